Context: an optimization exercise on an open-source flow, tuned for small area, a short achievable clock period and few clock cycles. The choices shown serve that exercise and are no tape-out recipe. RTL that was checked went through simulation tests only; none was proved equivalent to the original. Order is by start time. A run may have started before the one above it ended, and the first run may already hold edits. The series may have gaps, and a smaller design here may also do less where the tests do not look. No functional check of the RTL was part of runs 2 to 4. Power and IR drop assume default switching activity.

==> flow/design.v <==
module divider_control
(
    input  logic clk,
    input  logic rst,
    input  logic div_start,
    input  logic [2:0] div_op,
    input  logic [31:0] dividend,  
    input  logic [31:0] divisor,  
    input  logic [31:0] dividend_reg,
    input  logic [31:0] divisor_reg,
    input  logic dividend_msb,
    input  logic divisor_msb,
    input  logic [31:0] R_reg,
    output logic sub_shift,
    output logic shift_signal,
    output logic div_done,
    output logic [31:0] counter,
    output logic flip_dividend,
    output logic flip_divisor,
    output logic compute_sign,
    output logic special_zero,
    output logic divide_by_zero,
    output logic overflow,
    output logic div_stall,
    output logic compute_start
);
enum logic [2:0] {
    idle_state,
    shift_state,
    sub_state,
    start_state,
    done_compute
} state, next_state;
logic [31:0] counter_next;
always_comb begin : state_outputs
    div_done = '0;
    div_stall = '0;
    flip_dividend = '0;
    flip_divisor = '0;
    compute_sign = '0;
    compute_start = '0;
    special_zero = '0;
    divide_by_zero = '0;
    overflow = '0;
    sub_shift = '0;
    shift_signal = '0;
    counter_next = counter;
    unique case(state)
        idle_state: begin
            counter_next = 32'd31;
            if(div_start) begin
                div_stall = '1;
                compute_sign = '1;
                if(divisor == '0)
                    divide_by_zero = '1;
                else if((div_op == 3'b100 || div_op == 3'b110) && divisor == '1 && dividend == 32'h80000000)
                    overflow = '1;  
                else if((div_op == 3'b101 || div_op == 3'b111) && (divisor > dividend))
                    special_zero = '1;    
                else if(div_op == 3'b100 || div_op == 3'b110) begin
                    if(dividend_msb)
                        flip_dividend = '1;
                    if(divisor_msb)
                        flip_divisor = '1;
                end 
            end
        end
        start_state: begin
            div_stall = '1;
            compute_start = '1;
        end
        shift_state: begin
            div_stall = '1;
            shift_signal = '1;
        end
        sub_state: begin
            div_stall = '1;
            if(divisor_reg <= R_reg) begin
                sub_shift = '1;
            end
            counter_next = counter - 32'd1;
        end
        done_compute: begin
            div_done = '1;
        end
    endcase
end
always_comb begin : next_state_logic
    unique case(state)
        idle_state: begin
            if(div_start) begin
                if(divisor == '0)
                    next_state = done_compute;
                else if((div_op == 3'b100 || div_op == 3'b110) && divisor == '1 && dividend == 32'h80000000)
                    next_state = done_compute;
                else 
                    next_state = start_state;
            end
            else
                next_state = idle_state;            
        end
        start_state: begin
            if(divisor_reg > dividend_reg)
                next_state = done_compute;
            else begin    
                next_state = shift_state;
            end
        end
        shift_state: begin
            next_state = sub_state;
        end
        sub_state: begin
            if(counter == 0) begin
                next_state = done_compute;
            end
            else begin
                next_state = shift_state;
            end
        end
        done_compute: begin
            next_state = idle_state;
        end
        default: next_state = idle_state;
    endcase
end
always_ff @(posedge clk) begin: next_state_assignment
    if (rst) begin
        state <= idle_state;
        counter <= 0;
    end
    else begin
        state <= next_state;
        counter <= counter_next;
    end
end
endmodule
module divider_datapath
(
    input clk,
    input rst,
    input  logic [31:0] dividend,  
    input  logic [31:0] divisor,  
    input  logic [31:0] counter,
    input logic sub_shift,
    input logic [2:0] div_op,
    input  logic shift_signal,
    input  logic flip_dividend,
    input  logic flip_divisor,
    input  logic compute_sign,
    input  logic special_zero,
    input  logic divide_by_zero,
    input  logic overflow,
    input  logic compute_start,
    output logic [31:0] quotient,  
    output logic [31:0] remainder,  
    output logic dividend_msb,
    output logic divisor_msb,
    output logic [31:0] dividend_reg,
    output logic [31:0] divisor_reg,
    output logic [31:0] R_reg
); 
logic [31:0] Q_reg;
assign dividend_msb = dividend[31];
assign divisor_msb = divisor[31];
always_ff @(posedge clk) begin : set_inputs
    if(rst) begin
        dividend_reg <= '0;
        divisor_reg <= '0;
    end
    else if(compute_sign) begin
        if(flip_dividend && flip_divisor) begin
            dividend_reg <= ~(dividend) + 1;
            divisor_reg <= ~(divisor) + 1;
        end
        else if(flip_dividend) begin
            dividend_reg <= ~(dividend) + 1;
            divisor_reg <= divisor;
        end
        else if(flip_divisor) begin
            dividend_reg <= dividend;
            divisor_reg <= ~(divisor) + 1;
        end
        else begin
            dividend_reg <= dividend;
            divisor_reg <= divisor;
        end
    end
end : set_inputs
always_ff @(posedge clk) begin 
    if(rst) begin
        Q_reg <= '0;
        R_reg <= '0;
    end
    else if(special_zero) begin
        Q_reg <= '0;
        R_reg <= dividend_reg;
    end
    else if(divide_by_zero)begin
        Q_reg <= '1;
        R_reg <= dividend;
    end
    else if(overflow) begin
        Q_reg <= dividend;
        R_reg <= '0;
    end
    else if(compute_start) begin
        Q_reg <= '0;
        R_reg <= (divisor_reg > dividend_reg) ? dividend_reg : '0;
    end
    else if(sub_shift) begin
        R_reg <= R_reg - divisor_reg;
        Q_reg[counter] <= 1'b1;
    end
    else if(shift_signal) begin
        R_reg <= {R_reg[30:0], dividend_reg[counter]};
    end
end
always_comb begin
    if((div_op == 3'b100 || div_op == 3'b110) && divisor != '0) begin
        if(dividend_msb) begin
            if(~divisor_msb) begin
                quotient = ~(Q_reg) + 1;
                remainder = ~(R_reg) + 1;
            end
            else begin
                quotient = Q_reg;
                remainder = ~(R_reg) + 1;
            end
        end
        else begin
            if(divisor_msb) begin
                quotient = ~(Q_reg) + 1;
                remainder = R_reg;
            end
            else begin
                quotient = Q_reg;
                remainder = R_reg;
            end
        end    
    end
    else begin
        quotient = Q_reg;
        remainder = R_reg;
    end
end
endmodule
module divider
(
    input clk,
    input rst,
    input  logic div_start,
    input logic [2:0] div_op,
    input  logic [31:0] dividend,  
    input  logic [31:0] divisor,  
    output logic [31:0] quotient,  
    output logic [31:0] remainder,  
    output logic div_stall,
    output logic div_done
);
    logic sub_shift;
    logic shift_signal;
    logic flip_dividend;
    logic flip_divisor;
    logic compute_sign;
    logic special_zero;
    logic divide_by_zero;
    logic overflow;
    logic dividend_reg_bit;
    logic dividend_msb;
    logic divisor_msb;
    logic [31:0] dividend_reg;
    logic [31:0] divisor_reg;
    logic [31:0] R_reg;
    logic [31:0] counter;
    logic compute_start;
divider_control DIVIDER_CONTROL(
    .clk(clk),
    .rst(rst),
    .div_start(div_start),
    .div_op(div_op),
    .dividend(dividend), 
    .divisor(divisor),
    .dividend_reg(dividend_reg),
    .divisor_reg(divisor_reg),
    .dividend_msb(dividend_msb),
    .divisor_msb(divisor_msb),
    .R_reg(R_reg),
    .sub_shift(sub_shift),
    .shift_signal(shift_signal),
    .div_done(div_done),
    .flip_dividend(flip_dividend),
    .flip_divisor(flip_divisor),
    .compute_sign(compute_sign),
    .special_zero(special_zero),
    .divide_by_zero(divide_by_zero),
    .overflow(overflow),
    .counter(counter),
    .div_stall(div_stall),
    .compute_start(compute_start)
);
divider_datapath divider_datapath(
    .clk(clk),
    .rst(rst),
    .dividend(dividend), 
    .divisor(divisor),
    .dividend_reg(dividend_reg),
    .divisor_reg(divisor_reg),
    .dividend_msb(dividend_msb),
    .divisor_msb(divisor_msb),
    .div_op(div_op),
    .R_reg(R_reg),
    .sub_shift(sub_shift),
    .shift_signal(shift_signal),
    .flip_dividend(flip_dividend),
    .flip_divisor(flip_divisor),
    .compute_sign(compute_sign),
    .special_zero(special_zero),
    .divide_by_zero(divide_by_zero),
    .overflow(overflow),
    .counter(counter),
    .quotient(quotient),
    .remainder(remainder),
    .compute_start(compute_start)
);
endmodule
==> flow/run.sh <==
#!/bin/bash
# synth_recipe.tcl (not shown) runs the flow's synth.tcl, then flattens the netlist and writes it again
# the make line also repeats each setting of config.mk as NAME=value (left out here)
make -C /OpenROAD-flow-scripts/flow DESIGN_CONFIG=/design/flow/config.mk WORK_HOME=/design/flow/orfs CLKGATE_MAP_FILE= SYNTH_SCRIPT=/design/flow/synth_recipe.tcl finish
==> flow/config.mk <==
export PLATFORM = sky130hd
export DESIGN_NAME = divider
export DESIGN_NICKNAME = divider
export VERILOG_FILES = /design/flow/design.v
export SDC_FILE = /design/flow/constraint.sdc
export NUM_CORES = 4
export LEC_CHECK = 0
export CAP_MARGIN = 20
export CORE_MARGIN = 2
export CORE_UTILIZATION = 40
export PLACE_DENSITY = 0.6
export SLEW_MARGIN = 20
==> flow/constraint.sdc <==
create_clock -name core_clock -period 10.0 [get_ports {clk}]
set_input_delay 2.0000 -clock core_clock [delete_from_list [all_inputs] [get_ports {clk}]]
set_output_delay 2.0000 -clock core_clock [all_outputs]
set_load 0.01 [all_outputs]
==> results.json, run 1 <==
{
  "status": "no timing/DRC/antenna violations",
  "rsz0062_at_grt": "no",
  "final.setup.worst_slack_ns": 1.95,
  "cts_resized": 0,
  "die_area_mm2": 0.0388,
  "relSlewSlack_pct": 32.3,
  "finalSetupViolations": 0,
  "synthTopCellsByCount": "nor2_1, dfxtp_1, nand2_1",
  "cts-root-buf": "clkbuf_16",
  "timing.max_cap.violations": 0,
  "antenna_found_initial": 0,
  "fillers": 3724,
  "clock_path_buffers": 2,
  "via_per_inst": 6.18,
  "hp-start": "divider_datapath.dividend_reg[31]",
  "wirelength_mm": 53.4,
  "syn2layout_area_growth_pct": 14.9,
  "synth-edff-count": 0,
  "r2r_start": "DIVIDER_CONTROL.counter[1]",
  "yosysTopAreaCell": "dfxtp_1",
  "cts_max_level": 4,
  "fp.dieH_um": 197,
  "ant_nets": 0,
  "firstDrtPassIters": 5,
  "worstMarginPinSlew_ns": 1.02,
  "rr_endpoint": "divider_datapath.Q_reg[14]",
  "fmax_ghz": 0.124,
  "clk_pin_slew_ns": 0.06,
  "final_nets": 2251,
  "postCtsSetupBuffers": 0,
  "hold_path_end": "divider_datapath.dividend_reg[31]",
  "critPathLaunchType": "primary input",
  "cp.required_ns": 8.00,
  "cts_hold_repair.buffers": 0,
  "slew_viol_final": 0,
  "yosys_warnings": 2,
  "startpoint": "divisor[0]",
  "wl_per_cell_um": 20.9,
  "rrSetupSlack_ns": 4.95,
  "num_vias": 15800,
  "grt_pass1_wl_mm": 82.7,
  "syn-cell-area_mm2": 0.0149,
  "drc": 0,
  "die_w_um": 197,
  "clock_sinks": 163,
  "ys_async_sr_fraction_pct": 0,
  "critPathCaptureType": "output pin",
  "power.density_mw_per_mm2": 195,
  "ys_types": 77,
  "cts_inserted_buffers": 17,
  "critPathArrivalTime_ns": 6.05,
  "hold_class": "register to register",
  "cts_tree": "done",
  "tns_ns": 0,
  "ir_drop_uv": 126,
  "grt_pass1_vias": 14800,
  "ff2ff_path_depth": 11,
  "post-synth-top-count-cell": "nor2_1",
  "pre_cts_ws_ns": 1.92,
  "hold_path_depth": 2,
  "diodes": 0,
  "rows": 70,
  "yosysTopAreaCellShare_pct": 21.9,
  "place_hpwl_mm": 40.8,
  "clk_latency_ns": 0.46,
  "synth.avg_cell_area_um2": 7.31,
  "grtUsageTotal_pct": 27.3,
  "first_iter_violations": 1316,
  "port_buffers": 134,
  "coreArea_mm2": 0.0366,
  "period_share_pct": 80.5,
  "io_pins": 136,
  "syn_nets": 2213,
  "start_util_pct": 40.7,
  "clock_skew_ns": 0.00881,
  "synth-seq-area-share_pct": 21.9,
  "synth_flop_cell": "dfxtp_1",
  "place_congestion": 0.944,
  "grt_max_degree": 95,
  "grt-ovfl-total": 0,
  "ys_ff_latch": 163,
  "layout-drive-gt1-share_pct": 4.35,
  "crit_type": "primary input to output pin",
  "finalCriticalPeriod_ns": 8.05,
  "synthCells": 2039,
  "p_leak_uw": 0.00643,
  "synth_area_leaders": "dfxtp_1, ha_1, xnor2_1",
  "worstPathMaxFanout": 32,
  "finalHoldViolations": 0
}
-- kinds of logic after synthesis --
group | share of synthesized area (%)
AND/OR/NAND/NOR | 22.1
flip-flops | 21.9
AO/OA/AOI/OAI | 29.6
multiplexers | 2.00
buffers and inverters | 6.88
XOR/XNOR | 8.76
adder cells (fa/ha/maj) | 8.78
-- layer usage --
layer | GRT usage [%] | routed length, um
met4 | 14.2 | 2600
met3 | 3.38 | 2630
met5 | 0 | 0
met2 | 47.7 | 26100
met1 | 32.8 | 22000
-- cells in the final DEF, fill, tap and decap left out, drive strengths merged, types with 103 or more instances in the layout --
master and count:
a21oi 149, clkdlybuf4s50 133, dfxtp 163, ha 103
inv 131, nand2 154, nor2 208, o21ai 135
xnor2 118
-- worst max-delay path by stage --
stage,to
6_report,quotient[26]
5_1_grt,quotient[26]
4_1_cts,remainder[21]
3_5_place_dp,remainder[21]
3_3_place_gp,remainder[11]
2_1_floorplan,remainder[26]
-- power breakdown --
group / switching, uW / internal (uW)
clock: 287 / 437
combinational: 991 / 718
sequential: 170 / 729
total: 1450 / 1880
-- through the flow --
step	instances	power (uW)	instance area [um^2]	utilization (%)	hold WS, ns
after floorplan	2039	2050	14900	-	0.449
after global placement	2525	2570	16500	45.0	0.506
after detailed placement	2526	2590	16500	45.1	0.516
after CTS	2558	3320	17100	46.8	0.521
after global routing	2558	3550	17100	46.8	0.546
final	2558	3330	17100	46.8	0.518
-- final cells by class --
type / count / area, um^2 / share of cell area (%)
multi-input combinational: 1608 / 10700 / 62.2
sequential: 163 / 3260 / 19.1
tap: 468 / 586 / 3.42
clock inverter: 9 / 151 / 0.884
clock buffer: 23 / 478 / 2.79
timing repair buffer: 154 / 1490 / 8.69
inverter: 133 / 499 / 2.91
-- worst max-delay path, cell delays in order --
cell and delay, ns:
clkdlybuf4s50_1 0.47, inv_1 0.11, ha_1 0.20, or4b_1 0.51
or2_2 0.33, nor4_1 0.18, buf_4 0.19, nand4_1 0.39
and3_1 0.67, o41ai_1 0.23, xnor2_1 0.18, clkdlybuf4s50_1 0.56
Testbench counts, summed over its fixed seeds: cycles 77,838.
==> inputs of run 2 (changes only) <==
==> flow/design.v (replaced) <==
module divider
(
    input clk,
    input rst,
    input  logic div_start,
    input logic [2:0] div_op,
    input  logic [31:0] dividend,  
    input  logic [31:0] divisor,  
    output logic [31:0] quotient,  
    output logic [31:0] remainder,  
    output logic div_stall,
    output logic div_done
);
    localparam logic [1:0] S_IDLE = 2'b00, S_PREP = 2'b01, S_ITER = 2'b11, S_DONE = 2'b10;
    logic [1:0]  state;
    logic [31:0] rq;     
    logic [31:0] rr;     
    logic [31:0] rd;     
    logic [3:0]  cnt;    
    logic        nq;     
    logic        nr;     
    logic [31:0] rq_s, rr_s;
    assign rq_s = nq ? -rq : rq;
    assign rr_s = nr ? -rr : rr;
    assign quotient  = rq_s;
    assign remainder = rr_s;
    assign div_stall = state[0] | (div_start & ~state[1]);
    assign div_done  = (state == S_DONE);
    function automatic [5:0] lead0(input logic [31:0] x);
        lead0 = 6'd32;
        for (int i = 0; i < 32; i++)
            if (x[i]) lead0 = 6'(31 - i);
    endfunction
    logic [5:0] za, zb;
    logic       bzero;
    logic [6:0] diff;
    logic [4:0] it;
    assign za = lead0(rq ^ {32{nq}}) - {5'd0, nq};
    assign zb = lead0(rr ^ {32{nr}});
    assign bzero = zb[5] & ~nr;
    assign diff = {1'b0, zb} + 7'd2 - {1'b0, za};
    always_comb begin
        if (bzero || diff >= 7'd33 && !diff[6]) it = 5'd16;
        else if (diff[6]) it = 5'd0;
        else it = diff[5:1];
    end
    logic [31:0] rot0, rot1, rot2, rot3, rot4, hm;
    assign rot0 = rq_s;
    assign rot1 = it[0] ? {rot0[1:0],  rot0[31:2]}  : rot0;
    assign rot2 = it[1] ? {rot1[3:0],  rot1[31:4]}  : rot1;
    assign rot3 = it[2] ? {rot2[7:0],  rot2[31:8]}  : rot2;
    assign rot4 = it[3] ? {rot3[15:0], rot3[31:16]} : rot3;
    assign hm = ~(32'hffff_ffff >> {it, 1'b0});
    logic [33:0] x;
    logic [34:0] t1, t2, t3, s3, c3, a3, b3, d3;
    logic        ge1, ge2, ge3;
    assign x  = {rr, rq[31:30]};
    assign t1 = {1'b0, x} - {3'b0, rd};
    assign t2 = {1'b0, x} - {2'b0, rd, 1'b0};
    assign a3 = {1'b0, x};
    assign b3 = ~{2'b0, rd, 1'b0};
    assign d3 = ~{3'b0, rd};
    assign s3 = a3 ^ b3 ^ d3;
    assign c3 = (a3 & b3) | (a3 & d3) | (b3 & d3);
    logic [35:0] t3w;
    assign t3w = {s3, 1'b1} + {c3[33:0], 1'b1, 1'b1};
    assign t3 = t3w[35:1];
    assign ge1 = ~t1[34];
    assign ge2 = ~t2[34];
    assign ge3 = ~t3[34];
    logic [31:0] r_next;
    logic [1:0]  q_dig;
    always_comb begin
        if (ge3)      begin r_next = t3[31:0]; q_dig = 2'd3; end
        else if (ge2) begin r_next = t2[31:0]; q_dig = 2'd2; end
        else if (ge1) begin r_next = t1[31:0]; q_dig = 2'd1; end
        else          begin r_next = x[31:0];  q_dig = 2'd0; end
    end
    always_ff @(posedge clk) begin
        if (rst) state <= S_IDLE;
        else begin
            case (state)
                S_IDLE: if (div_start) state <= S_PREP;
                S_PREP: state <= (it == 5'd0) ? S_DONE : S_ITER;
                S_ITER: if (cnt == 4'd0) state <= S_DONE;
                default: state <= S_IDLE;
            endcase
        end
    end
    always_ff @(posedge clk) begin
        case (state)
            S_PREP: begin
                rr  <= rot4 & ~hm;
                rq  <= rot4 & hm;
                rd  <= rr_s;
                cnt <= it[3:0] - 4'd1;
                nq  <= (nq ^ nr) & ~bzero;
                nr  <= nq;
            end
            S_ITER: begin
                rr  <= r_next;
                rq  <= {rq[29:0], q_dig};
                cnt <= cnt - 4'd1;
            end
            default: begin
                rr  <= divisor;
                rq  <= dividend;
                nq  <= ~div_op[0] & dividend[31];
                nr  <= ~div_op[0] & divisor[31];
            end
        endcase
    end
endmodule
==> run 2 against run 1 <==
Non-clock buffer count is 2 lower. Cell count is 0.66% lower. Synthesized cell count fell by 2.5%. Clock skew rose by 0.0080 ns. Fmax down 3.1%. Critical path depth is 19 higher. Flip-flop and latch count shrank 59.
==> results.json, run 2 <==
{
  "ys_types": 88,
  "place_hpwl_mm": 41.2,
  "coreArea_mm2": 0.0374,
  "cts_max_level": 3,
  "clk_latency_ns": 0.40,
  "diodes": 0,
  "critPathLaunchType": "register",
  "syn-cell-area_mm2": 0.0151,
  "drc": 0,
  "yosys_warnings": 1,
  "start_util_pct": 40.3,
  "status": "no timing/DRC/antenna violations",
  "wirelength_mm": 52.4,
  "syn_nets": 2208,
  "timing.max_cap.violations": 0,
  "hold_ws_ns": 0.641,
  "grt-ovfl-total": 0,
  "pre_cts_ws_ns": 1.81,
  "clock_skew_ns": 0.0168,
  "ant_nets": 0,
  "antenna_found_initial": 0,
  "grt_pass1_wl_mm": 80.7,
  "clk_pin_slew_ns": 0.09,
  "final_util_pct": 45.4,
  "final_nets": 2244,
  "clock_path_buffers": 2,
  "wl_per_cell_um": 20.6,
  "synth_flop_cell": "dfxtp_1",
  "grt_max_degree": 71,
  "synthTopCellsByCount": "nand2_1, nor2_1, o21ai_0",
  "layout-drive-gt1-share_pct": 5.22,
  "finalSetupViolations": 0,
  "worstMarginPinSlew_ns": 1.12,
  "synth_area_leaders": "ha_1, dfxtp_1, edfxtp_1",
  "synthCells": 1989,
  "layout_commonest_cell": "nand2_1",
  "io_pins": 136,
  "critPathCaptureType": "register",
  "place_congestion": 0.926,
  "ys_async_sr_fraction_pct": 0,
  "cpMaxStageDelayCell": "edfxtp_1",
  "yosysTopAreaCellShare_pct": 9.45,
  "crit_top_cell": "o21ai_0",
  "post-synth-top-count-cell": "nand2_1",
  "period_share_pct": 83.1,
  "die_area_mm2": 0.0393,
  "firstDrtPassIters": 5,
  "die_w_um": 198,
  "yosysTopAreaCell": "ha_1",
  "cp.required_ns": 10.26,
  "rows": 71,
  "cts-root-buf": "clkbuf_16",
  "port_buffers": 133,
  "final_cell_mix": "nand2_1, nor2_1, o21ai_0",
  "finalCriticalPeriod_ns": 8.31,
  "finalHoldViolations": 0,
  "synth-seq-area-share_pct": 16.3,
  "via_per_inst": 5.86,
  "synth-edff-count": 38,
  "crit_type": "register to register",
  "fp.dieH_um": 198,
  "hold_class": "register to register",
  "tns_ns": 0,
  "num_vias": 14900,
  "cts_hold_repair.buffers": 0,
  "ys_ff_latch": 104,
  "cts_resized": 0,
  "top_regs": "rd x32, rq x32, rr x32",
  "postCtsSetupBuffers": 0,
  "cts_inserted_buffers": 9,
  "critPathArrivalTime_ns": 8.57,
  "syn2layout_area_growth_pct": 12.4,
  "synth.avg_cell_area_um2": 7.59,
  "cts_tree": "done",
  "first_iter_violations": 1135,
  "fmax_ghz": 0.120,
  "rsz0062_at_grt": "no",
  "relSlewSlack_pct": 24.6,
  "final.setup.worst_slack_ns": 1.69,
  "crit_path_max_incr_delay_ns": 0.87,
  "clock_sinks": 104,
  "worstPathMaxFanout": 70,
  "slew_viol_final": 0,
  "grt_pass1_vias": 14500,
  "grtUsageTotal_pct": 26.6
}
[run 2: area by class of cell]
class	instances	area [um^2]
repair buffers	152	1470
multi-input cells	1629	11600
fillers	3768	20400
clock inverters	7	51.3
flip-flops and latches	104	2460
inverters	129	484
well taps	511	639
clock buffers	9	225
[run 2: metrics by stage]
step	area, um^2	std cells
global route	17000	2541
finish	17000	2541
global placement	16700	2525
CTS	17000	2541
floorplan	15100	1989
detailed placement	16700	2525
[run 2: per-layer routing]
| metal | part of all wire (%) | GRT usage [%] | wire length [um] | up-vias |
|---|---|---|---|---|
| met5 | 0 | 0 | 0 | - |
| met1 | 45 | 35.0 | 23700 | 7022 |
| met3 | 4.6 | 2.38 | 2410 | 95 |
| met4 | 4.8 | 13.3 | 2500 | 0 |
| li1 | - | - | - | 7311 |
| met2 | 45 | 43.6 | 23800 | 467 |
[run 2: path summary, 6_finish.rpt]
| kind | from | end | slack (ns) | cells past startpoint |
|---|---|---|---|---|
| setup / recovery | nr | rr[6] | 1.69 | 31 |
| setup reg to reg | nr | rr[6] | 1.69 | 31 |
| hold / removal | cnt[0] | cnt[0] | 0.64 | 1 |
| hold reg to reg | cnt[0] | cnt[0] | 0.64 | 1 |
[run 2: cells by family (layout without fill, tap and decap cells)]
family                   count (synthesis)  in the layout  synth area share (%)
flip-flops                             104            104                  16.3
XOR/XNOR                               132            132                  7.71
buffers and inverters                  256            297                  6.86
multiplexers                           117            117                  8.19
adder cells (fa/ha/maj)                149            149                  14.1
AND/OR/NAND/NOR                        623            623                  19.6
AO/OA/AOI/OAI                          608            608                  27.2
[run 2: critical path: cells and delay by family, from the launching register on]
family	cells	cell delay, ns
AO/OA/AOI/OAI	17	3.27
AND/OR/NAND/NOR	4	1.05
buffers and inverters	4	1.03
multiplexers	3	0.99
adder cells (fa/ha/maj)	3	0.91
flip-flops	1	0.87
Power of run 2 is left out: the tool's default activity adds up to more than one toggle a clock period on the data nets, which glitch-free logic cannot reach.
==> inputs of run 3 (changes only) <==
--- a/flow/design.v
+++ b/flow/design.v
@@ -21,5 +21,7 @@
     logic        nr;     
+    logic [5:0]  lza;    
+    logic [5:0]  lzb;    
     logic [31:0] rq_s, rr_s;
-    assign rq_s = nq ? -rq : rq;
-    assign rr_s = nr ? -rr : rr;
+    cneg u_nq (.x(rq), .n(nq), .y(rq_s));
+    cneg u_nr (.x(rr), .n(nr), .y(rr_s));
     assign quotient  = rq_s;
@@ -28,8 +30,8 @@
     assign div_done  = (state == S_DONE);
-    function automatic [5:0] lead0(input logic [31:0] x);
-        lead0 = 6'd32;
-        for (int i = 0; i < 32; i++)
-            if (x[i]) lead0 = 6'(31 - i);
-    endfunction
-    logic [5:0] za, zb;
+    logic sa_in, sb_in;
+    logic [5:0] lza_in, lzb_in;
+    assign sa_in = ~div_op[0] & dividend[31];
+    assign sb_in = ~div_op[0] & divisor[31];
+    lzc32 u_lza (.x(dividend ^ {32{sa_in}}), .n(lza_in));
+    lzc32 u_lzb (.x(divisor ^ {32{sb_in}}), .n(lzb_in));
     logic       bzero;
@@ -37,10 +39,8 @@
     logic [4:0] it;
-    assign za = lead0(rq ^ {32{nq}}) - {5'd0, nq};
-    assign zb = lead0(rr ^ {32{nr}});
-    assign bzero = zb[5] & ~nr;
-    assign diff = {1'b0, zb} + 7'd2 - {1'b0, za};
+    assign bzero = lzb[5] & ~nr;
+    assign diff = {1'b0, lzb} + {6'd0, nq} + 7'd2 - {1'b0, lza};    
     always_comb begin
-        if (bzero || diff >= 7'd33 && !diff[6]) it = 5'd16;
+        if (bzero || (!diff[6] && diff[5])) it = 5'd16;
         else if (diff[6]) it = 5'd0;
-        else it = diff[5:1];
+        else it = {1'b0, diff[4:1]};
     end
@@ -54,7 +54,9 @@
     logic [33:0] x;
-    logic [34:0] t1, t2, t3, s3, c3, a3, b3, d3;
-    logic        ge1, ge2, ge3;
-    assign x  = {rr, rq[31:30]};
-    assign t1 = {1'b0, x} - {3'b0, rd};
-    assign t2 = {1'b0, x} - {2'b0, rd, 1'b0};
+    assign x = {rr, rq[31:30]};
+    logic [33:0] t1; logic c1;
+    skadd #(34) u_t1 (.a(x), .b(~{2'b0, rd}), .ci(1'b1), .s(t1), .co(c1));
+    logic [32:0] t2h; logic c2;
+    skadd #(33) u_t2 (.a(x[33:1]), .b(~{1'b0, rd}), .ci(1'b1), .s(t2h), .co(c2));
+    logic [34:0] a3, b3, d3, s3, c3, t3;
+    logic c3o;
     assign a3 = {1'b0, x};
@@ -64,7 +66,6 @@
     assign c3 = (a3 & b3) | (a3 & d3) | (b3 & d3);
-    logic [35:0] t3w;
-    assign t3w = {s3, 1'b1} + {c3[33:0], 1'b1, 1'b1};
-    assign t3 = t3w[35:1];
-    assign ge1 = ~t1[34];
-    assign ge2 = ~t2[34];
+    skadd #(35) u_t3 (.a(s3), .b({c3[33:0], 1'b1}), .ci(1'b1), .s(t3), .co(c3o));
+    logic ge1, ge2, ge3;
+    assign ge1 = c1;
+    assign ge2 = c2;
     assign ge3 = ~t3[34];
@@ -73,6 +74,7 @@
     always_comb begin
-        if (ge3)      begin r_next = t3[31:0]; q_dig = 2'd3; end
-        else if (ge2) begin r_next = t2[31:0]; q_dig = 2'd2; end
-        else if (ge1) begin r_next = t1[31:0]; q_dig = 2'd1; end
-        else          begin r_next = x[31:0];  q_dig = 2'd0; end
+        if (ge3)      r_next = t3[31:0];
+        else if (ge2) r_next = {t2h[30:0], x[0]};
+        else if (ge1) r_next = t1[31:0];
+        else          r_next = x[31:0];
+        q_dig = {ge2, ge3 | (ge1 & ~ge2)};
     end
@@ -90,2 +92,4 @@
     always_ff @(posedge clk) begin
+        lza <= lza_in;
+        lzb <= lzb_in;
         case (state)
@@ -107,4 +111,4 @@
                 rq  <= dividend;
-                nq  <= ~div_op[0] & dividend[31];
-                nr  <= ~div_op[0] & divisor[31];
+                nq  <= sa_in;
+                nr  <= sb_in;
             end
@@ -113 +117,65 @@
 endmodule
+module skadd #(parameter int W = 32)
+(
+    input  logic [W-1:0] a,
+    input  logic [W-1:0] b,
+    input  logic         ci,
+    output logic [W-1:0] s,
+    output logic         co
+);
+    logic [W-1:0] g, p, G, P;
+    always_comb begin
+        g = a & b;
+        p = a ^ b;
+        G = g;
+        P = p;
+        G[0] = g[0] | (p[0] & ci);
+        for (int l = 0; (1 << l) < W; l++)
+            for (int i = 0; i < W; i++)
+                if ((i >> l) & 1) begin
+                    G[i] = G[i] | (P[i] & G[((i >> l) << l) - 1]);
+                    P[i] = P[i] & P[((i >> l) << l) - 1];
+                end
+    end
+    assign s  = p ^ {G[W-2:0], ci};
+    assign co = G[W-1];
+endmodule
+module cneg
+(
+    input  logic [31:0] x,
+    input  logic        n,
+    output logic [31:0] y
+);
+    logic [31:0] o;
+    always_comb begin
+        o = x;
+        for (int l = 0; l < 5; l++)
+            for (int i = 0; i < 32; i++)
+                if ((i >> l) & 1)
+                    o[i] = o[i] | o[((i >> l) << l) - 1];
+    end
+    assign y = x ^ ({32{n}} & {o[30:0], 1'b0});
+endmodule
+module lzc32
+(
+    input  logic [31:0] x,
+    output logic [5:0]  n
+);
+    logic [31:0] v1;
+    logic [15:0] v2;
+    logic [7:0]  v3;
+    logic [3:0]  v4;
+    logic [4:0]  z;
+    always_comb begin
+        z[4] = (x[31:16] == 16'd0);
+        v1   = z[4] ? {x[15:0], 16'd0} : x;
+        z[3] = (v1[31:24] == 8'd0);
+        v2   = z[3] ? v1[23:8] : v1[31:16];
+        z[2] = (v2[15:12] == 4'd0);
+        v3   = z[2] ? v2[11:4] : v2[15:8];
+        z[1] = (v3[7:6] == 2'd0);
+        v4   = z[1] ? v3[5:2] : v3[7:4];
+        z[0] = ~v4[3];
+        n    = (x == 32'd0) ? 6'd32 : {1'b0, z};
+    end
+endmodule
--- a/flow/config.mk
+++ b/flow/config.mk
@@ -11,2 +11,3 @@
 export PLACE_DENSITY = 0.6
+export SETUP_SLACK_MARGIN = 5
 export SLEW_MARGIN = 20
==> run 3 against run 2 <==
First-iteration DRC count grew 49%. Largest cell class unchanged. Die area grew 0.48%. Synthesized cell count down 2.7%. Fmax rose by 33%. Critical endpoint is now remainder[28]. Area after synthesis is 0.50% higher. Highest routed layer is now met5. Critical path depth shrank 19. Critical path type is now register to output pin. Sequential share of layout area is 0.10 points higher. Routed wire length rose by 21%.
==> results.json, run 3 <==
{
  "cp.depth": 12,
  "crit_chain": "or4_4 > or3_4 > or4_4 > or4b_4 > nand4b_4 > or4_4 > buf_4 > buf_6 > buf_6 > o31ai_4 > xnor2_2 > buf_2",
  "clock_path_buffers": 2,
  "ir_drop_uv": 142,
  "period_share_pct": 62.6,
  "synth_flop_cell": "dfxtp_1",
  "fp.dieH_um": 199,
  "post-synth-top-count-cell": "nand2_1",
  "finalHoldViolations": 0,
  "status": "no timing/DRC/antenna violations",
  "clock_skew_ns": 0.00969,
  "syn_nets": 2162,
  "grtUsageTotal_pct": 31.9,
  "rsz0062_at_grt": "yes",
  "grt_pass1_vias": 15600,
  "via_per_inst": 6.31,
  "hp-start": "rq[2]",
  "num_vias": 16500,
  "coreArea_mm2": 0.0375,
  "crit_top_cell": "or4_4",
  "hold_class": "register to register",
  "ys_types": 85,
  "cts_inserted_buffers": 17,
  "finalCriticalPeriod_ns": 6.26,
  "cts_max_level": 4,
  "start_util_pct": 40.4,
  "wl_per_cell_um": 24.3,
  "clk_pin_slew_ns": 0.06,
  "grt_max_degree": 59,
  "power.density_mw_per_mm2": 313,
  "place_hpwl_mm": 48.1,
  "critPathCaptureType": "output pin",
  "grt_use_met1_pct": 44.3,
  "cp_num_buf_inv": 4,
  "top_regs": "rd x32, rq x32, rr x32",
  "ff2ff_path_depth": 13,
  "stdcell_count": 2612,
  "tns_ns": 0,
  "hold_path_depth": 2,
  "layout-drive-gt1-share_pct": 13.9,
  "cts_tree": "done",
  "use_met3_pct": 5.54,
  "p_total_uw": 5820,
  "p_leak_uw": 0.00759,
  "ant_nets": 0,
  "synth.avg_cell_area_um2": 7.83,
  "first_iter_violations": 1693,
  "yosysTopAreaCell": "dfxtp_1",
  "use_met2_pct": 48.3,
  "relSlewSlack_pct": 34.9,
  "yosys_warnings": 6,
  "rrSetupSlack_ns": 5.02,
  "busiest_layer": "met2",
  "fmax_ghz": 0.160,
  "synth_area_leaders": "dfxtp_1, ha_1, edfxtp_1",
  "slew_viol_final": 0,
  "place_congestion": 0.980,
  "worstPathMaxFanout": 5,
  "synth-seq-area-share_pct": 17.8,
  "layout_commonest_cell": "nand2_1",
  "final_nets": 2313,
  "yosysTopAreaCellShare_pct": 10.3,
  "worstMarginPinSlew_ns": 0.975,
  "pre_cts_ws_ns": 3.71,
  "final.setup.worst_slack_ns": 3.74,
  "design_area_mm2": 0.0186,
  "clk_latency_ns": 0.45,
  "synth-edff-count": 38,
  "rows": 71,
  "grt-ovfl-total": 0,
  "firstDrtPassIters": 5,
  "crit_path_max_incr_delay_ns": 0.54,
  "cts-root-buf": "clkbuf_16",
  "synthCells": 1936,
  "setup.worst_path.end": "remainder[28]",
  "critPathLaunchType": "register",
  "die_w_um": 199,
  "rr_endpoint": "rq[12]",
  "clock_sinks": 116,
  "finalSetupViolations": 0,
  "crit_type": "register to output pin",
  "dp.cells": 2505,
  "cpLargestDelayFamily": "simple AND/OR/NAND/NOR gates",
  "cp.required_ns": 8.00,
  "port_buffers": 133,
  "r2r_start": "nq",
  "startpoint": "rr[3]",
  "syn-cell-area_mm2": 0.0152,
  "cpMaxStageDelayCell": "or4b_4",
  "grt_pass1_wl_mm": 94.9,
  "syn2layout_area_growth_pct": 22.8,
  "ys_ff_latch": 116,
  "critPathArrivalTime_ns": 4.26,
  "io_pins": 136,
  "timing.max_cap.violations": 0,
  "antenna_found_initial": 3,
  "die_area_mm2": 0.0395,
  "final_cell_mix": "nand2_1, o21ai_0, inv_1, nor2_1, a21oi_1",
  "synthTopCellsByCount": "nand2_1, o21ai_0, inv_1",
  "drc": 0,
  "ys_async_sr_fraction_pct": 0,
  "place_area_mm2": 0.0170,
  "wirelength_mm": 63.6
}
## run 3: cell count changes in the layout (fill, tap and decap cells not counted), sizes merged, moves of 18 or more
| cell | before | now |
|---|---|---|
| a211oi | 16 | 34 |
| a21o | 56 | 29 |
| buf | 19 | 118 |
| clkdlybuf4s50 | 133 | 92 |
| nand2 | 200 | 177 |
| nand4 | 5 | 24 |
| nor2 | 161 | 126 |
| nor4 | 4 | 23 |
| o211ai | 16 | 50 |
## run 3: kinds of logic after synthesis
logic type | share of synthesized area (%)
AOI/OAI and AO/OA | 28.0
and+or+nand+nor | 18.6
buffers and inverters | 5.86
adders and majority gates | 15.2
xor gates and xnor gates | 7.80
DFF | 17.8
muxes | 6.76
## run 3: power by group
part / switching (uW) / total, uW / internal (uW)
sequential: 212 / 851 / 639
combinational: 2610 / 4370 / 1760
clock: 270 / 594 / 325
total: 3090 / 5820 / 2730
## run 3: metrics by stage
stage                     hold WS [ns]  utilization [%]
after global placement           0.569             45.4
after detailed placement         0.590             45.4
after floorplan                  0.510                -
final                            0.556             49.7
after global routing             0.606             49.6
after CTS                        0.610             48.4
## run 3: what timing repair did
action | 4_1_cts | 5_1_grt
setup buffers | 54 | 19
gates cloned | 1 | 0
gates resized for setup | 144 | 73
hold buffers | 0 | 0
endpoints found under the setup margin | 114 | 96
pin swaps | 26 | 22
## run 3: how the worst min path moves through the flow
stage / endpoint
2_1_floorplan: rq[31]
3_5_place_dp: rq[4]
3_3_place_gp: rq[4]
6_report: rq[4]
5_1_grt: rq[4]
4_1_cts: rq[4]
## run 3: worst register-to-register path: stages (launching register included)
cell,delay [ns]
edfxtp_1,0.43
inv_1,0.31
nor2_1,0.13
fa_1,0.44
a211o_1,0.34
a2111oi_4,0.54
o31a_1,0.44
o21ai_2,0.09
buf_4,0.29
mux2_2,0.38
mux2i_1,0.41
mux2i_1,0.20
mux2i_1,0.66
o21ai_0,0.17
## run 3: metal layers
metal | wire (um) | part of all wire [%]
met1 | 27900 | 44
met3 | 5100 | 8.0
met2 | 27700 | 44
met4 | 2950 | 4.6
met5 | 13 | 0.020
## run 3: final cells by class
cell class	count	area, um^2
Multi-Input combinational cell	1589	12200
Timing Repair Buffer	236	2050
Antenna cell	1	2.50
Tap cell	511	639
Clock buffer	18	439
Sequential cell	116	2720
Inverter	127	478
Fill cell	3682	18900
Clock inverter	14	105
==> inputs of run 4 (changes only) <==
--- a/flow/config.mk
+++ b/flow/config.mk
@@ -11,3 +11,2 @@
 export PLACE_DENSITY = 0.6
-export SETUP_SLACK_MARGIN = 5
 export SLEW_MARGIN = 20
==> run 4 against run 3 <==
Cell count shrank 2.7%. Sequential share of layout area increased by 0.70 points. Critical path depth decreased by 2. Die area is the same. Power fell by 2.7%. Global-route usage fell by 0.54 points. Critical endpoint is now remainder[31]. Clock power is 11% higher. Highest routed layer is now met4. Synthesized cell count unchanged. Hold slack improved by 0.073 ns.
==> results.json, run 4 <==
{
  "crit_chain": "or4_4 > or3_4 > or4_4 > or4b_4 > nand4b_4 > or4_4 > or3_4 > o21ai_2 > xnor2_1 > clkdlybuf4s50_1",
  "critPathArrivalTime_ns": 4.76,
  "synthCells": 1936,
  "clock_path_buffers": 2,
  "rsz0062_at_grt": "no",
  "grt_max_degree": 58,
  "grt_pass1_vias": 15000,
  "cts-root-buf": "clkbuf_16",
  "power.density_mw_per_mm2": 321,
  "timing.max_cap.violations": 0,
  "yosys_warnings": 6,
  "post-synth-top-count-cell": "nand2_1",
  "hold_ws_ns": 0.628,
  "worstMarginPinSlew_ns": 1.18,
  "grtUsageTotal_pct": 31.4,
  "tns_ns": 0,
  "ir_drop_uv": 151,
  "fillers": 3779,
  "wirelength_mm": 61.8,
  "p_int_uw": 2690,
  "ys_async_sr_fraction_pct": 0,
  "synthTopCellsByCount": "nand2_1, o21ai_0, inv_1",
  "num_vias": 16000,
  "syn-cell-area_mm2": 0.0152,
  "cp_num_buf_inv": 1,
  "clk_latency_ns": 0.45,
  "ant_nets": 0,
  "p_seq_share_pct": 14.9,
  "ys_types": 85,
  "cts_inserted_buffers": 17,
  "crit_path_max_incr_delay_ns": 0.59,
  "synth_area_leaders": "dfxtp_1, ha_1, edfxtp_1",
  "synth_flop_cell": "dfxtp_1",
  "synth-edff-count": 38,
  "combinationalPowerShare_pct": 73.4,
  "status": "no timing/DRC/antenna violations",
  "slew_viol_final": 0,
  "cts_resized": 0,
  "finalCriticalPeriod_ns": 6.76,
  "crit_top_cell": "or4_4",
  "rr_endpoint": "rr[4]",
  "cp.required_ns": 8.00,
  "finalHoldViolations": 0,
  "p_leak_uw": 0.00706,
  "grt-ovfl-total": 0,
  "period_share_pct": 67.6,
  "clk_pin_slew_ns": 0.06,
  "coreArea_mm2": 0.0375,
  "switching_share_pct": 52.4,
  "critPathCaptureType": "output pin",
  "cts_tree": "done",
  "worstPathMaxFanout": 8,
  "die_area_mm2": 0.0395,
  "critPathLaunchType": "register",
  "postCtsSetupBuffers": 0,
  "grt_pass1_wl_mm": 93.4,
  "via_per_inst": 6.28,
  "first_iter_violations": 1635,
  "layout_commonest_cell": "nand2_1",
  "hp-start": "rq[14]",
  "regArea_mm2": 0.00270,
  "place_congestion": 0.977,
  "start_util_pct": 40.4,
  "rows": 71,
  "firstDrtPassIters": 6,
  "wl_per_cell_um": 24.3,
  "port_buffers": 133,
  "hold_path_depth": 2,
  "multi_input_area_mm2": 0.0116,
  "p_clk_share_pct": 11.7,
  "ys_ff_latch": 116,
  "relSlewSlack_pct": 19.0,
  "synth-seq-area-share_pct": 17.8,
  "fmax_ghz": 0.148,
  "synth.avg_cell_area_um2": 7.83,
  "finalSetupViolations": 0,
  "drc": 0,
  "ff2ff_path_depth": 13,
  "layout-drive-gt1-share_pct": 5.81,
  "hold_class": "register to register",
  "cts_hold_repair.buffers": 0,
  "io_pins": 136,
  "syn2layout_area_growth_pct": 16.3,
  "syn_nets": 2162,
  "r2r_start": "nq",
  "clock_skew_ns": 0.0177,
  "cts_max_level": 4,
  "cpLargestDelayFamily": "simple AND/OR/NAND/NOR gates",
  "netSwitchingPower_uw": 2970,
  "top_regs": "rd x32, rq x32, rr x32",
  "cpMaxStageDelayCell": "clkdlybuf4s50_1",
  "yosysTopAreaCellShare_pct": 10.3,
  "crit_type": "register to output pin",
  "final_nets": 2243,
  "place_hpwl_mm": 48.4,
  "die_w_um": 199,
  "antenna_found_initial": 0,
  "rrSetupSlack_ns": 3.95,
  "final_cell_mix": "nand2_1, o21ai_0, clkdlybuf4s50_1",
  "yosysTopAreaCell": "dfxtp_1",
  "fp.dieH_um": 199,
  "diodes": 0,
  "clock_sinks": 116,
  "hold_path_end": "rq[16]"
}
## run 4: worst min-delay path, delay by kind of cell, from the launching register on
family,cells,cell delay (ns)
flip-flops,1,0.36
AO/OA/AOI/OAI,1,0.11
AND/OR/NAND/NOR,1,0.10
## run 4: area by class of cell
cell class	count	share of cell area, %
Sequential cell	116	15.3
Inverter	127	2.71
Clock buffer	21	2.80
Timing Repair Buffer	167	9.04
Multi-Input combinational cell	1588	65.8
Clock inverter	11	0.681
Tap cell	511	3.63
## run 4: how the worst max path moves through the flow
stage	from	endpoint	slack, ns	cells after the start
6_report	rr[2]	remainder[31]	3.24	10
5_1_grt	rr[2]	remainder[31]	3.10	10
4_1_cts	rr[2]	remainder[31]	3.19	10
3_5_place_dp	rr[2]	remainder[31]	3.69	10
3_3_place_gp	rr[1]	remainder[31]	3.69	10
2_1_floorplan	rr[2]	remainder[31]	4.51	9
## run 4: kinds of logic after synthesis
kind of cell               Yosys count  synth area share (%)
buffers and inverters              232                  5.86
and+or+nand+nor                    573                  18.6
muxes                               99                  6.76
AOI/OAI and AO/OA                  625                  28.0
xor gates and xnor gates           135                  7.80
adders and majority gates          156                  15.2
DFF                                116                  17.8
## run 4: metal layers
| layer | part of all wire (%) | routed length, um | global-route usage [%] |
|---|---|---|---|
| met4 | 3.9 | 2410 | 12.9 |
| met5 | 0 | 0 | 0 |
| met3 | 8.2 | 5100 | 6.07 |
| met2 | 43 | 26700 | 46.9 |
| met1 | 45 | 27700 | 44.0 |
## run 4: power groups by stage
stage | sequential, uW | combinational (uW) | clock [uW]
after floorplan | 760 | 2780 | 0
after global placement | 849 | 3990 | 0
after detailed placement | 850 | 4040 | 0
after CTS | 842 | 4070 | 664
after global routing | 861 | 4540 | 683
final | 844 | 4160 | 660
## run 4: metrics by stage
step                      cells  power [uW]  setup slack [ns]  area [um^2]  util, %
after global placement     2508        4840              3.69        17000     45.4
after detailed placement   2508        4890              3.69        17000     45.4
after floorplan            1936        3540              4.51        15200        -
after global routing       2541        6080              3.10        17600     47.0
after CTS                  2540        5580              3.19        17600     47.0
final                      2541        5660              3.24        17600     47.0
==> inputs of run 5 (changes only) <==
--- a/flow/design.v
+++ b/flow/design.v
@@ -13,4 +13,5 @@
 );
-    localparam logic [1:0] S_IDLE = 2'b00, S_PREP = 2'b01, S_ITER = 2'b11, S_DONE = 2'b10;
-    logic [1:0]  state;
+    localparam logic [2:0] S_IDLE = 3'b000, S_PREP = 3'b001, S_ITER = 3'b011,
+                           S_FIX  = 3'b101, S_DONE = 3'b010;
+    logic [2:0]  state;
     logic [31:0] rq;     
@@ -23,2 +24,3 @@
     logic [5:0]  lzb;    
+    logic        bzr;    
     logic [31:0] rq_s, rr_s;
@@ -26,6 +28,6 @@
     cneg u_nr (.x(rr), .n(nr), .y(rr_s));
-    assign quotient  = rq_s;
-    assign remainder = rr_s;
+    assign quotient  = rq;
+    assign remainder = rr;
     assign div_stall = state[0] | (div_start & ~state[1]);
-    assign div_done  = (state == S_DONE);
+    assign div_done  = state[1] & ~state[0];
     logic sa_in, sb_in;
@@ -36,19 +38,18 @@
     lzc32 u_lzb (.x(divisor ^ {32{sb_in}}), .n(lzb_in));
-    logic       bzero;
-    logic [6:0] diff;
-    logic [4:0] it;
-    assign bzero = lzb[5] & ~nr;
-    assign diff = {1'b0, lzb} + {6'd0, nq} + 7'd2 - {1'b0, lza};    
-    always_comb begin
-        if (bzero || (!diff[6] && diff[5])) it = 5'd16;
-        else if (diff[6]) it = 5'd0;
-        else it = {1'b0, diff[4:1]};
-    end
+    logic       big;
+    logic [4:0] diff;
+    logic [3:0] itl;
+    logic [4:0] itr;
+    assign big  = lzb[5] | (lzb[4:1] == 4'hf);
+    logic [6:0] dfull; assign dfull = {1'b0,lzb} + {6'd0, nq} + 7'd2 - {1'b0,lza}; assign diff = dfull[6] ? 5'd0 : dfull[4:0];
+    assign itl  = big ? 4'd0 : diff[4:1];
+    assign itr  = {big, itl};
+    assign bzr  = lzb[5] & ~nr;
     logic [31:0] rot0, rot1, rot2, rot3, rot4, hm;
     assign rot0 = rq_s;
-    assign rot1 = it[0] ? {rot0[1:0],  rot0[31:2]}  : rot0;
-    assign rot2 = it[1] ? {rot1[3:0],  rot1[31:4]}  : rot1;
-    assign rot3 = it[2] ? {rot2[7:0],  rot2[31:8]}  : rot2;
-    assign rot4 = it[3] ? {rot3[15:0], rot3[31:16]} : rot3;
-    assign hm = ~(32'hffff_ffff >> {it, 1'b0});
+    assign rot1 = itr[0] ? {rot0[1:0],  rot0[31:2]}  : rot0;
+    assign rot2 = itr[1] ? {rot1[3:0],  rot1[31:4]}  : rot1;
+    assign rot3 = itr[2] ? {rot2[7:0],  rot2[31:8]}  : rot2;
+    assign rot4 = itr[3] ? {rot3[15:0], rot3[31:16]} : rot3;
+    assign hm = ~(32'hffff_ffff >> {itr, 1'b0});
     logic [33:0] x;
@@ -85,4 +86,5 @@
                 S_IDLE: if (div_start) state <= S_PREP;
-                S_PREP: state <= (it == 5'd0) ? S_DONE : S_ITER;
-                S_ITER: if (cnt == 4'd0) state <= S_DONE;
+                S_PREP: state <= (itr != 5'd0) ? S_ITER : (nq ^ nr) | nq ? S_FIX : S_DONE;
+                S_ITER: if (cnt == 4'd0) state <= (nq | nr) ? S_FIX : S_DONE;
+                S_FIX:  state <= S_DONE;
                 default: state <= S_IDLE;
@@ -99,4 +101,4 @@
                 rd  <= rr_s;
-                cnt <= it[3:0] - 4'd1;
-                nq  <= (nq ^ nr) & ~bzero;
+                cnt <= itl - 4'd1;
+                nq  <= (nq ^ nr) & ~bzr;
                 nr  <= nq;
@@ -107,2 +109,6 @@
                 cnt <= cnt - 4'd1;
+            end
+            S_FIX: begin
+                rr  <= rr_s;
+                rq  <= rq_s;
             end
--- a/flow/config.mk
+++ b/flow/config.mk
@@ -11,2 +11,3 @@
 export PLACE_DENSITY = 0.6
+export SETUP_SLACK_MARGIN = 5
 export SLEW_MARGIN = 20
==> run 5 against run 4 <==
Critical path depth shrank 6. Utilization is 0.30 points lower. Cell count is 6.3% higher. Highest routed layer unchanged. Critical path type is now primary input to output pin. Flip-flop and latch count is 1 higher. Global-route usage up 2.6 points. Count of clock-buffer cells in the layout grew 4.
==> results.json, run 5 <==
{
  "start_util_pct": 40.4,
  "port_buffers": 133,
  "synth-edff-count": 40,
  "cts_hold_repair.buffers": 0,
  "final_cell_mix": "a21oi_1, nor2_1, nand2_1",
  "synth-seq-area-share_pct": 17.2,
  "worstMarginPinSlew_ns": 1.16,
  "die_area_mm2": 0.0415,
  "finalHoldViolations": 0,
  "fmax_ghz": 0.204,
  "ys_types": 85,
  "hp-start": "cnt[0]",
  "startpoint": "div_start",
  "first_iter_violations": 2005,
  "via_per_inst": 6.69,
  "timing.max_cap.violations": 0,
  "rsz0062_at_grt": "yes",
  "grtUsageTotal_pct": 34.0,
  "firstDrtPassIters": 6,
  "clk_latency_ns": 0.44,
  "synth.avg_cell_area_um2": 7.63,
  "layout_commonest_cell": "a21oi_1",
  "syn2layout_area_growth_pct": 15.8,
  "cts_max_level": 4,
  "cts-root-buf": "clkbuf_16",
  "rows": 73,
  "wl_per_cell_um": 26.5,
  "clock_skew_ns": 0.0134,
  "yosysTopAreaCell": "dfxtp_1",
  "period_share_pct": 49.0,
  "layout-drive-gt1-share_pct": 6.34,
  "place_hpwl_mm": 54.1,
  "synthTopCellsByCount": "a21oi_1, nor2_1, nand2_1",
  "crit_type": "primary input to output pin",
  "slew_viol_final": 0,
  "critPathArrivalTime_ns": 2.90,
  "relSlewSlack_pct": 22.3,
  "ys_ff_latch": 117,
  "cp.required_ns": 8.00,
  "finalCriticalPeriod_ns": 4.90,
  "tns_ns": 0,
  "ant_nets": 0,
  "finalSetupViolations": 0,
  "clock_path_buffers": 2,
  "clk_pin_slew_ns": 0.06,
  "rrSetupSlack_ns": 5.17,
  "syn_nets": 2319,
  "synth_area_leaders": "dfxtp_1, ha_1, edfxtp_1",
  "fp.dieH_um": 204,
  "ys_async_sr_fraction_pct": 0,
  "clock_sinks": 117,
  "top_regs": "rd x32, rq x32, rr x32",
  "critPathCaptureType": "output pin",
  "grt_pass1_vias": 17300,
  "synth_flop_cell": "dfxtp_1",
  "drc": 0,
  "num_vias": 18100,
  "grt_pass1_wl_mm": 108,
  "antenna_found_initial": 0,
  "yosys_warnings": 6,
  "cts_inserted_buffers": 17,
  "coreArea_mm2": 0.0395,
  "yosysTopAreaCellShare_pct": 9.65,
  "final_nets": 2390,
  "worstPathMaxFanout": 2,
  "diodes": 0,
  "critPathLaunchType": "primary input",
  "die_w_um": 204,
  "place_congestion": 0.995,
  "post-synth-top-count-cell": "a21oi_1",
  "syn-cell-area_mm2": 0.0160,
  "wirelength_mm": 71.6,
  "grt_max_degree": 57,
  "grt-ovfl-total": 0,
  "io_pins": 136,
  "r2r_start": "nq",
  "hold_class": "register to register",
  "cts_tree": "done",
  "synthCells": 2093,
  "status": "no timing/DRC/antenna violations"
}
[run 5: kinds of logic (layout without fill, tap and decap cells)]
group                      Yosys count  count (layout)  share of synthesized area, %
DFF                                117             117                          17.2
AOI/OAI and AO/OA                  771             771                          32.2
xor gates and xnor gates           128             128                          7.02
buffers and inverters              221             305                          5.29
and+or+nand+nor                    642             642                          20.0
muxes                               58              58                          3.91
adders and majority gates          156             156                          14.4
[run 5: per-stage QoR]
step	cell area, um^2	setup WS (ns)	util, %	cells	hold slack (ns)
6_report	18500	5.10	46.7	2702	0.655
5_1_grt	18500	4.87	46.7	2702	0.685
4_1_cts	18400	4.90	46.6	2702	0.649
3_5_place_dp	17800	4.04	45.1	2670	0.635
3_3_place_gp	17800	4.04	45.1	2670	0.626
2_1_floorplan	16000	5.50	-	2093	0.556
[run 5: per-layer routing]
metal	part of all wire (%)	global-route usage (%)	wire, um
met5	0	0	0
met2	44	53.4	31700
met1	41	44.6	29100
met4	5.5	17.0	3910
met3	9.5	6.26	6830
[run 5: area by class of cell]
| class | count | area (um^2) |
|---|---|---|
| timing repair buffer | 175 | 1650 |
| tap | 525 | 657 |
| clock buffer | 25 | 538 |
| multi-input combinational | 1755 | 12500 |
| fill | 3934 | 21100 |
| sequential | 117 | 2740 |
| inverter | 98 | 368 |
| clock inverter | 7 | 65.1 |
[run 5: worst max-delay path, stage by stage]
cell,delay [ns]
clkdlybuf4s50_1,0.46
nand2b_1,0.08
nand2b_1,0.08
dlygate4sd2_1,0.28
[run 5: timing repair]
item                                    CTS  global route
gates resized for setup                   5            12
setup buffers                             0             0
endpoints found under the setup margin    9            14
[run 5: final timing paths]
| kind | cells past startpoint | endpoint |
|---|---|---|
| worst min register to register | 1 | cnt[0] |
| worst min-delay path | 1 | cnt[0] |
| worst max-delay path | 4 | div_stall |
| worst max register to register | 13 | rr[21] |
Testbench counts for the RTL of run 5, summed over its fixed seeds: cycles 16,580.
Power of run 5 is not shown: the default activity estimate is doubtful for this run.
==> inputs of run 6 (changes only) <==
--- a/flow/config.mk
+++ b/flow/config.mk
@@ -9,4 +9,4 @@
 export CORE_MARGIN = 2
-export CORE_UTILIZATION = 40
-export PLACE_DENSITY = 0.6
+export CORE_UTILIZATION = 60
+export PLACE_DENSITY = 0.75
 export SETUP_SLACK_MARGIN = 5
==> run 6 against run 5 <==
Cell count decreased by 7.0%. Routed wire length decreased by 5.0%. Via count increased by 4.1%. Die area decreased by 33%.
==> results.json, run 6 <==
{
  "fillers": 2182,
  "synth_compound_area_share_pct": 32.2,
  "ys_types": 85,
  "hold_ws_ns": 0.684,
  "startpoint": "nq",
  "coreArea_mm2": 0.0261,
  "yosysTopAreaCellShare_pct": 9.65,
  "clock_path_buffers": 2,
  "rsz0062_at_grt": "yes",
  "place_hpwl_mm": 49.8,
  "crit_type": "register to register",
  "num_vias": 18800,
  "cts_tree": "done",
  "cp.required_ns": 10.27,
  "via_per_inst": 7.50,
  "grt_pass1_wl_mm": 103,
  "drc": 0,
  "synth_top_family_by_area": "compound AO/OA/AOI/OAI gates",
  "synth_xor_area_share_pct": 7.02,
  "wl_per_cell_um": 27.1,
  "yosys_warnings": 6,
  "synthTopCellsByCount": "a21oi_1, nor2_1, nand2_1",
  "finalCriticalPeriod_ns": 5.10,
  "cts_hold_repair.buffers": 0,
  "clk_latency_ns": 0.44,
  "critPathArrivalTime_ns": 5.37,
  "wirelength_mm": 68.0,
  "clock_skew_ns": 0.0141,
  "port_buffers": 133,
  "die_w_um": 167,
  "critPathCaptureType": "register",
  "syn-cell-area_mm2": 0.0160,
  "timing.max_cap.violations": 0,
  "final_nets": 2391,
  "syn_nets": 2319,
  "clk_pin_slew_ns": 0.06,
  "io_pins": 136,
  "fmax_ghz": 0.196,
  "grt_max_degree": 57,
  "ys_async_sr_fraction_pct": 0,
  "finalSetupViolations": 0,
  "syn2layout_area_growth_pct": 14.1,
  "synthCells": 2093,
  "synth-seq-area-share_pct": 17.2,
  "firstDrtPassIters": 7,
  "hp-start": "lzb[5]",
  "final_cell_mix": "a21oi_1, nor2_1, nand2_1",
  "grt_pass1_vias": 17700,
  "post-synth-top-count-cell": "a21oi_1",
  "synth_area_leaders": "dfxtp_1, ha_1, edfxtp_1",
  "cts_inserted_buffers": 17,
  "clock_sinks": 117,
  "slew_viol_final": 0,
  "worstPathMaxFanout": 42,
  "die_area_mm2": 0.0279,
  "finalHoldViolations": 0,
  "synthMuxAreaShare_pct": 3.91,
  "critPathLaunchType": "register",
  "antenna_found_initial": 0,
  "ant_nets": 0,
  "fp.dieH_um": 167,
  "grtUsageTotal_pct": 47.1,
  "synthAdderAreaFrac_pct": 14.4,
  "status": "no timing/DRC/antenna violations",
  "cts_max_level": 4,
  "first_iter_violations": 3147,
  "relSlewSlack_pct": 25.7,
  "grt-ovfl-total": 0,
  "yosysTopAreaCell": "dfxtp_1",
  "hold_class": "register to register",
  "ys_ff_latch": 117,
  "rows": 59,
  "layout-drive-gt1-share_pct": 6.29,
  "yosys.area_share.simple_pct": 20.0,
  "worstMarginPinSlew_ns": 1.10,
  "period_share_pct": 51.0,
  "synth.avg_cell_area_um2": 7.63,
  "place_congestion": 1.06,
  "synth-edff-count": 40,
  "tns_ns": 0,
  "layout_commonest_cell": "a21oi_1",
  "start_util_pct": 61.3,
  "top_regs": "rd x32, rq x32, rr x32",
  "cts-root-buf": "clkbuf_16",
  "synth_flop_cell": "dfxtp_1",
  "r2r_start": "nq"
}
==> run 6: changes by cell type in the layout (fill, tap and decap cells not counted), sizes merged <==
cell           before  now
bufinv              1    2
clkinv              4    9
diode               0    1
clkdlybuf4s50     130  132
dlymetal6s2s        2    0
clkbuf             25   20
inv                98   97
==> run 6: final timing paths <==
check                           cells past startpoint  slack, ns  endpoint
worst min register to register                      3       0.68        nq
worst min-delay path                                3       0.68        nq
worst max-delay path                               14       4.90    rq[27]
worst max register to register                     14       4.90    rq[27]
==> run 6: repair_timing <==
action	4_1_cts	5_1_grt
setup buffers	0	0
setup endpoints to repair	4	13
resized for setup	4	12
==> run 6: metal layers <==
| metal | GRT usage, % | up-vias | wire length, um |
|---|---|---|---|
| met2 | 71.3 | 1592 | 28900 |
| met3 | 12.2 | 430 | 9250 |
| met1 | 58.3 | 8669 | 23900 |
| met4 | 33.5 | 0 | 5960 |
| li1 | - | 8146 | - |
| met5 | 0 | - | 0 |
==> run 6: cell families after synthesis <==
group	count (synthesis)
muxes	58
xor gates and xnor gates	128
adders and majority gates	156
AOI/OAI and AO/OA	771
and+or+nand+nor	642
buffers and inverters	221
DFF	117
==> run 6: area by class of cell <==
| class | count | area (um^2) | area share [%] |
|---|---|---|---|
| multi-input cells | 1755 | 12500 | 68.5 |
| repair buffers | 176 | 1650 | 9.07 |
| clock inverters | 12 | 113 | 0.618 |
| inverters | 98 | 368 | 2.02 |
| well taps | 335 | 419 | 2.30 |
| flip-flops and latches | 117 | 2740 | 15.1 |
| clock buffers | 19 | 443 | 2.43 |
| diodes | 1 | 2.50 | 0.0137 |
==> run 6: worst max-delay path, stage by stage (launching register included) <==
cell and delay (ns):
edfxtp_1 0.33, buf_4 0.44, nand2b_1 0.18, fa_1 0.43, nor2b_1 0.23, o31ai_1 0.20
and3_1 0.22, buf_4 0.21, nor2_2 0.12, buf_4 0.45, mux2i_1 0.66, mux2i_1 0.25
mux2i_1 0.47, nand2_1 0.10, a21oi_1 0.57
==> run 6: through the flow <==
stage / instances / setup slack (ns) / utilization (%) / instance area (um^2)
4_1_cts: 2511 / 4.93 / 69.6 / 18100
3_5_place_dp: 2480 / 4.05 / 67.5 / 17600
3_3_place_gp: 2480 / 4.00 / 67.5 / 17600
5_1_grt: 2512 / 4.83 / 69.9 / 18200
2_1_floorplan: 2093 / 5.50 / - / 16000
6_report: 2513 / 4.90 / 69.9 / 18200
Power of run 6 is not shown: the default activity estimate is doubtful for this run.
==> inputs of run 7 (changes only) <==
--- a/flow/design.v
+++ b/flow/design.v
@@ -45,3 +45,3 @@
     assign itl  = big ? 4'd0 : diff[4:1];
-    assign itr  = {big, itl};
+    assign itr  = (big | state[2]) ? 5'b10000 : {1'b0, itl};
     assign bzr  = lzb[5] & ~nr;
@@ -112,3 +112,3 @@
                 rr  <= rr_s;
-                rq  <= rq_s;
+                rq  <= rot4 & hm;
             end
--- a/flow/config.mk
+++ b/flow/config.mk
@@ -9,4 +9,4 @@
 export CORE_MARGIN = 2
-export CORE_UTILIZATION = 60
-export PLACE_DENSITY = 0.75
+export CORE_UTILIZATION = 40
+export PLACE_DENSITY = 0.6
 export SETUP_SLACK_MARGIN = 5
==> run 7 against run 6 <==
Via count shrank 8.5%. Final area grew 0.79%. Still clean on timing, DRC and antenna. Area after synthesis shrank 1.1%. Fmax grew 3.6%. Sequential share of layout area shrank 0.17 points. Synthesized cell count shrank 2.6%. Critical path depth is the same. Count of clock-buffer cells in the layout grew 2. Register-to-register slack gained 0.18 ns.
==> results.json, run 7 <==
{
  "post-synth-top-count-cell": "nand2_1",
  "grt_pass1_wl_mm": 101,
  "synth_area_leaders": "dfxtp_1, ha_1, edfxtp_1",
  "timing.max_cap.violations": 0,
  "finalCriticalPeriod_ns": 4.92,
  "period_share_pct": 49.2,
  "antenna_found_initial": 4,
  "cts-root-buf": "clkbuf_16",
  "fillers": 3885,
  "worstMarginPinSlew_ns": 1.13,
  "clock_path_buffers": 2,
  "layout_commonest_cell": "nand2_1",
  "cpMaxStageDelayCell": "a221oi_1",
  "grtUsageTotal_pct": 32.4,
  "io_pins": 136,
  "final_cell_mix": "nand2_1, nor2_1, o21ai_0",
  "slew_viol_final": 0,
  "status": "no timing/DRC/antenna violations",
  "ys_types": 98,
  "drc": 0,
  "yosysTopAreaCell": "dfxtp_1",
  "num_vias": 17200,
  "ys_ff_latch": 117,
  "cp.required_ns": 10.31,
  "grt-ovfl-total": 0,
  "wl_per_cell_um": 25.7,
  "fp.dieH_um": 203,
  "cts_tree": "done",
  "critPathLaunchType": "register",
  "ant_nets": 0,
  "cp_num_buf_inv": 3,
  "finalHoldViolations": 0,
  "final_nets": 2330,
  "cts_max_level": 4,
  "crit_type": "register to register",
  "top_regs": "rd x32, rq x32, rr x32",
  "r2r_start": "nq",
  "coreArea_mm2": 0.0388,
  "syn-cell-area_mm2": 0.0158,
  "first_iter_violations": 1893,
  "grt_pass1_vias": 16400,
  "die_area_mm2": 0.0411,
  "clock_sinks": 117,
  "yosys_warnings": 6,
  "synth-edff-count": 39,
  "startpoint": "nq",
  "tns_ns": 0,
  "synthCells": 2039,
  "synth-seq-area-share_pct": 17.3,
  "start_util_pct": 40.7,
  "via_per_inst": 6.54,
  "clock_skew_ns": 0.0176,
  "syn2layout_area_growth_pct": 16.2,
  "hold_class": "register to register",
  "cts_inserted_buffers": 17,
  "critPathArrivalTime_ns": 5.24,
  "place_hpwl_mm": 52.5,
  "finalSetupViolations": 0,
  "layout-drive-gt1-share_pct": 7.18,
  "diodes": 0,
  "syn_nets": 2265,
  "port_buffers": 133,
  "clk_latency_ns": 0.45,
  "rows": 72,
  "grt_max_degree": 53,
  "synth_flop_cell": "dfxtp_1",
  "worstPathMaxFanout": 44,
  "cpLargestDelayFamily": "compound AO/OA/AOI/OAI gates",
  "critPathCaptureType": "register",
  "crit_chain": "buf_6 > clkinvlp_4 > nor2_1 > fa_1 > a211o_1 > and4_1 > or3_4 > nand2_2 > buf_4 > mux2i_1 > mux2_2 > a22oi_1 > a221oi_1 > nand2_1",
  "synthTopCellsByCount": "nand2_1, nor2_1, o21ai_0",
  "yosysTopAreaCellShare_pct": 9.88,
  "relSlewSlack_pct": 24.6,
  "crit_path_max_incr_delay_ns": 0.63,
  "ys_async_sr_fraction_pct": 0,
  "wirelength_mm": 67.6,
  "die_w_um": 203,
  "clk_pin_slew_ns": 0.07,
  "hp-start": "cnt[0]",
  "synth.avg_cell_area_um2": 7.75,
  "place_congestion": 1.02,
  "fmax_ghz": 0.203,
  "rsz0062_at_grt": "no",
  "firstDrtPassIters": 6
}
run 7: cell types whose count changed in the layout (fill, tap and decap cells not counted), moves of 16 or more:
cell / delta
buf_4: -16
a22oi_1: +21
a21o_1: -21
a21oi_1: -50
nand2_1: +21
o22ai_1: -29
a211oi_1: -28
run 7: per-stage QoR:
stage | util (%) | instance area (um^2) | setup slack, ns | hold WS, ns | cells
2_1_floorplan | - | 15800 | 5.33 | 0.547 | 2039
3_3_place_gp | 45.2 | 17500 | 4.03 | 0.607 | 2600
3_5_place_dp | 45.2 | 17600 | 3.96 | 0.607 | 2600
4_1_cts | 47.0 | 18200 | 4.92 | 0.633 | 2632
5_1_grt | 47.3 | 18400 | 5.00 | 0.667 | 2635
6_report | 47.3 | 18400 | 5.08 | 0.624 | 2635
run 7: logic make-up after synthesis:
family | Yosys count | synth area share, %
buffers and inverters | 218 | 5.43
flip-flops | 117 | 17.3
AND/OR/NAND/NOR | 666 | 20.9
adder cells (fa/ha/maj) | 156 | 14.5
AO/OA/AOI/OAI | 681 | 29.9
XOR/XNOR | 135 | 7.48
multiplexers | 66 | 4.45
run 7: layout make-up:
| class | count | area (um^2) | share of cell area (%) |
|---|---|---|---|
| clock buffer | 21 | 526 | 2.86 |
| clock inverter | 11 | 96.3 | 0.525 |
| sequential | 117 | 2730 | 14.9 |
| multi-input combinational | 1704 | 12400 | 67.5 |
| inverter | 102 | 387 | 2.11 |
| timing repair buffer | 162 | 1580 | 8.63 |
| tap | 518 | 648 | 3.53 |
run 7: path summary, 6_finish.rpt:
| kind | slack, ns | to | cells past startpoint |
|---|---|---|---|
| setup / recovery | 5.08 | rr[8] | 14 |
| hold / removal | 0.62 | state[0] | 2 |
| setup reg to reg | 5.08 | rr[8] | 14 |
| hold reg to reg | 0.62 | state[0] | 2 |
run 7: what timing repair did:
action	4_1_cts	5_1_grt
gates resized for setup	15	29
buffers inserted	0	2
hold buffers	0	0
setup endpoints to repair	22	45
run 7: routing by layer:
metal | wire length (um) | vias to the layer above | global-route usage, % | part of all wire (%)
met1 | 28300 | 8207 | 43.1 | 42
met4 | 3620 | 6 | 15.9 | 5.3
li1 | - | 7859 | - | -
met3 | 5800 | 175 | 5.46 | 8.6
met5 | 42 | - | 0 | 0.062
met2 | 29800 | 988 | 50.7 | 44
run 7: worst register-to-register path, delay by kind of cell, from the launching register on:
kind                       cells  cell delay [ns]
muxes                          2             0.69
AOI/OAI and AO/OA              3             1.20
adders and majority gates      1             0.47
and+or+nand+nor                5             1.12
DFF                            1             0.38
buffers and inverters          3             0.95
Testbench counts for the RTL of run 7, summed over its fixed seeds: cycles 16,580.
Power of run 7 is not shown: default switching activity piles up to over one toggle a cycle in this logic, so the estimate is an artifact.
==> inputs of run 8 (changes only) <==
==> flow/flow/run.sh (new file) <==
#!/bin/bash
# Standard layout (standard.sh, unchanged synthesis), with two
# changes to how the layout is made:
#  - the port buffers are buf_1 cells (repair_timing upsizes them where
#    timing needs it) instead of the delay cells buffer_ports picks
#  - repair_timing aims for a setup slack of 5.6 ns
export BUFFER_PORTS_ARGS="-buffer_cell sky130_fd_sc_hd__buf_1"
export SETUP_SLACK_MARGIN=5.6
bash standard.sh > standard.log 2>&1
==> flow/standard.sh (new file) <==
#!/bin/bash
# synth_recipe.tcl (not shown) runs the flow's synth.tcl, then flattens the netlist and writes it again
# the make line also repeats each setting of config.mk as NAME=value (left out here)
make -C /OpenROAD-flow-scripts/flow DESIGN_CONFIG=/design/flow/config.mk WORK_HOME=/design/flow/orfs CLKGATE_MAP_FILE= SYNTH_SCRIPT=/design/flow/synth_recipe.tcl "${@:-finish}"
--- a/flow/config.mk
+++ b/flow/config.mk
@@ -11,3 +11,2 @@
 export PLACE_DENSITY = 0.6
-export SETUP_SLACK_MARGIN = 5
 export SLEW_MARGIN = 20
removed: flow/run.sh
==> run 8 against run 7 <==
Synthesized cell count stayed put. Count of clock-buffer cells in the layout grew 3. Flip-flop and latch count unchanged. Utilization fell by 0.57 points. Hold slack gained 0.0077 ns. Fmax grew 12%. Setup slack better by 0.52 ns. Routed wire length is 0.38% lower. Via count is 2.2% higher. Sequential share of layout area increased by 0.21 points. Die area did not move. First-iteration DRC count up 8.8%.
==> results.json, run 8 <==
{
  "status": "no timing/DRC/antenna violations",
  "synthTopCellsByCount": "nand2_1, nor2_1, o21ai_0",
  "num_vias": 17600,
  "fillers": 3878,
  "syn-cell-area_mm2": 0.0158,
  "port_buffers": 133,
  "ys_ff_latch": 117,
  "grt_max_degree": 53,
  "final_cell_mix": "nand2_1, nor2_1, a21oi_1",
  "synth_area_leaders": "dfxtp_1, ha_1, edfxtp_1",
  "wl_per_cell_um": 25.2,
  "final_nets": 2369,
  "yosysTopAreaCellShare_pct": 9.88,
  "slew_viol_final": 0,
  "finalSetupViolations": 0,
  "place_hpwl_mm": 51.6,
  "ys_async_sr_fraction_pct": 0,
  "grt_pass1_wl_mm": 100,
  "ys_types": 98,
  "critPathLaunchType": "primary input",
  "synth.avg_cell_area_um2": 7.75,
  "synth-seq-area-share_pct": 17.3,
  "cts-root-buf": "clkbuf_16",
  "synth_flop_cell": "dfxtp_1",
  "hold_class": "register to register",
  "start_util_pct": 40.7,
  "firstDrtPassIters": 7,
  "grtUsageTotal_pct": 31.7,
  "layout_commonest_cell": "nand2_1",
  "io_pins": 136,
  "worstPathMaxFanout": 2,
  "cts_max_level": 4,
  "clock_skew_ns": 0.0160,
  "ant_nets": 0,
  "fp.dieH_um": 203,
  "synth-edff-count": 39,
  "antenna_found_initial": 1,
  "via_per_inst": 6.58,
  "post-synth-top-count-cell": "nand2_1",
  "timing.max_cap.violations": 0,
  "clock_path_buffers": 2,
  "relSlewSlack_pct": 42.2,
  "wirelength_mm": 67.4,
  "pre_cts_ws_ns": 4.23,
  "syn_nets": 2265,
  "critPathArrivalTime_ns": 2.40,
  "die_area_mm2": 0.0411,
  "finalCriticalPeriod_ns": 4.40,
  "yosys_warnings": 6,
  "coreArea_mm2": 0.0388,
  "first_iter_violations": 2059,
  "tns_ns": 0,
  "cts_inserted_buffers": 17,
  "clk_latency_ns": 0.44,
  "place_congestion": 1.03,
  "clock_sinks": 117,
  "final.setup.worst_slack_ns": 5.60,
  "yosysTopAreaCell": "dfxtp_1",
  "crit_type": "primary input to output pin",
  "rsz0062_at_grt": "yes",
  "period_share_pct": 44.0,
  "critPathCaptureType": "output pin",
  "worstMarginPinSlew_ns": 0.860,
  "cts_tree": "done",
  "grt-ovfl-total": 0,
  "finalHoldViolations": 0,
  "synthCells": 2039,
  "clk_pin_slew_ns": 0.06,
  "drc": 0,
  "top_regs": "rd x32, rq x32, rr x32",
  "layout-drive-gt1-share_pct": 11.6,
  "grt_pass1_vias": 16300,
  "syn2layout_area_growth_pct": 14.8,
  "cp.required_ns": 8.00,
  "fmax_ghz": 0.227,
  "die_w_um": 203,
  "rows": 72
}
[run 8: cell count changes in the layout (fill, tap and decap cells not counted), sizes merged, moves of 7 or more]
cell           previous run  this run
buf                      29       192
inv                     109       102
dlymetal6s2s              7         0
clkdlybuf4s50           123         0
clkbuf                   23        30
[run 8: final timing paths]
| path | from | end | slack (ns) | depth (start not counted) |
|---|---|---|---|---|
| setup / recovery | div_start | div_stall | 5.60 | 4 |
| setup reg to reg | state[2] | rr[12] | 5.66 | 10 |
| hold reg to reg | rq[27] | rq[29] | 0.63 | 2 |
| hold / removal | rq[27] | rq[29] | 0.63 | 2 |
[run 8: kinds of logic after synthesis]
family,share of synthesized area [%]
buf+inv,5.43
compound gates,29.9
xor+xnor,7.48
fa+ha+maj,14.5
mux,4.45
simple gates,20.9
flops,17.3
[run 8: through the flow]
stage | hold WS, ns | instances | util (%) | cell area (um^2)
CTS | 0.615 | 2666 | 46.0 | 17900
global placement | 0.608 | 2601 | 43.2 | 16800
global route | 0.665 | 2674 | 46.7 | 18100
finish | 0.632 | 2675 | 46.7 | 18100
floorplan | 0.547 | 2039 | - | 15900
detailed placement | 0.601 | 2601 | 43.2 | 16800
[run 8: final cells by class]
class | count | area, um^2 | share of cell area, %
tap | 518 | 648 | 3.57
sequential | 117 | 2740 | 15.1
timing repair inverter | 1 | 5.00 | 0.0276
multi-input combinational | 1706 | 12700 | 70.0
timing repair buffer | 198 | 1080 | 5.94
inverter | 102 | 390 | 2.15
clock inverter | 8 | 71.3 | 0.393
antenna | 1 | 2.50 | 0.0138
clock buffer | 24 | 503 | 2.77
[run 8: layer usage]
layer,track usage [%],vias up,share of wire [%]
met5,0,-,0.024
met3,4.74,202,9.4
li1,-,7949,-
met2,49.3,1075,44
met1,42.6,8386,41
met4,16.3,2,5.6
[run 8: worst max-delay path, cell delays in order]
cell and delay, ns:
buf_8 0.10, nand2b_4 0.08, nand2b_4 0.07, buf_2 0.15
[run 8: timing repair]
| action | CTS | global route |
|---|---|---|
| hold buffers | 0 | 0 |
| cloned | 1 | 2 |
| setup endpoints to repair | 72 | 67 |
| pin swaps | 4 | 6 |
| buffers inserted | 32 | 6 |
| gates resized for setup | 67 | 55 |
Power of run 8 is left out for the same reason.
==> inputs of run 9 (changes only) <==
--- a/flow/flow/run.sh
+++ b/flow/flow/run.sh
@@ -5,5 +5,5 @@
 #    timing needs it) instead of the delay cells buffer_ports picks
-#  - repair_timing aims for a setup slack of 5.6 ns
+#  - repair_timing aims for a setup slack of 5.4 ns
 export BUFFER_PORTS_ARGS="-buffer_cell sky130_fd_sc_hd__buf_1"
-export SETUP_SLACK_MARGIN=5.6
+export SETUP_SLACK_MARGIN=5.4
 bash standard.sh > standard.log 2>&1
==> run 9 against run 8 <==
Global-route usage increased by 0.57 points. Setup slack worse by 0.19 ns. Critical path depth is 10 higher. First-iteration DRC count increased by 4.6%.
==> results.json, run 9 <==
{
  "post-synth-top-count-cell": "nand2_1",
  "finalCriticalPeriod_ns": 4.60,
  "wirelength_mm": 67.6,
  "ant_nets": 0,
  "rsz0062_at_grt": "yes",
  "syn2layout_area_growth_pct": 13.0,
  "grtUsageTotal_pct": 32.3,
  "start_util_pct": 40.7,
  "crit_path_max_incr_delay_ns": 0.49,
  "io_pins": 136,
  "num_vias": 17300,
  "worstMarginPinSlew_ns": 1.07,
  "ys_async_sr_fraction_pct": 0,
  "antenna_found_initial": 4,
  "cts_max_level": 4,
  "grt_max_degree": 53,
  "timing.max_cap.violations": 0,
  "finalHoldViolations": 0,
  "synth-seq-area-share_pct": 17.3,
  "fillers": 3910,
  "hold_class": "register to register",
  "cts-root-buf": "clkbuf_16",
  "status": "no timing/DRC/antenna violations",
  "top_regs": "rd x32, rq x32, rr x32",
  "synth-edff-count": 39,
  "yosysTopAreaCellShare_pct": 9.88,
  "period_share_pct": 46.0,
  "ys_ff_latch": 117,
  "firstDrtPassIters": 9,
  "via_per_inst": 6.52,
  "cts_inserted_buffers": 17,
  "layout_commonest_cell": "nand2_1",
  "synth.avg_cell_area_um2": 7.75,
  "grt_pass1_wl_mm": 102,
  "synth_flop_cell": "dfxtp_1",
  "place_congestion": 1.01,
  "critPathArrivalTime_ns": 4.81,
  "syn-cell-area_mm2": 0.0158,
  "coreArea_mm2": 0.0388,
  "clock_sinks": 117,
  "place_hpwl_mm": 52.5,
  "clk_pin_slew_ns": 0.06,
  "wl_per_cell_um": 25.5,
  "syn_nets": 2265,
  "tns_ns": 0,
  "port_buffers": 133,
  "cts_hold_repair.buffers": 0,
  "final_nets": 2347,
  "fp.dieH_um": 203,
  "layout-drive-gt1-share_pct": 9.37,
  "grt-ovfl-total": 0,
  "synthTopCellsByCount": "nand2_1, nor2_1, o21ai_0",
  "relSlewSlack_pct": 28.4,
  "multi_input_area_mm2": 0.0126,
  "crit_type": "register to register",
  "rows": 72,
  "fmax_ghz": 0.217,
  "ys_types": 98,
  "cp.required_ns": 10.22,
  "first_iter_violations": 2154,
  "worstPathMaxFanout": 52,
  "regArea_mm2": 0.00274,
  "die_area_mm2": 0.0411,
  "finalSetupViolations": 0,
  "cts_tree": "done",
  "clock_skew_ns": 0.0139,
  "yosys_warnings": 6,
  "slew_viol_final": 0,
  "clock_path_buffers": 2,
  "synth_area_leaders": "dfxtp_1, ha_1, edfxtp_1",
  "die_w_um": 203,
  "drc": 0,
  "grt_pass1_vias": 16200,
  "cpMaxStageDelayCell": "or3_2",
  "synthCells": 2039,
  "final_cell_mix": "nand2_1, nor2_1, o21ai_0",
  "critPathLaunchType": "register",
  "crit_chain": "buf_6 > clkinvlp_4 > nor2_1 > fa_1 > a211o_1 > a211oi_4 > o31ai_4 > or3_2 > clkbuf_8 > nand2_2 > o22ai_1 > nor3_4 > nand2b_1 > o2111ai_1",
  "clk_latency_ns": 0.43,
  "critPathCaptureType": "register",
  "yosysTopAreaCell": "dfxtp_1"
}
-- run 9: layout make-up --
cell class / instances / area share (%)
Multi-Input combinational cell: 1704 / 70.5
Clock buffer: 18 / 2.40
Tap cell: 518 / 3.63
Inverter: 102 / 2.16
Sequential cell: 117 / 15.3
Clock inverter: 14 / 0.862
Antenna cell: 2 / 0.0280
Timing Repair Buffer: 179 / 5.12
-- run 9: final timing paths --
path / from / end / cells past startpoint / slack (ns)
worst min-delay path: cnt[2] / state[1] / 2 / 0.62
worst min register to register: cnt[2] / state[1] / 2 / 0.62
worst max register to register: nq / rr[4] / 14 / 5.40
worst max-delay path: nq / rr[4] / 14 / 5.40
-- run 9: logic make-up after synthesis --
kind of cell               count (synthesis)  synth area share, %
AOI/OAI and AO/OA                        681                 29.9
and+or+nand+nor                          666                 20.9
buffers and inverters                    218                 5.43
adders and majority gates                156                 14.5
xor gates and xnor gates                 135                 7.48
DFF                                      117                 17.3
muxes                                     66                 4.45
-- run 9: per-stage QoR --
stage | instances | utilization (%) | worst slack, ns | hold slack, ns | area (um^2)
after global routing | 2652 | 46.0 | 5.33 | 0.655 | 17900
after floorplan | 2039 | - | 5.40 | 0.547 | 15800
after detailed placement | 2598 | 43.0 | 4.18 | 0.613 | 16700
after global placement | 2598 | 43.0 | 4.20 | 0.612 | 16700
final | 2654 | 46.0 | 5.40 | 0.621 | 17900
after CTS | 2635 | 45.1 | 5.25 | 0.625 | 17500
-- run 9: per-layer routing --
layer	track usage [%]	vias to the layer above	wire length, um
li1	-	7912	-
met1	42.8	8327	28200
met2	50.1	882	29900
met3	6.63	187	5980
met4	15.2	4	3460
met5	0	-	22
-- run 9: what timing repair did --
action                     CTS  global route
setup buffers                5            16
pin swaps                    1             4
cloned                       0             1
gates resized for setup     38            53
setup endpoints to repair   69            54
-- run 9: worst max-delay path: cells and delay by family, from the launching register on --
kind	cells	cell delay (ns)
AO/OA/AOI/OAI	5	1.22
adder cells (fa/ha/maj)	1	0.45
buffers and inverters	3	0.76
flip-flops	1	0.38
AND/OR/NAND/NOR	5	1.54
Power of run 9 is left out for the same reason.
==> inputs of run 10 (changes only) <==
--- a/flow/flow/run.sh
+++ b/flow/flow/run.sh
@@ -5,5 +5,5 @@
 #    timing needs it) instead of the delay cells buffer_ports picks
-#  - repair_timing aims for a setup slack of 5.4 ns
+#  - repair_timing aims for a setup slack of 5.6 ns
 export BUFFER_PORTS_ARGS="-buffer_cell sky130_fd_sc_hd__buf_1"
-export SETUP_SLACK_MARGIN=5.4
+export SETUP_SLACK_MARGIN=5.6
 bash standard.sh > standard.log 2>&1
--- a/flow/config.mk
+++ b/flow/config.mk
@@ -10,2 +10,3 @@
 export CORE_UTILIZATION = 40
+export CTS_BUF_LIST = sky130_fd_sc_hd__clkbuf_4 sky130_fd_sc_hd__clkbuf_8
 export PLACE_DENSITY = 0.6
==> run 10 against run 9 <==
Fmax increased by 4.8%. Via count increased by 2.2%. Largest cell class unchanged. Still clean on timing, DRC and antenna. Critical path depth decreased by 10. Die area unchanged. Critical endpoint is now div_stall. Area after synthesis unchanged. Highest routed layer unchanged.
==> results.json, run 10 <==
{
  "final.setup.worst_slack_ns": 5.61,
  "cts-root-buf": "clkbuf_8",
  "worstPathMaxFanout": 2,
  "die_w_um": 203,
  "num_vias": 17700,
  "cts_max_level": 4,
  "start_util_pct": 40.7,
  "synth_flop_cell": "dfxtp_1",
  "final_cell_mix": "nand2_1, nor2_1, a21oi_1",
  "place_hpwl_mm": 51.6,
  "period_share_pct": 43.9,
  "grtUsageTotal_pct": 31.7,
  "cp.required_ns": 8.00,
  "diodes": 0,
  "rsz0062_at_grt": "yes",
  "syn_nets": 2265,
  "antenna_found_initial": 1,
  "final_nets": 2370,
  "ys_types": 98,
  "die_area_mm2": 0.0411,
  "timing.max_cap.violations": 0,
  "via_per_inst": 6.62,
  "port_buffers": 133,
  "pre_cts_ws_ns": 4.23,
  "coreArea_mm2": 0.0388,
  "grt-ovfl-total": 0,
  "yosysTopAreaCell": "dfxtp_1",
  "critPathLaunchType": "primary input",
  "syn2layout_area_growth_pct": 13.9,
  "place_congestion": 1.03,
  "ys_ff_latch": 117,
  "relSlewSlack_pct": 39.5,
  "yosysTopAreaCellShare_pct": 9.88,
  "hold_class": "register to register",
  "grt_pass1_vias": 16400,
  "synth-edff-count": 39,
  "status": "no timing/DRC/antenna violations",
  "clock_skew_ns": 0.0247,
  "ys_async_sr_fraction_pct": 0,
  "wl_per_cell_um": 25.1,
  "clock_sinks": 117,
  "finalCriticalPeriod_ns": 4.39,
  "rows": 72,
  "layout_commonest_cell": "nand2_1",
  "synth-seq-area-share_pct": 17.3,
  "finalHoldViolations": 0,
  "synth.avg_cell_area_um2": 7.75,
  "firstDrtPassIters": 9,
  "layout-drive-gt1-share_pct": 11.7,
  "fp.dieH_um": 203,
  "hold_path_depth": 2,
  "synthCells": 2039,
  "cts_tree": "done",
  "syn-cell-area_mm2": 0.0158,
  "clock_path_buffers": 2,
  "post-synth-top-count-cell": "nand2_1",
  "grt_max_degree": 53,
  "slew_viol_final": 0,
  "ff2ff_path_depth": 14,
  "synth_area_leaders": "dfxtp_1, ha_1, edfxtp_1",
  "finalSetupViolations": 0,
  "wirelength_mm": 67.2,
  "crit_type": "primary input to output pin",
  "top_regs": "rd x32, rq x32, rr x32",
  "critPathCaptureType": "output pin",
  "synthTopCellsByCount": "nand2_1, nor2_1, o21ai_0",
  "drc": 0,
  "fmax_ghz": 0.228,
  "cts_inserted_buffers": 17,
  "clk_latency_ns": 0.47,
  "yosys_warnings": 6,
  "cts_hold_repair.buffers": 0,
  "tns_ns": 0,
  "ant_nets": 0,
  "first_iter_violations": 1970,
  "worstMarginPinSlew_ns": 0.897,
  "io_pins": 136,
  "critPathArrivalTime_ns": 2.39,
  "clk_pin_slew_ns": 0.07,
  "grt_pass1_wl_mm": 100
}
run 10: cell counts after synthesis:
Identical to the previous run, type by type.
run 10: cell type report:
| class | count | area (um^2) |
|---|---|---|
| multi-input combinational | 1706 | 12700 |
| tap | 518 | 648 |
| inverter | 102 | 390 |
| timing repair buffer | 199 | 1080 |
| fill | 3923 | 20800 |
| clock buffer | 23 | 298 |
| timing repair inverter | 1 | 5.00 |
| clock inverter | 9 | 101 |
| sequential | 117 | 2740 |
run 10: worst max-delay path, stage by stage:
cell and delay (ns):
buf_8 0.10, nand2b_4 0.08, nand2b_4 0.06, buf_2 0.14
run 10: repair_timing:
| item | 4_1_cts | 5_1_grt |
|---|---|---|
| endpoints found under the setup margin | 72 | 53 |
| gates resized for setup | 63 | 57 |
| pin swaps | 4 | 5 |
| gates cloned | 1 | 2 |
| buffers inserted | 32 | 7 |
run 10: through the flow:
step                cells  area (um^2)  hold WS, ns  utilization, %
floorplan            2039        15900        0.547               -
global placement     2601        16800        0.608            43.2
detailed placement   2601        16800        0.601            43.2
CTS                  2666        17700        0.618            45.5
global route         2675        18000        0.670            46.3
finish               2675        18000        0.640            46.3
run 10: logic make-up after synthesis:
logic type	share of synthesized area [%]
xor gates and xnor gates	7.48
DFF	17.3
adders and majority gates	14.5
muxes	4.45
AOI/OAI and AO/OA	29.9
and+or+nand+nor	20.9
buffers and inverters	5.43
run 10: per-layer routing:
metal / wire (um) / up-vias / global-route usage (%)
li1: - / 7935 / -
met1: 27900 / 8474 / 42.6
met2: 29100 / 1055 / 49.1
met3: 6280 / 230 / 5.10
met4: 3850 / 2 / 16.2
met5: 7 / - / 0
run 10: worst paths after layout:
path	start	to	slack (ns)
min reg2reg	cnt[3]	state[1]	0.64
max	div_start	div_stall	5.61
min	cnt[3]	state[1]	0.64
max reg2reg	nq	rr[16]	5.71
Power of run 10 is left out for the same reason.
==> inputs of run 11 (changes only) <==
--- a/flow/config.mk
+++ b/flow/config.mk
@@ -7,3 +7,3 @@
 export LEC_CHECK = 0
-export CAP_MARGIN = 20
+export CAP_MARGIN = 5
 export CORE_MARGIN = 2
@@ -12,2 +12,2 @@
 export PLACE_DENSITY = 0.6
-export SLEW_MARGIN = 20
+export SLEW_MARGIN = 5
==> run 11 against run 10 <==
Still clean on timing, DRC and antenna. Register-to-register slack about the same. Hold slack unchanged. Count of clock-buffer cells in the layout unchanged. Utilization unchanged. Largest cell class unchanged. Highest routed layer unchanged.
==> results.json, run 11 <==
{
  "critPathLaunchType": "primary input",
  "cts-root-buf": "clkbuf_8",
  "period_share_pct": 43.9,
  "crit_path_max_incr_delay_ns": 0.14,
  "yosysTopAreaCell": "dfxtp_1",
  "synth_flop_cell": "dfxtp_1",
  "grt_max_degree": 53,
  "wl_per_cell_um": 25.1,
  "io_pins": 136,
  "critPathArrivalTime_ns": 2.39,
  "yosysTopAreaCellShare_pct": 9.88,
  "finalSetupViolations": 0,
  "first_iter_violations": 1970,
  "clock_sinks": 117,
  "cts_max_level": 4,
  "layout_commonest_cell": "nand2_1",
  "synth_area_leaders": "dfxtp_1, ha_1, edfxtp_1",
  "status": "no timing/DRC/antenna violations",
  "crit_top_cell": "nand2b_4",
  "cpMaxStageDelayCell": "buf_2",
  "grt-ovfl-total": 0,
  "wirelength_mm": 67.2,
  "place_hpwl_mm": 51.6,
  "timing.max_cap.violations": 0,
  "critPathCaptureType": "output pin",
  "finalCriticalPeriod_ns": 4.39,
  "worstMarginPinSlew_ns": 0.897,
  "worstPathMaxFanout": 2,
  "grtUsageTotal_pct": 31.7,
  "antenna_found_initial": 1,
  "syn2layout_area_growth_pct": 13.9,
  "synth-edff-count": 39,
  "slew_viol_final": 0,
  "ys_ff_latch": 117,
  "crit_type": "primary input to output pin",
  "tns_ns": 0,
  "drc": 0,
  "fp.dieH_um": 203,
  "synthTopCellsByCount": "nand2_1, nor2_1, o21ai_0",
  "coreArea_mm2": 0.0388,
  "die_w_um": 203,
  "final_nets": 2370,
  "die_area_mm2": 0.0411,
  "fmax_ghz": 0.228,
  "firstDrtPassIters": 9,
  "synthCells": 2039,
  "dp.cells": 2601,
  "syn-cell-area_mm2": 0.0158,
  "hold_path_depth": 2,
  "clock_skew_ns": 0.0247,
  "finalHoldViolations": 0,
  "post-synth-top-count-cell": "nand2_1",
  "layout-drive-gt1-share_pct": 11.7,
  "clock_path_buffers": 2,
  "cp.required_ns": 8.00,
  "final_util_pct": 46.3,
  "diodes": 0,
  "num_vias": 17700,
  "rsz0062_at_grt": "yes",
  "place_congestion": 1.03,
  "grt_pass1_wl_mm": 100,
  "yosys_warnings": 6,
  "via_per_inst": 6.62,
  "final_cell_mix": "nand2_1, nor2_1, a21oi_1",
  "hold_class": "register to register",
  "port_buffers": 133,
  "cts_tree": "done",
  "rows": 72,
  "relSlewSlack_pct": 39.5,
  "cts_inserted_buffers": 17,
  "cts_hold_repair.buffers": 0,
  "synth.avg_cell_area_um2": 7.75,
  "stdcell_count": 2675,
  "ys_async_sr_fraction_pct": 0,
  "start_util_pct": 40.7,
  "clk_latency_ns": 0.47,
  "top_regs": "rd x32, rq x32, rr x32",
  "ant_nets": 0,
  "synth-seq-area-share_pct": 17.3,
  "grt_pass1_vias": 16400,
  "syn_nets": 2265,
  "clk_pin_slew_ns": 0.07,
  "ff2ff_path_depth": 14,
  "crit_chain": "buf_8 > nand2b_4 > nand2b_4 > buf_2",
  "ys_types": 98
}
run 11: cell counts in the layout (fill, tap and decap cells not counted):
No cell type changed its count.
run 11: layout make-up:
type | instances | area, um^2
sequential | 117 | 2740
tap | 518 | 648
multi-input combinational | 1706 | 12700
clock inverter | 9 | 101
inverter | 102 | 390
clock buffer | 23 | 298
timing repair inverter | 1 | 5.00
timing repair buffer | 199 | 1080
fill | 3923 | 20800
run 11: logic make-up (layout without fill, tap and decap cells):
| logic type | after synthesis | count (layout) | share of synthesized area (%) |
|---|---|---|---|
| compound gates | 681 | 681 | 29.9 |
| simple gates | 666 | 668 | 20.9 |
| buf+inv | 218 | 334 | 5.43 |
| fa+ha+maj | 156 | 156 | 14.5 |
| xor+xnor | 135 | 135 | 7.48 |
| flops | 117 | 117 | 17.3 |
| mux | 66 | 66 | 4.45 |
run 11: layer usage:
metal  GRT usage (%)  vias up  part of all wire, %
met5               0        -                0.010
met4            16.2        2                  5.7
met3            5.10      230                  9.3
met2            49.1     1055                   43
met1            42.6     8474                   42
li1                -     7935                    -
run 11: timing repair:
item / 4_1_cts / 5_1_grt
setup buffers: 32 / 7
resized for setup: 63 / 57
setup endpoints to repair: 72 / 53
cloned: 1 / 2
pin swaps: 4 / 5
run 11: final timing paths:
check	startpoint	endpoint	slack (ns)
setup / recovery	div_start	div_stall	5.61
hold reg to reg	cnt[3]	state[1]	0.64
hold / removal	cnt[3]	state[1]	0.64
setup reg to reg	nq	rr[16]	5.71
run 11: through the flow:
stage	hold slack, ns	instance area, um^2	worst slack (ns)
final	0.640	18000	5.61
after global routing	0.670	18000	5.59
after CTS	0.618	17700	5.58
after detailed placement	0.601	16800	4.23
after global placement	0.608	16800	4.28
after floorplan	0.547	15900	5.47
run 11: worst max-delay path: cells and delay by family:
kind | cells | cell delay [ns]
buffers and inverters | 2 | 0.24
AND/OR/NAND/NOR | 2 | 0.14
Power of run 11 is left out for the same reason.
==> inputs of run 12 (changes only) <==
--- a/flow/design.v
+++ b/flow/design.v
@@ -36,3 +36,9 @@
     assign sb_in = ~div_op[0] & divisor[31];
-    lzc32 u_lza (.x(dividend ^ {32{sa_in}}), .n(lza_in));
+    logic [7:0] atop;
+    assign atop = dividend[31:24] ^ {8{sa_in}};
+    always_comb begin
+        lza_in = 6'd8;
+        for (int i = 0; i < 8; i++)
+            if (atop[i]) lza_in = 6'(7 - i);
+    end
     lzc32 u_lzb (.x(divisor ^ {32{sb_in}}), .n(lzb_in));
--- a/flow/config.mk
+++ b/flow/config.mk
@@ -7,3 +7,3 @@
 export LEC_CHECK = 0
-export CAP_MARGIN = 5
+export CAP_MARGIN = 20
 export CORE_MARGIN = 2
@@ -12,2 +12,2 @@
 export PLACE_DENSITY = 0.6
-export SLEW_MARGIN = 5
+export SLEW_MARGIN = 20
==> run 12 against run 11 <==
Sequential share of layout area increased by 1.0 points. Cell count decreased by 7.6%. Setup slack got worse by 0.063 ns. Critical endpoint unchanged. Clock skew down 0.0078 ns. Flip-flop and latch count down 2. Still clean on timing, DRC and antenna. Die area fell by 6.2%. Count of clock-buffer cells in the layout fell by 4.
==> results.json, run 12 <==
{
  "yosysTopAreaCellShare_pct": 10.3,
  "critPathCaptureType": "output pin",
  "cp.required_ns": 8.00,
  "yosys_warnings": 6,
  "firstDrtPassIters": 6,
  "clk_pin_slew_ns": 0.07,
  "drc": 0,
  "fmax_ghz": 0.225,
  "yosysTopAreaCell": "dfxtp_1",
  "clk_latency_ns": 0.47,
  "grt_max_degree": 49,
  "grt_pass1_wl_mm": 91.9,
  "rsz0062_at_grt": "yes",
  "synth_area_leaders": "dfxtp_1, ha_1, edfxtp_1",
  "cts_inserted_buffers": 17,
  "post-synth-top-count-cell": "nand2_1",
  "coreArea_mm2": 0.0365,
  "cts_max_level": 4,
  "ys_async_sr_fraction_pct": 0,
  "clock_skew_ns": 0.0169,
  "synth.avg_cell_area_um2": 7.83,
  "die_area_mm2": 0.0386,
  "syn-cell-area_mm2": 0.0148,
  "syn2layout_area_growth_pct": 12.4,
  "diodes": 0,
  "ant_nets": 0,
  "finalCriticalPeriod_ns": 4.45,
  "io_pins": 136,
  "finalHoldViolations": 0,
  "via_per_inst": 6.48,
  "cts_tree": "done",
  "grt_pass1_vias": 14700,
  "critPathArrivalTime_ns": 2.45,
  "fillers": 3717,
  "rows": 70,
  "cts-root-buf": "clkbuf_8",
  "design_area_mm2": 0.0166,
  "cts_hold_repair.buffers": 0,
  "antenna_found_initial": 2,
  "start_util_pct": 40.5,
  "ys_types": 99,
  "wirelength_mm": 61.7,
  "top_regs": "rd x32, rq x32, rr x32",
  "syn_nets": 2114,
  "synth-seq-area-share_pct": 18.2,
  "clock_sinks": 115,
  "grtUsageTotal_pct": 31.4,
  "first_iter_violations": 1770,
  "grt-ovfl-total": 0,
  "worstMarginPinSlew_ns": 0.866,
  "ys_ff_latch": 115,
  "synth-edff-count": 39,
  "critPathLaunchType": "primary input",
  "timing.max_cap.violations": 0,
  "dp.cells": 2420,
  "place_hpwl_mm": 47.4,
  "num_vias": 16000,
  "layout_commonest_cell": "nand2_1",
  "synthTopCellsByCount": "nand2_1, nor2_1, o21ai_0",
  "relSlewSlack_pct": 42.1,
  "place_area_mm2": 0.0157,
  "status": "no timing/DRC/antenna violations",
  "place_congestion": 0.981,
  "synth_flop_cell": "dfxtp_1",
  "finalSetupViolations": 0,
  "hold_class": "register to register",
  "layout-drive-gt1-share_pct": 10.4,
  "final_nets": 2214,
  "port_buffers": 133,
  "stdcell_count": 2471,
  "fp.dieH_um": 196,
  "worstPathMaxFanout": 2,
  "hold_ws_ns": 0.616,
  "crit_type": "primary input to output pin",
  "clock_path_buffers": 2,
  "final_cell_mix": "nand2_1, nor2_1, o21ai_0",
  "period_share_pct": 44.5,
  "tns_ns": 0,
  "wl_per_cell_um": 25.0,
  "synthCells": 1890,
  "die_w_um": 196,
  "slew_viol_final": 0
}
run 12: worst max-delay path, cell delays in order:
cell,delay [ns]
buf_1,0.08
inv_2,0.06
o21ai_4,0.17
buf_6,0.13
run 12: cell type report:
| class | count | area, um^2 | area share, % |
|---|---|---|---|
| well taps | 468 | 586 | 3.52 |
| clock inverters | 13 | 208 | 1.25 |
| flip-flops and latches | 115 | 2700 | 16.2 |
| clock buffers | 19 | 249 | 1.50 |
| repair buffers | 179 | 918 | 5.52 |
| inverters | 102 | 387 | 2.32 |
| multi-input cells | 1575 | 11600 | 69.7 |
run 12: repair_timing:
| action | in CTS | in global routing |
|---|---|---|
| resized for setup | 43 | 42 |
| buffers inserted | 17 | 1 |
| cloned | 1 | 0 |
| pin swaps | 7 | 3 |
| endpoints found under the setup margin | 46 | 46 |
run 12: path summary, 6_finish.rpt:
path / startpoint / endpoint / slack [ns] / cells past startpoint
setup / recovery: div_start / div_stall / 5.55 / 4
hold / removal: cnt[1] / state[2] / 0.62 / 3
setup reg to reg: lzb[1] / rr[2] / 5.70 / 15
hold reg to reg: cnt[1] / state[2] / 0.62 / 3
run 12: kinds of logic (layout without fill, tap and decap cells):
logic type	count (synthesis)	count (layout)	share of synthesized area [%]
compound gates	637	638	29.2
simple gates	586	586	19.3
buf+inv	201	313	5.46
fa+ha+maj	154	154	15.4
xor+xnor	127	127	7.51
flops	115	115	18.2
mux	70	70	5.00
run 12: routing by layer:
metal  wire, um  GRT usage [%]  share of wire, %
met1      26600           44.0                43
met5         38              0             0.062
met4       2330           11.4               3.8
met3       5580           4.93               9.0
met2      27200           48.8                44
run 12: metrics by stage:
step	setup slack, ns	util, %
after floorplan	5.66	-
after global placement	3.94	43.0
after detailed placement	4.01	43.0
after CTS	5.49	45.1
after global routing	5.49	45.6
final	5.55	45.6
Testbench counts for the RTL of run 12, summed over its fixed seeds: cycles 16,581.
Power of run 12 is not shown: the default activity estimate is doubtful for this run.
==> inputs of run 13 (changes only) <==
--- a/flow/design.v
+++ b/flow/design.v
@@ -36,8 +36,8 @@
     assign sb_in = ~div_op[0] & divisor[31];
-    logic [7:0] atop;
-    assign atop = dividend[31:24] ^ {8{sa_in}};
+    logic [3:0] atop;
+    assign atop = dividend[31:28] ^ {4{sa_in}};
     always_comb begin
-        lza_in = 6'd8;
-        for (int i = 0; i < 8; i++)
-            if (atop[i]) lza_in = 6'(7 - i);
+        lza_in = 6'd4;
+        for (int i = 0; i < 4; i++)
+            if (atop[i]) lza_in = 6'(3 - i);
     end
==> run 13 against run 12 <==
Hold slack better by 0.0048 ns. Routed wire length is 0.22% lower. Cell count is 1.7% lower. Area after synthesis is 1.6% lower. Highest routed layer is now met4. Clock skew is 0.0020 ns higher. Critical endpoint is now rr[2].
==> results.json, run 13 <==
{
  "status": "no timing/DRC/antenna violations",
  "critPathCaptureType": "register",
  "cts_hold_repair.buffers": 0,
  "ys_async_sr_fraction_pct": 0,
  "synthTopCellsByCount": "nand2_1, a21oi_1, nor2_1",
  "cts_tree": "done",
  "wirelength_mm": 61.6,
  "cts_inserted_buffers": 17,
  "num_vias": 15700,
  "hold_class": "register to register",
  "fp.dieH_um": 195,
  "via_per_inst": 6.48,
  "ys_types": 82,
  "first_iter_violations": 1851,
  "syn_nets": 2084,
  "yosysTopAreaCellShare_pct": 10.3,
  "finalHoldViolations": 0,
  "critPathLaunchType": "register",
  "port_buffers": 133,
  "timing.max_cap.violations": 0,
  "clock_sinks": 114,
  "clock_path_buffers": 2,
  "layout-drive-gt1-share_pct": 9.81,
  "clock_skew_ns": 0.0189,
  "fmax_ghz": 0.228,
  "yosysTopAreaCell": "dfxtp_1",
  "ys_ff_latch": 114,
  "synth_area_leaders": "dfxtp_1, ha_1, edfxtp_1",
  "coreArea_mm2": 0.0357,
  "cts_max_level": 4,
  "wl_per_cell_um": 25.4,
  "die_area_mm2": 0.0380,
  "synth.avg_cell_area_um2": 7.83,
  "place_congestion": 0.994,
  "start_util_pct": 40.7,
  "final_nets": 2178,
  "grtUsageTotal_pct": 31.8,
  "slew_viol_final": 0,
  "cp.required_ns": 10.39,
  "tns_ns": 0,
  "synth_flop_cell": "dfxtp_1",
  "diodes": 0,
  "antenna_found_initial": 1,
  "worstPathMaxFanout": 40,
  "rows": 69,
  "yosys_warnings": 6,
  "grt-ovfl-total": 0,
  "synthCells": 1860,
  "rsz0062_at_grt": "no",
  "relSlewSlack_pct": 33.1,
  "syn-cell-area_mm2": 0.0146,
  "fillers": 3666,
  "grt_pass1_vias": 14800,
  "clk_latency_ns": 0.50,
  "synth-seq-area-share_pct": 18.4,
  "ant_nets": 0,
  "drc": 0,
  "finalCriticalPeriod_ns": 4.39,
  "die_w_um": 195,
  "critPathArrivalTime_ns": 4.79,
  "syn2layout_area_growth_pct": 12.7,
  "top_regs": "rd x32, rq x32, rr x32",
  "period_share_pct": 43.9,
  "grt_pass1_wl_mm": 92.0,
  "final_cell_mix": "nand2_1, a21oi_1, nor2_1, o21ai_0, buf_1",
  "place_hpwl_mm": 47.3,
  "finalSetupViolations": 0,
  "firstDrtPassIters": 7,
  "clk_pin_slew_ns": 0.09,
  "worstMarginPinSlew_ns": 1.00,
  "synth-edff-count": 39,
  "grt_max_degree": 48,
  "io_pins": 136,
  "post-synth-top-count-cell": "nand2_1",
  "crit_type": "register to register",
  "cts-root-buf": "clkbuf_8",
  "layout_commonest_cell": "nand2_1"
}
## run 13: cell count changes after synthesis, moves of 8 or more
cell	previous run	this run
nand2_1	169	156
o21a_1	14	6
o211ai_1	24	41
a21oi_1	131	149
nor3_1	49	39
clkbuf_1	57	81
buf_2	25	12
nor2_1	167	146
o21ai_1	9	1
mux2i_1	48	56
## run 13: cell families (layout without fill, tap and decap cells)
logic type      count (synthesis)  count (layout)  synth area share [%]
xor+xnor                      127             127                  7.64
fa+ha+maj                     154             154                  15.6
flops                         114             114                  18.4
buf+inv                       198             305                  5.25
simple gates                  544             544                  18.1
compound gates                641             641                  29.0
mux                            82              82                  6.01
## run 13: final timing paths
kind,from,end,slack (ns),depth (start not counted)
worst max-delay path,lzb[1],rr[2],5.61,15
worst min-delay path,cnt[0],cnt[0],0.62,1
worst max register to register,lzb[1],rr[2],5.61,15
worst min register to register,cnt[0],cnt[0],0.62,1
## run 13: per-layer routing
layer | share of wire (%) | routed length [um] | GRT usage, % | vias up
met4 | 4.2 | 2600 | 13.3 | 0
li1 | - | - | - | 7159
met5 | 0 | 0 | 0 | -
met3 | 8.6 | 5310 | 5.29 | 123
met2 | 44 | 27200 | 49.3 | 805
met1 | 43 | 26500 | 43.8 | 7644
## run 13: cell type report
type	count	area [um^2]	share of cell area, %
timing repair buffer	178	916	5.58
clock inverter	15	209	1.27
sequential	114	2680	16.3
multi-input combinational	1548	11400	69.7
inverter	95	360	2.20
tap	461	577	3.51
clock buffer	17	234	1.43
## run 13: worst max-delay path, stage by stage (launching register included)
cell and delay [ns]:
dfxtp_2 0.43, inv_1 0.06, ha_1 0.27, inv_1 0.06
fa_1 0.46, a21o_1 0.21, and4b_2 0.31, o21ai_4 0.21
buf_12 0.25, mux2_2 0.38, o21ai_0 0.20, a31oi_2 0.12
mux2i_1 0.47, mux2i_1 0.32, a211oi_1 0.39, o21ai_0 0.11
## run 13: through the flow
stage | setup WS, ns | hold WS, ns | area (um^2) | util (%) | instances
6_report | 5.61 | 0.621 | 16400 | 45.9 | 2428
3_3_place_gp | 4.65 | 0.601 | 15500 | 43.4 | 2379
5_1_grt | 5.59 | 0.651 | 16400 | 45.9 | 2428
2_1_floorplan | 5.83 | 0.547 | 14600 | - | 1860
4_1_cts | 5.57 | 0.624 | 16100 | 45.2 | 2417
3_5_place_dp | 4.61 | 0.598 | 15500 | 43.4 | 2380
## run 13: repair_timing
item | CTS | global route
pin swaps | 3 | 5
gates resized for setup | 41 | 44
endpoints found under the setup margin | 68 | 43
buffers inserted | 5 | 11
Testbench counts for the RTL of run 13, summed over its fixed seeds: cycles 16,632.
Power of run 13 is not shown: default switching activity piles up to over one toggle a cycle in this logic, so the estimate is an artifact.

[afterwards: timing with drivers on the ports]
The results above use ideal ports. As a check the final layouts listed here were re-extracted and re-timed, cells and wires unchanged. Step 1, drivers: a clkbuf_16 drives clk and a buf_2 each remaining input, both assumed. Step 2 moves the port delays by t, midway between the first and last clock arrival at a register: inputs arrive t later, outputs are due t later. That takes back most of the time a late clock gives input paths. Slacks: ideal ports / drivers / drivers and shift; pairs: ideal ports / drivers.
run	shift t [ns]	setup WS [ns]	hold WS [ns]	latest minus earliest clock arrival (ns)	pins driven straight from the clock port
run 1	0.504	1.947 / 1.922 / 1.922	0.518 / 0.518 / 0.518	0.009 / 0.009	1
run 2	0.435	1.687 / 1.687 / 1.687	0.641 / 0.641 / 0.641	0.017 / 0.017	1
run 3	0.500	3.744 / 3.688 / 4.188	0.556 / 0.556 / 0.556	0.010 / 0.009	1
run 4	0.493	3.241 / 3.187 / 3.680	0.628 / 0.628 / 0.628	0.018 / 0.018	1
run 5	0.484	5.101 / 5.078 / 4.667	0.655 / 0.655 / 0.655	0.014 / 0.013	1
run 6	0.480	4.900 / 4.900 / 4.641	0.684 / 0.684 / 0.684	0.014 / 0.014	1
run 7	0.495	5.076 / 5.076 / 4.645	0.624 / 0.624 / 0.624	0.018 / 0.017	1
run 8	0.478	5.597 / 5.550 / 5.180	0.632 / 0.632 / 0.632	0.016 / 0.016	1
run 9	0.477	5.402 / 5.402 / 5.015	0.621 / 0.621 / 0.621	0.014 / 0.014	1
run 10	0.506	5.615 / 5.563 / 5.134	0.640 / 0.640 / 0.640	0.025 / 0.025	1
run 11	0.506	5.615 / 5.563 / 5.134	0.640 / 0.640 / 0.640	0.025 / 0.025	1
run 12	0.506	5.551 / 5.529 / 5.193	0.616 / 0.616 / 0.616	0.017 / 0.017	1
run 13	0.546	5.607 / 5.585 / 5.271	0.621 / 0.621 / 0.621	0.019 / 0.019	1
After both steps setup and hold are still met in every run listed.
